Context: an optimization exercise on an open-source flow, tuned for small area. The choices shown serve that exercise and are no tape-out recipe. The RTL was checked by simulation tests, not by an equivalence proof against the original design. Runs are listed by start time; runs that overlapped did not see each other's results, and the first one shown may already differ from the original design. Some runs may be left out. An edit can pass the tests and still lose a function that they never use. Power figures rest on the tool's default switching activity, not on a simulated workload.

**flow/design.v**
```verilog
module cl_builder
#(
    parameter DATA_WIDTH = 32,
    parameter DATA_PER_CL = 16,
    parameter CL_WIDTH = 512,
    parameter EVICTION_POLICY = "ALL_ZEROS"  
)
(
    input logic clk,
    input logic reset,
    input logic evict,
    input logic data_wr,
    input logic [DATA_WIDTH - 1 : 0 ] data_in,
    output logic out_cl_valid,
    output logic [CL_WIDTH - 1 : 0 ] out_cl
);
    logic                       build_data_valid    [DATA_PER_CL];
    logic [DATA_WIDTH - 1 : 0 ] build_cl            [DATA_PER_CL];
    logic [DATA_PER_CL - 1 : 0][DATA_WIDTH - 1 : 0 ] out_cl_elements;
    logic build_cl_full;
    assign build_cl_full = build_data_valid[DATA_PER_CL-1];
    assign out_cl = out_cl_elements;
    always_ff @(posedge clk) begin
        out_cl_valid <= build_cl_full || evict;
        if (data_wr) begin
            build_cl[0]         <= data_in;
            build_data_valid[0] <= 1;
        end
        else if (build_cl_full || evict || reset) begin
            build_data_valid[0] <= 0;
        end
        for (int i = 1; i < DATA_PER_CL; i++) begin
            if (build_cl_full || evict || reset) begin
                build_data_valid[i] <= 0;
            end
            else if (data_wr) begin
                build_data_valid[i] <= build_data_valid[i-1];
            end
            if (data_wr) begin
                build_cl[i] <= build_cl[i-1];
            end
        end
        for (int i = 0; i < DATA_PER_CL; i++) begin
            if (build_data_valid[i]) begin
                out_cl_elements[i] <= build_cl[i];
            end
            else begin
                if (EVICTION_POLICY == "ALL_ZEROS") begin
                    out_cl_elements[i] <= '0;
                end
                else if (EVICTION_POLICY == "ALL_ONES") begin
                    out_cl_elements[i] <= '1;
                end
            end
        end
    end
endmodule
module cl_fifo
#(
    parameter DATA_WIDTH = 512,
    parameter DEPTH = 8,
    parameter COUNT_WIDTH = 3,
    parameter ALM_FULL_DIFF = 4
)
(
    input  logic                      clock,
    input  logic                      sclr,
    input  logic                      wrreq,
    input  logic                      rdreq,
    input  logic [DATA_WIDTH - 1 : 0] data,
    output logic                      empty,
    output logic                      full,
    output logic                      almost_full,
    output logic [DATA_WIDTH - 1 : 0] q
);
    localparam ALM_FULL_VALUE = DEPTH - ALM_FULL_DIFF;
    logic [DATA_WIDTH - 1 : 0] mem [DEPTH];
    logic [COUNT_WIDTH - 1 : 0] wr_ptr;
    logic [COUNT_WIDTH - 1 : 0] rd_ptr;
    logic [COUNT_WIDTH : 0]     count;
    logic do_wr;
    logic do_rd;
    assign empty       = (count == 0);
    assign full        = (count == DEPTH);
    assign almost_full = (count >= ALM_FULL_VALUE);
    assign q           = mem[rd_ptr];
    assign do_wr = wrreq && !full;
    assign do_rd = rdreq && !empty;
    always_ff @(posedge clock) begin
        if (do_wr) begin
            mem[wr_ptr] <= data;
        end
    end
    always_ff @(posedge clock) begin
        if (sclr) begin
            wr_ptr <= '0;
            rd_ptr <= '0;
            count  <= '0;
        end
        else begin
            if (do_wr) begin
                wr_ptr <= (wr_ptr == DEPTH - 1) ? '0 : wr_ptr + 1'b1;
            end
            if (do_rd) begin
                rd_ptr <= (rd_ptr == DEPTH - 1) ? '0 : rd_ptr + 1'b1;
            end
            count <= count + do_wr - do_rd;
        end
    end
endmodule
module buffered_cl_builder
#(
    parameter DATA_WIDTH = 32,
    parameter DATA_PER_CL = 16,
    parameter CL_WIDTH = 512,
    parameter EVICTION_POLICY = "ALL_ZEROS",  
    parameter BUFFER_DEPTH = 8,  
    parameter ALM_FULL_DIFF = 4  
)
(
    input logic clk,
    input logic reset,
    input logic evict,
    input logic data_wr,
    input logic [DATA_WIDTH - 1 : 0 ] data_in,
    input logic cl_rd,
    output logic alm_full,
    output logic out_cl_valid,
    output logic [CL_WIDTH - 1 : 0 ] out_cl
);
    logic clb_out_cl_valid;
    logic [CL_WIDTH - 1 : 0 ] clb_out_cl;
    logic                      fifo_wr_en;
    logic [CL_WIDTH - 1 : 0 ]  fifo_data_in;
    logic                      fifo_empty;
    logic                      fifo_full;
    logic                      fifo_alm_full;
    logic [CL_WIDTH - 1 : 0 ]  fifo_data_out;
    assign out_cl_valid = ~fifo_empty;
    assign out_cl       = fifo_data_out;
    assign alm_full     = fifo_alm_full;
    always_ff @(posedge clk) begin
        fifo_wr_en   <= clb_out_cl_valid;
        fifo_data_in <= clb_out_cl;
    end
    cl_builder #(
        .DATA_WIDTH(DATA_WIDTH),
        .DATA_PER_CL(DATA_PER_CL),
        .CL_WIDTH(CL_WIDTH),
        .EVICTION_POLICY(EVICTION_POLICY)
    ) cl_builder_internal_mod (
        .clk(clk),
        .reset(reset),
        .evict(evict),
        .data_wr(data_wr),
        .data_in(data_in),
        .out_cl_valid(clb_out_cl_valid),
        .out_cl(clb_out_cl)
    );
    cl_fifo #(
        .DATA_WIDTH(CL_WIDTH),
        .DEPTH(BUFFER_DEPTH),
        .COUNT_WIDTH($clog2(BUFFER_DEPTH)),
        .ALM_FULL_DIFF(ALM_FULL_DIFF)
    ) buffer_fifo_mod (
        .clock(clk),
        .sclr(reset),
        .wrreq(fifo_wr_en),
        .rdreq(cl_rd),
        .data(fifo_data_in),
        .empty(fifo_empty),
        .full(fifo_full),
        .almost_full(fifo_alm_full),
        .q(fifo_data_out)
    );
endmodule
```
**flow/run.sh**
```bash
#!/bin/bash
# synth_recipe.tcl (not shown) runs the flow's synth.tcl, then flattens the netlist and writes it again
# the make line also repeats each setting of config.mk as NAME=value (left out here)
make -C /OpenROAD-flow-scripts/flow DESIGN_CONFIG=/design/flow/config.mk WORK_HOME=/design/flow/orfs CLKGATE_MAP_FILE= SYNTH_SCRIPT=/design/flow/synth_recipe.tcl finish
```
**flow/config.mk**
```make
export PLATFORM = sky130hd
export DESIGN_NAME = buffered_cl_builder
export DESIGN_NICKNAME = buffered_cl_builder
export VERILOG_FILES = /design/flow/design.v
export SDC_FILE = /design/flow/constraint.sdc
export NUM_CORES = 4
export LEC_CHECK = 0
export CAP_MARGIN = 20
export CORE_MARGIN = 2
export CORE_UTILIZATION = 50
export SLEW_MARGIN = 20
export SYNTH_MEMORY_MAX_BITS = 8192
```
**flow/constraint.sdc**
```tcl
create_clock -name core_clock -period 6.0 [get_ports {clk}]
set_input_delay 1.2000 -clock core_clock [delete_from_list [all_inputs] [get_ports {clk}]]
set_output_delay 1.2000 -clock core_clock [all_outputs]
set_load 0.01 [all_outputs]
```
==> impl_metrics.csv, run 1 <==
group,metric,value,unit
status,status,"timing/DRC/antenna clean",
finish,filler_cell_count,27300,
placed_design,hpwl,250,mm
global_routing,grt_max_degree,107,
worst_hold_path,hp-start,"cl_builder_internal_mod.out_cl_elements[222]$_SDFF_PN0_",
placed_design,place.gp.congestion,0.744,
power_and_ir_drop,intPower,71200,µW
finish,area_growth_syn_to_layout,16.6,%
floorplan,num_io_pins,551,
route,viasPerCell,5.58,
floorplan,die_area,393000,µm²
power_and_ir_drop,p_leak,0.0727,µW
route,ant_nets,0,
clock_tree,ctsHoldBuffers,0,
setup_path,critPathSlowestCell,"dfxtp_4",
route,drt-initial-drc-count,6938,
floorplan,row_count,228,
power_and_ir_drop,p_per_area,414,nW/µm²
synthesis,netlist_area,194000,µm²
finish,final_cell_mix,"edfxtp_1, dfxtp_1, mux4_2, clkbuf_16, clkdlybuf4s50_1",
floorplan,coreArea,386000,µm²
sta,drv_slew,0,
setup_path,worstPathCellList,"buf_12, buf_12, mux4_2, mux2_2, clkdlybuf4s50_1",
global_routing,antenna_found_initial,32,
route,avgRoutedWirePerCell,29.3,µm
global_routing,grt_pass1_vias,86000,
finish,fin_util,58.6,%
clock_tree,cts_sinks,5663,
clock_tree,cts_max_path_buffers,4,
power_and_ir_drop,seqPwrFrac,47.6,%
setup_path,reg2reg_to,"buffer_fifo_mod.mem[4][20]$_DFFE_PP_",
worst_hold_path,hold_end,"fifo_data_in[222]$_DFF_P_",
clock_tree,cts_buffers,571,
synthesis,yosysTopAreaCell,"edfxtp_1",
floorplan,start_util,50.2,%
clock_tree,cts_resized,0,
job,maxCapViolCount,0,
synthesis,synth_fp_nets,8201,
setup_path,critPathTopFamily,"buffers and inverters",
sta,hold_violations,0,
power_and_ir_drop,p_sw,22400,µW
global_routing,overflow,0,
setup_path,r2r_start,"buffer_fifo_mod.count[2]$_SDFF_PP0_",
sta,grt_setup_unrepaired,"false",
finish,final_common_cell,"edfxtp_1",
global_routing,track_usage,22.2,%
synthesis,synth_edf_count,4608,
floorplan,die_h,627,µm
clock_tree,ctsHtreeMaxLevel,6,
worst_hold_path,hp-class,"reg2reg",
setup_path,regToRegSetupSlack,2.74,ns
setup_path,cp-start-kind,"flop",
placed_design,portBuffers,550,
sta,setup_viol,0,
power_and_ir_drop,peakVddDrop,0.000279,V
clock_tree,clock_latency,1.03,ns
clock_tree,clk_pin_slew,0.06,ns
synthesis,synth-main-ff-cell,"edfxtp_1",
synthesis,async_flop_share,0,%
synthesis,yosysWarnings,5,
clock_tree,cts_setup_buffers,0,
setup_path,crit_path_end_kind,"output port",
synthesis,yosysTopAreaCellShare,71.4,%
setup_path,ff2ff_path_depth,7,
sta,fin_crit_sh,89.8,%
setup_path,slowest_delay,1.03,ns
sta,slew_headroom,29.4,%
setup_path,arrival,4.19,ns
global_routing,grt_pass1_wl,623,mm
synthesis,ys_ff_latch,5663,
setup_path,path_max_fanout,36,
route,drc,0,
finish,drive_gt1_share,27.0,%
floorplan,die_x,627,µm
route,dr_total_vias,82800,
setup_path,critPathMostFrequentCell,"buf_12",
sta,fin_skew,0.0504,ns
route,firstDrtPassIters,5,
sta,fin_crit,5.39,ns
clock_tree,cts_tree,"yes",
sta,tns,0,ns
worst_hold_path,whs_path_depth,0,
synthesis,synth.avg_cell_area,23.8,µm²
sta,fmax,186,MHz
sta,tightest_slew,1.06,ns
power_and_ir_drop,switching_share,23.9,%
finish,num-nets-final,9196,
synthesis,synth_area_leaders,"edfxtp_1, mux4_2, dfxtp_1, mux2_2, and2_1",
synthesis,syn-instance-count,8153,
power_and_ir_drop,clkPwrFrac,37.5,%
clock_tree,clock-root-buffer,"clkbuf_16",
synthesis,seq_area_frac_synth,82.2,%
setup_path,required,4.80,ns
synthesis,synth_cell_types,30,
route,drt_wl_total,435,mm
setup_path,critical_path_class,"reg2out",
power_and_ir_drop,pwr-share-comb,14.9,%
setup_path,worst-path-buf-inv,3,
## cells in the mapped netlist (10+ instances only)
master	count
mux4_2	1024
clkbuf_1	192
mux2_2	512
buf_6	41
nor2_1	19
ha_1	10
and2_1	513
dfxtp_1	1055
edfxtp_1	4608
buf_2	105
mux2i_1	18
inv_1	10
## registers in the layout, indices dropped and copies added (netlist names), named ones only
| signal | cells |
|---|---|
| buffer_fifo_mod.count | 4 |
| cl_builder_internal_mod.out_cl_valid | 1 |
| cl_builder_internal_mod.build_cl | 512 |
| fifo_data_in | 512 |
| buffer_fifo_mod.mem | 4096 |
| cl_builder_internal_mod.build_data_valid | 16 |
| buffer_fifo_mod.rd_ptr | 3 |
| buffer_fifo_mod.wr_ptr | 3 |
| cl_builder_internal_mod.out_cl_elements | 512 |
| fifo_wr_en | 1 |
## logic make-up after synthesis
| kind of cell | after synthesis | synth area share, % |
|---|---|---|
| AOI/OAI and AO/OA | 12 | 0.0342 |
| xor gates and xnor gates | 1 | 0.00452 |
| adders and majority gates | 11 | 0.0748 |
| buffers and inverters | 349 | 0.902 |
| DFF | 5663 | 82.2 |
| muxes | 1554 | 15.0 |
| and+or+nand+nor | 563 | 1.79 |
## final cells by class
class                           instances  area (µm²)  share of cell area [%]
Clock buffer                          827       16100                    7.12
Inverter                               10        37.5                  0.0166
Multi-Input combinational cell       2141       32800                    14.5
Antenna cell                           17        42.5                  0.0188
Clock inverter                        235        2660                    1.18
Timing Repair Buffer                  761        8540                    3.77
Tap cell                             5175        6470                    2.86
Sequential cell                      5663      160000                    70.5
## worst register-to-register path, delay by kind of cell, from the launching register on
kind,cells,cell delay (ns)
adders and majority gates,1,0.14
buffers and inverters,3,1.55
DFF,1,0.32
and+or+nand+nor,3,0.81
## how the worst max path moves through the flow
stage	endpoint	cells past startpoint	slack, ns
global placement	out_cl[436]	5	1.58
detailed placement	out_cl[434]	5	1.56
finish	out_cl[38]	5	0.61
CTS	out_cl[434]	5	0.45
floorplan	buffer_fifo_mod.mem[0][0]$_DFFE_PP_	5	-11.49
global route	out_cl[434]	5	0.42
## power by group through the flow
| stage | Clock [µW] | Sequential, µW | Combinational, µW |
|---|---|---|---|
| after CTS | 35700 | 44600 | 14300 |
| after detailed placement | 0 | 45400 | 14200 |
| after floorplan | 0 | 45600 | 7440 |
| final | 35100 | 44500 | 13900 |
| after global routing | 37300 | 44700 | 14700 |
| after global placement | 0 | 45300 | 14300 |
## per-stage QoR
stage	cells	hold slack (ns)	area, µm²	power [µW]	worst slack [ns]
floorplan	8153	0.310	194000	53000	-11.49
global placement	13700	0.310	207000	59600	1.58
detailed placement	13800	0.312	207000	59600	1.56
CTS	14800	0.293	226000	94600	0.449
global route	14800	0.310	226000	96600	0.421
finish	14800	0.298	226000	93600	0.612
## metal layers
layer,global-route usage [%],vias to the layer above,routed length [µm]
li1,-,35200,-
met1,30.1,44700,179000
met2,36.5,2257,215000
met3,3.73,632,24600
met4,7.95,2,16300
met5,0,-,10
==> inputs of run 2 (changes only) <==
==> flow/design.v (replaced) <==
module buffered_cl_builder
#(
    parameter DATA_WIDTH = 32,
    parameter DATA_PER_CL = 16,
    parameter CL_WIDTH = 512,
    parameter EVICTION_POLICY = "ALL_ZEROS",
    parameter BUFFER_DEPTH = 8,
    parameter ALM_FULL_DIFF = 4
)
(
    input logic clk,
    input logic reset,
    input logic evict,
    input logic data_wr,
    input logic [DATA_WIDTH - 1 : 0 ] data_in,
    input logic cl_rd,
    output logic alm_full,
    output logic out_cl_valid,
    output logic [CL_WIDTH - 1 : 0 ] out_cl
);
    localparam NBIG = 4;                 
    localparam M    = 4;                 
    localparam SA   = 5;                 
    localparam SB   = 6;
    localparam NONE = 7;                 
    localparam NSLOT = 7;
    localparam QLEN = 6;                 
    logic [4:0] bn;                      
    logic [2:0] bslot;                   
    logic       close;
    assign close = bn[4] | evict;
    logic [2:0] count;                   
    logic       c1, c2;                  
    logic       rd;
    assign rd           = cl_rd & (count != 3'd0);
    assign out_cl_valid = (count != 3'd0);
    assign alm_full     = count[2];
    always_ff @(posedge clk) begin
        c1 <= close & ~reset;
        c2 <= c1 & ~reset;
        if (reset)
            count <= '0;
        else
            count <= count + {2'b0, c2} - {2'b0, rd};
    end
    logic [DATA_WIDTH-1:0] big  [NBIG][DATA_PER_CL];
    logic [3:0]            big_n [NBIG];     
    logic [DATA_WIDTH-1:0] med  [3];
    logic [1:0]            med_n;            
    logic [DATA_WIDTH-1:0] sa, sb;
    logic [NSLOT-1:0] occ;               
    logic [2:0]       q [QLEN];
    logic [2:0]       qlen;
    logic [2:0]       head;
    assign head = q[0];
    logic [NSLOT-1:0] freed, avail, wen;
    logic             grow;              
    logic             need_slot;         
    logic [2:0]       ns;                
    logic [1:0]       need;              
    always_comb begin
        freed = '0;
        if (rd && head != NONE) freed[head] = 1'b1;
        grow = ~close & data_wr &
               ((bslot == NONE) ||
                ((bslot == SA || bslot == SB) && bn == 5'd1) ||
                (bslot == M && bn == 5'd3));
        need_slot = (close & data_wr) | grow;
        avail = ~occ | freed;
        if (grow && bslot != NONE) avail[bslot] = 1'b1;
        if (close || bslot == NONE)
            need = 2'd0;
        else if (bslot == M)
            need = 2'd2;
        else
            need = 2'd1;
        if (need == 2'd0 && avail[SA])
            ns = SA;
        else if (need == 2'd0 && avail[SB])
            ns = SB;
        else if (need != 2'd2 && avail[M])
            ns = M;
        else if (avail[0])
            ns = 3'd0;
        else if (avail[1])
            ns = 3'd1;
        else if (avail[2])
            ns = 3'd2;
        else
            ns = 3'd3;
        wen = '0;
        if (need_slot)
            wen[ns] = 1'b1;
        else if (data_wr && bslot != NONE)
            wen[bslot] = 1'b1;
    end
    logic [DATA_WIDTH-1:0] mv [3];
    always_comb begin
        case (bslot)
            3'd0: for (int i = 0; i < 3; i++) mv[i] = big[0][i];
            3'd1: for (int i = 0; i < 3; i++) mv[i] = big[1][i];
            3'd2: for (int i = 0; i < 3; i++) mv[i] = big[2][i];
            3'd3: for (int i = 0; i < 3; i++) mv[i] = big[3][i];
            3'd4: for (int i = 0; i < 3; i++) mv[i] = med[i];
            3'd5: begin mv[0] = sa; mv[1] = med[0]; mv[2] = med[1]; end
            default: begin mv[0] = sb; mv[1] = med[0]; mv[2] = med[1]; end
        endcase
    end
    always_ff @(posedge clk) begin
        if (reset) begin
            occ   <= '0;
            qlen  <= '0;
            bn    <= '0;
            bslot <= NONE;
        end
        else begin
            qlen <= qlen + {2'b0, close} - {2'b0, rd};
            occ  <= (occ & ~freed & ~((grow && bslot != NONE) ? (7'b1 << bslot) : 7'b0)) | wen;
            if (close) begin
                bn    <= {4'b0, data_wr};
                bslot <= data_wr ? ns : NONE;
            end
            else if (data_wr) begin
                bn <= bn + 5'd1;
                if (grow) bslot <= ns;
            end
        end
        for (int i = 0; i < QLEN; i++) begin
            if (close && (qlen - {2'b0, rd}) == i)
                q[i] <= (bn == 5'd0) ? NONE : bslot;
            else if (rd)
                q[i] <= (i == QLEN - 1) ? q[i] : q[i+1];
        end
        if (close) begin
            for (int s = 0; s < NBIG; s++)
                if (bslot == s) big_n[s] <= bn[3:0] - 4'd1;
            if (bslot == M) med_n <= bn[1:0] - 2'd1;
        end
        for (int s = 0; s < NBIG; s++) begin
            if (wen[s]) begin
                big[s][0] <= data_in;
                for (int i = 1; i < 4; i++) big[s][i] <= mv[i-1];
                for (int i = 4; i < DATA_PER_CL; i++) big[s][i] <= big[s][i-1];
            end
        end
        if (wen[M]) begin
            med[0] <= data_in;
            med[1] <= mv[0];
            med[2] <= mv[1];
        end
        if (wen[SA]) sa <= data_in;
        if (wen[SB]) sb <= data_in;
    end
    logic [3:0] head_n;                  
    logic       head_some;               
    always_comb begin
        head_some = 1'b1;
        case (head)
            3'd0: head_n = big_n[0];
            3'd1: head_n = big_n[1];
            3'd2: head_n = big_n[2];
            3'd3: head_n = big_n[3];
            3'd4: head_n = {2'b0, med_n};
            3'd5, 3'd6: head_n = 4'd0;
            default: begin head_n = 4'd0; head_some = 1'b0; end
        endcase
    end
    always_comb begin
        for (int i = 0; i < DATA_PER_CL; i++) begin
            logic [DATA_WIDTH-1:0] w;
            case (head)
                3'd0: w = big[0][i];
                3'd1: w = big[1][i];
                3'd2: w = big[2][i];
                3'd3: w = big[3][i];
                3'd4: w = (i < 3) ? med[i % 3] : '0;
                3'd5: w = (i == 0) ? sa : '0;
                3'd6: w = (i == 0) ? sb : '0;
                default: w = '0;
            endcase
            out_cl[i*DATA_WIDTH +: DATA_WIDTH] = (head_some && i <= head_n) ? w : '0;
        end
    end
endmodule
==> impl_metrics.csv, run 2 <==
group,metric,value,unit
floorplan,die_area,175000,µm²
route,drt_wl_total,253,mm
sta,drv_slew,0,
clock_tree,cts_sinks,2266,
finish,drive_gt1_share,10.7,%
global_routing,grt_max_degree,187,
power_and_ir_drop,intPower,30500,µW
setup_path,critPathSlowestCell,"clkdlybuf4s50_1",
floorplan,row_count,152,
synthesis,yosysMostFrequentCell,"edfxtp_1",
placed_design,portBuffers,550,
clock_tree,clk_pin_slew,0.06,ns
setup_path,slowest_delay,0.68,ns
route,ant_nets,0,
status,status,"timing/DRC/antenna clean",
setup_path,cp-start-kind,"flop",
global_routing,track_usage,28.5,%
synthesis,synth_cell_types,77,
global_routing,grt_pass1_vias,50300,
setup_path,regToRegSetupSlack,0.99,ns
route,firstDrtPassIters,10,
clock_tree,cts_max_path_buffers,3,
finish,area_growth_syn_to_layout,18.6,%
finish,final_cell_mix,"edfxtp_1, a22oi_1, a21oi_1, clkdlybuf4s50_1, clkbuf_16",
synthesis,ys_ff_latch,2266,
power_and_ir_drop,p_total,45000,µW
worst_hold_path,whs_path_depth,0,
setup_path,worstPathCellList,"inv_1, ha_1, ha_4, buf_4, buf_6, a222oi_1, a21oi_1, clkdlybuf4s50_1",
sta,tns,0,ns
finish,fin_util,59.5,%
power_and_ir_drop,seqPwrFrac,43.2,%
job,maxCapViolCount,0,
clock_tree,clock-root-buffer,"clkbuf_16",
setup_path,crit_path_end_kind,"output port",
synthesis,synth.avg_cell_area,17.0,µm²
power_and_ir_drop,switching_share,32.3,%
sta,tightest_slew,1.33,ns
power_and_ir_drop,p_leak,0.0302,µW
sta,hold_violations,0,
synthesis,syn-instance-count,5055,
finish,top_register,"big",
floorplan,start_util,50.2,%
setup_path,path_max_fanout,58,
placed_design,place.gp.congestion,0.901,
power_and_ir_drop,pwr-share-comb,27.6,%
sta,setup_viol,0,
global_routing,overflow,0,
route,drc,0,
worst_hold_path,hp-start,"big[10][23]$_DFFE_PP_",
synthesis,synth_fp_nets,5121,
power_and_ir_drop,clkPwrFrac,29.1,%
synthesis,yosysTopAreaCell,"edfxtp_1",
clock_tree,clock_latency,0.86,ns
synthesis,async_flop_share,0,%
sta,fin_crit,5.85,ns
setup_path,ff2ff_path_depth,13,
synthesis,synth_edf_count,2244,
synthesis,netlist_area,85800,µm²
placed_design,hpwl,158,mm
global_routing,grt_pass1_wl,366,mm
worst_hold_path,hold_end,"big[11][23]$_DFFE_PP_",
global_routing,met1_usage,41.1,%
finish,final_common_cell,"edfxtp_1",
clock_tree,cts_tree,"yes",
setup_path,critical_path_class,"reg2out",
finish,num-nets-final,5656,
setup_path,required,4.80,ns
sta,fmax,171,MHz
setup_path,r2r_start,"bslot[1]$_SDFFE_PP1P_",
setup_path,reg2reg_to,"big[4][11]$_DFFE_PP_",
sta,fin_crit_sh,97.4,%
worst_hold_path,hp-class,"reg2reg",
floorplan,die_x,418,µm
global_routing,met3_usage,4.46,%
route,drt-initial-drc-count,7293,
synthesis,ys_top_cells_by_count,"edfxtp_1, a22oi_1, a21oi_1",
sta,fin_skew,0.0263,ns
power_and_ir_drop,peakVddDrop,0.000440,V
global_routing,top_usage_layer,"met2",
route,dr_total_vias,51700,
synthesis,yosysWarnings,6,
setup_path,arrival,4.65,ns
power_and_ir_drop,p_per_area,443,nW/µm²
route,viasPerCell,6.46,
synthesis,synth-main-ff-cell,"edfxtp_1",
clock_tree,cts_buffers,224,
floorplan,num_io_pins,551,
finish,largest_register_ffs,2048,
synthesis,seq_area_frac_synth,79.1,%
synthesis,yosysTopAreaCellShare,78.6,%
floorplan,die_h,418,µm
sta,slew_headroom,11.6,%
global_routing,antenna_found_initial,6,
clock_tree,ctsHtreeMaxLevel,4,
route,avgRoutedWirePerCell,31.6,µm
floorplan,coreArea,171000,µm²
power_and_ir_drop,p_sw,14600,µW
sta,grt_setup_unrepaired,"false",
global_routing,grt_use_met2,42.6,%
finish,largestRegisters,"big: 2048 flops, med: 96 flops",
synthesis,synth_area_leaders,"edfxtp_1, a22oi_1, a21oi_1, a222oi_1, clkbuf_1",
[run 2: changes by cell type after synthesis, moves of 507 or more]
cell and change:
edfxtp_1 -2364, and2_1 -507, a22oi_1 +996, dfxtp_1 -1033, a21oi_1 +543, mux4_2 -1024
[run 2: metal layers]
| metal | share of wire, % | vias up | routed length [µm] |
|---|---|---|---|
| met5 | 0.0043 | - | 11 |
| li1 | - | 22200 | - |
| met2 | 45 | 3067 | 115000 |
| met1 | 41 | 26000 | 103000 |
| met3 | 8.6 | 447 | 21700 |
| met4 | 5.4 | 2 | 13600 |
[run 2: logic make-up after synthesis]
group                      share of synthesized area (%)
muxes                                               1.06
adders and majority gates                          0.441
and+or+nand+nor                                     1.63
buffers and inverters                               1.95
AOI/OAI and AO/OA                                   15.7
xor gates and xnor gates                           0.112
DFF                                                 79.1
[run 2: critical path, delay by kind of cell (launching register included)]
kind	cells	cell delay, ns
AOI/OAI and AO/OA	2	0.78
buffers and inverters	4	1.95
DFF	1	0.45
adders and majority gates	2	0.52
[run 2: layout make-up]
type / count / area (µm²)
fill: 12700 / 69300
tap: 2233 / 2790
timing repair buffer: 703 / 7480
clock buffer: 297 / 5970
inverter: 29 / 109
antenna: 2 / 5.00
clock inverter: 109 / 813
sequential: 2266 / 67800
multi-input combinational: 2366 / 16700
[run 2: power by group through the flow]
| stage | Clock [µW] | Sequential [µW] | Combinational, µW |
|---|---|---|---|
| 2_1_floorplan | 0 | 19800 | 6190 |
| 3_3_place_gp | 0 | 19700 | 12300 |
| 3_5_place_dp | 0 | 19800 | 12300 |
| 4_1_cts | 13300 | 19500 | 12400 |
| 5_1_grt | 13900 | 19600 | 13000 |
| 6_report | 13100 | 19500 | 12400 |
[run 2: worst max-delay path by stage]
stage                                  from              endpoint
after floorplan                       cl_rd  big[32][0]$_DFFE_PP_
after global placement    q[0][1]$_DFFE_PP_           out_cl[415]
after detailed placement  q[0][1]$_DFFE_PP_           out_cl[415]
after CTS                 q[0][0]$_DFFE_PP_           out_cl[278]
after global routing      q[0][0]$_DFFE_PP_            out_cl[69]
final                     q[0][0]$_DFFE_PP_            out_cl[89]
[run 2: through the flow]
step / std cells / worst slack (ns) / cell area, µm² / hold slack [ns]
finish: 8005 / 0.154 / 102000 / 0.432
CTS: 7999 / 0.00284 / 102000 / 0.427
floorplan: 5055 / -5.39 / 85800 / 0.414
global route: 8005 / 0.0167 / 102000 / 0.441
global placement: 7593 / 0.643 / 94800 / 0.428
detailed placement: 7593 / 0.558 / 94800 / 0.429
[run 2: timing repair]
action	4_1_cts	5_1_grt
resized for setup	16	2
hold buffers	0	0
setup buffers	0	4
hold endpoints to repair	0	0
pin swaps	0	2
setup endpoints to repair	210	79
==> inputs of run 3 (changes only) <==
--- a/flow/config.mk
+++ b/flow/config.mk
@@ -7,2 +7,3 @@
 export LEC_CHECK = 0
+export ABC_AREA = 1
 export CAP_MARGIN = 20
@@ -10,2 +11,4 @@
 export CORE_UTILIZATION = 50
+export CTS_BUF_LIST = sky130_fd_sc_hd__clkbuf_4
+export CTS_CLUSTER_SIZE = 20
 export SLEW_MARGIN = 20
==> impl_metrics.csv, run 3 <==
group,metric,value,unit
status,status,"timing/DRC/antenna clean",
route,dr_total_vias,59300,
setup_path,arrival,4.73,ns
floorplan,start_util,50.4,%
job,maxCapViolCount,0,
placed_design,placed_cells,9022,
floorplan,coreArea,174000,µm²
sta,tns,0,ns
setup_path,crit_path_end_kind,"output port",
placed_design,portBuffers,550,
sta,grt_setup_unrepaired,"true",
finish,largestRegisters,"big: 2048 flops, med: 96 flops",
global_routing,met3_usage,5.80,%
sta,setup_viol,0,
floorplan,die_h,423,µm
route,drt-initial-drc-count,7216,
floorplan,die_area,179000,µm²
sta,fin_crit,5.93,ns
synthesis,synth_area_leaders,"edfxtp_1, nand2_1, a41oi_1, a221oi_1, clkbuf_1",
sta,fin_skew,0.102,ns
clock_tree,cts_buffers,595,
clock_tree,clock-root-buffer,"clkbuf_4",
clock_tree,cts_tree,"yes",
power_and_ir_drop,peakVddDrop,0.000671,V
floorplan,num_io_pins,551,
setup_path,r2r_start,"q[0][0]$_DFFE_PP_",
clock_tree,cts_max_path_buffers,4,
global_routing,grt_pass1_wl,405,mm
sta,hold_violations,0,
route,viasPerCell,5.93,
finish,final_cell_mix,"edfxtp_1, nand2_1, clkbuf_4, clkdlybuf4s50_1, a41oi_1",
clock_tree,clock_latency,1.40,ns
setup_path,cp-start-kind,"flop",
setup_path,cp-startpoint,"q[0][0]$_DFFE_PP_",
finish,area_growth_syn_to_layout,20.4,%
synthesis,netlist_area,87700,µm²
finish,top_register,"big",
floorplan,row_count,153,
route,drc,0,
global_routing,grt_pass1_vias,58900,
synthesis,yosysMostFrequentCell,"edfxtp_1",
synthesis,synth_cell_types,43,
sta,fin_crit_sh,98.8,%
sta,fmax,169,MHz
finish,num-nets-final,7389,
worst_hold_path,hp-class,"reg2reg",
global_routing,track_usage,31.0,%
global_routing,grt_use_met2,45.6,%
synthesis,yosysTopAreaCellShare,76.9,%
clock_tree,ctsHtreeMaxLevel,6,
finish,final_common_cell,"edfxtp_1",
worst_hold_path,hp-start,"big[36][24]$_DFFE_PP_",
synthesis,syn-instance-count,6307,
placed_design,hpwl,177,mm
power_and_ir_drop,p_leak,0.0335,µW
sta,slew_headroom,20.8,%
finish,drive_gt1_share,16.4,%
finish,stdcell_count,10000,
route,drt_wl_total,280,mm
global_routing,top_usage_layer,"met2",
sta,tightest_slew,1.19,ns
global_routing,antenna_found_initial,7,
global_routing,overflow,0,
placed_design,place.gp.congestion,0.904,
route,ant_nets,0,
global_routing,met1_usage,43.1,%
synthesis,synth.avg_cell_area,13.9,µm²
power_and_ir_drop,p_per_area,423,nW/µm²
route,firstDrtPassIters,7,
synthesis,yosysTopAreaCell,"edfxtp_1",
synthesis,synth_fp_nets,6373,
finish,largest_register_ffs,2048,
synthesis,synth-main-ff-cell,"edfxtp_1",
route,avgRoutedWirePerCell,28.0,µm
setup_path,path_max_fanout,8,
global_routing,grt_max_degree,176,
synthesis,yosysWarnings,6,
clock_tree,clk_pin_slew,0.06,ns
finish,filler_cell_count,13400,
synthesis,async_flop_share,0,%
synthesis,synth_edf_count,2244,
floorplan,die_x,423,µm
setup_path,critical_path_class,"reg2out",
clock_tree,cts_sinks,2266,
setup_path,required,4.80,ns
synthesis,ys_ff_latch,2266,
clock_tree,ctsHoldBuffers,0,
synthesis,seq_area_frac_synth,77.4,%
sta,drv_slew,0,
synthesis,ys_top_cells_by_count,"edfxtp_1, nand2_1, a41oi_1",
run 3: changes by cell type after synthesis, moves of 66 or more:
cell and change:
a21oi_1 -478, a221oi_1 +149, a222oi_1 -181, a22oi_1 -992, a31oi_1 -93, a41oi_1 +397
inv_1 +234, mux2_2 -77, nand2_1 +1911, nand3_1 +66, o22ai_1 +89
run 3: worst paths after layout:
check / endpoint / slack, ns / cells after the start
setup / recovery: out_cl[250] / 0.07 / 13
hold / removal: big[37][24]$_DFFE_PP_ / 0.37 / 0
setup reg to reg: big[18][20]$_DFFE_PP_ / 1.49 / 18
hold reg to reg: big[37][24]$_DFFE_PP_ / 0.37 / 0
run 3: per-layer routing:
| layer | vias to the layer above | wire length (µm) | share of wire (%) |
|---|---|---|---|
| met1 | 29200 | 113000 | 40 |
| met5 | - | 20 | 0.0071 |
| met2 | 3592 | 125000 | 45 |
| met3 | 588 | 24700 | 8.8 |
| met4 | 4 | 17300 | 6.2 |
| li1 | 25900 | - | - |
run 3: power breakdown:
group / switching (µW) / internal (µW) / leakage, µW / total [µW]
Sequential: 382 / 18400 / 0.0204 / 18800
Clock: 6100 / 6680 / 0.00419 / 12800
Combinational: 8780 / 4310 / 0.00891 / 13100
run 3: through the flow:
step	hold slack (ns)	total power [µW]	util, %	worst slack (ns)	area (µm²)
6_report	0.374	44600	60.7	0.0721	106000
5_1_grt	0.388	46400	60.6	-0.0430	106000
4_1_cts	0.388	44700	60.5	0.00441	105000
3_5_place_dp	0.400	31300	55.9	0.464	97300
3_3_place_gp	0.395	31200	55.9	0.556	97300
2_1_floorplan	0.388	25100	-	-8.69	87800
run 3: cell type report:
class	count	area (µm²)	area share, %
repair inverters	3	26.3	0.0249
multi-input cells	3405	18400	17.4
repair buffers	778	8350	7.91
inverters	274	1090	1.04
well taps	2325	2910	2.76
diodes	6	15.0	0.0142
flip-flops and latches	2266	67800	64.3
clock inverters	119	689	0.653
clock buffers	833	6250	5.93
run 3: cell families after synthesis:
logic type / Yosys count / share of synthesized area (%)
flip-flops: 2266 / 77.4
AO/OA/AOI/OAI: 1023 / 9.06
buffers and inverters: 638 / 2.78
XOR/XNOR: 6 / 0.0599
AND/OR/NAND/NOR: 2345 / 10.3
adder cells (fa/ha/maj): 29 / 0.431
run 3: worst max-delay path, cell delays in order, from the launching register on:
cell	delay, ns
edfxtp_1	0.44
inv_2	0.15
ha_2	0.26
ha_4	0.25
clkinvlp_4	0.12
nand4_1	0.13
a21oi_1	0.08
inv_1	0.14
nand2_2	0.12
nor2_4	0.13
buf_4	0.15
a21oi_4	0.10
a41oi_1	0.65
clkdlybuf4s50_1	0.68
run 3: what timing repair did:
item	in CTS	in global routing
pin swaps	9	1
resized for setup	126	24
setup endpoints to repair	480	76
buffers inserted	17	2
cloned	8	1
==> inputs of run 4 (changes only) <==
--- a/flow/config.mk
+++ b/flow/config.mk
@@ -7,3 +7,2 @@
 export LEC_CHECK = 0
-export ABC_AREA = 1
 export CAP_MARGIN = 20
@@ -11,4 +10,5 @@
 export CORE_UTILIZATION = 50
-export CTS_BUF_LIST = sky130_fd_sc_hd__clkbuf_4
-export CTS_CLUSTER_SIZE = 20
+export CTS_BUF_LIST = sky130_fd_sc_hd__clkbuf_16
+export CTS_CLUSTER_DIAMETER = 100
+export CTS_CLUSTER_SIZE = 30
 export SLEW_MARGIN = 20
==> impl_metrics.csv, run 4 <==
group,metric,value,unit
status,status,"timing/DRC/antenna clean",
finish,top_register,"big",
synthesis,synth_edf_count,2244,
global_routing,grt_pass1_vias,48800,
synthesis,synth_fp_nets,5121,
clock_tree,clk_pin_slew,0.11,ns
power_and_ir_drop,intPower,25800,µW
setup_path,path_max_fanout,18,
setup_path,slowest_delay,0.61,ns
synthesis,synth_area_leaders,"edfxtp_1, a22oi_1, a21oi_1, a222oi_1, clkbuf_1",
clock_tree,cts_sinks,2266,
setup_path,critPathSlowestCell,"a21oi_4",
synthesis,ys_ff_latch,2266,
power_and_ir_drop,peakVddDrop,0.000450,V
job,maxCapViolCount,0,
clock_tree,ctsHtreeMaxLevel,3,
synthesis,synth_cell_types,77,
worst_hold_path,hp-class,"reg2reg",
placed_design,place_area,94800,µm²
global_routing,overflow,0,
route,dr_total_vias,50700,
finish,fin_util,56.9,%
clock_tree,cts_tree,"yes",
finish,postLayoutCellArea,97200,µm²
route,drc,0,
sta,slew_headroom,18.7,%
finish,num-nets-final,5517,
synthesis,yosysWarnings,6,
worst_hold_path,hp-start,"big[40][11]$_DFFE_PP_",
placed_design,portBuffers,550,
sta,hold_slack,0.436,ns
setup_path,r2r_start,"bslot[2]$_SDFFE_PP1P_",
finish,drive_gt1_share,7.75,%
setup_path,worstPathCellList,"inv_1, ha_1, ha_4, a222oi_1, o21ai_1, a21boi_4, and2_1, a21oi_4, buf_4, a21oi_1, clkdlybuf4s50_1",
route,drt_wl_total,250,mm
setup_path,cp-startpoint,"q[0][0]$_DFFE_PP_",
setup_path,worst-path-buf-inv,3,
global_routing,antenna_found_initial,5,
sta,fin_crit,5.80,ns
setup_path,required,4.80,ns
global_routing,grt_max_degree,187,
finish,final_cell_mix,"edfxtp_1, a22oi_1, a21oi_1, clkdlybuf4s50_1, a222oi_1",
floorplan,num_io_pins,551,
route,firstDrtPassIters,10,
clock_tree,cts_max_path_buffers,3,
clock_tree,clock_latency,0.76,ns
route,avgRoutedWirePerCell,32.5,µm
synthesis,async_flop_share,0,%
finish,area_growth_syn_to_layout,13.3,%
floorplan,die_h,418,µm
placed_design,place.gp.congestion,0.901,
floorplan,die_x,418,µm
floorplan,row_count,152,
sta,hold_violations,0,
synthesis,yosysMostFrequentCell,"edfxtp_1",
finish,largest_register_ffs,2048,
setup_path,cp-start-kind,"flop",
synthesis,netlist_area,85800,µm²
sta,tightest_slew,1.22,ns
power_and_ir_drop,clkPwrFrac,18.6,%
floorplan,start_util,50.2,%
synthesis,syn-instance-count,5055,
setup_path,critPathTopFamily,"compound AO/OA/AOI/OAI gates",
sta,fin_crit_sh,96.6,%
global_routing,track_usage,28.0,%
sta,grt_setup_unrepaired,"true",
global_routing,grt_pass1_wl,360,mm
finish,final_common_cell,"edfxtp_1",
power_and_ir_drop,p_leak,0.0280,µW
setup_path,arrival,4.60,ns
route,viasPerCell,6.57,
synthesis,yosysTopAreaCell,"edfxtp_1",
synthesis,synth-main-ff-cell,"edfxtp_1",
setup_path,critical_path_class,"reg2out",
sta,fmax,173,MHz
sta,drv_slew,0,
clock_tree,cts_buffers,86,
route,ant_nets,0,
placed_design,hpwl,158,mm
route,drt-initial-drc-count,7454,
power_and_ir_drop,switching_share,34.2,%
synthesis,ys_top_cells_by_count,"edfxtp_1, a22oi_1, a21oi_1",
power_and_ir_drop,pwr-share-comb,31.7,%
clock_tree,clock-root-buffer,"clkbuf_16",
power_and_ir_drop,p_per_area,402,nW/µm²
synthesis,seq_area_frac_synth,79.1,%
sta,setup_viol,0,
floorplan,coreArea,171000,µm²
power_and_ir_drop,seqPwrFrac,49.7,%
synthesis,synth.avg_cell_area,17.0,µm²
setup_path,crit_path_end_kind,"output port",
sta,fin_skew,0.0417,ns
finish,largestRegisters,"big: 2048 flops, med: 96 flops",
power_and_ir_drop,p_sw,13400,µW
synthesis,yosysTopAreaCellShare,78.6,%
floorplan,die_area,175000,µm²
run 4: cell types whose count changed after synthesis, moves of 64 or more:
| cell | previous run | this run |
|---|---|---|
| a222oi_1 | 0 | 181 |
| nand2_1 | 2022 | 111 |
| a21oi_1 | 70 | 548 |
| a211oi_1 | 65 | 1 |
| a31oi_1 | 21 | 114 |
| inv_1 | 263 | 29 |
| a41oi_1 | 400 | 3 |
| nand3_1 | 71 | 5 |
| o22ai_1 | 91 | 2 |
| a22oi_1 | 4 | 996 |
| a221oi_1 | 163 | 14 |
| mux2_2 | 0 | 77 |
run 4: worst reg2reg max path: stages, from the launching register on:
cell and delay, ns:
dfxtp_2 0.74, inv_1 0.22, ha_4 0.34, nor4_1 0.72, a21oi_1 0.12, o21ai_2 0.21
o22ai_1 0.12, nand2_1 0.17, ha_2 0.31, nand3b_1 0.27, or4b_4 0.63, nand2_8 0.25
buf_12 0.44
run 4: kinds of logic after synthesis:
kind of cell,synth area share [%]
AO/OA/AOI/OAI,15.7
XOR/XNOR,0.112
adder cells (fa/ha/maj),0.441
buffers and inverters,1.95
flip-flops,79.1
multiplexers,1.06
AND/OR/NAND/NOR,1.63
run 4: power by group through the flow:
stage | combinational (µW) | sequential (µW) | clock, µW
final | 12400 | 19400 | 7300
after CTS | 12400 | 19400 | 7400
after global routing | 13000 | 19600 | 7890
after detailed placement | 12300 | 19800 | 0
after global placement | 12300 | 19700 | 0
after floorplan | 6190 | 19800 | 0
run 4: cell type report:
type	count	area (µm²)
Antenna cell	3	7.51
Clock buffer	87	2180
Clock inverter	22	186
Fill cell	13000	73800
Inverter	29	109
Multi-Input combinational cell	2366	16700
Sequential cell	2266	67800
Tap cell	2233	2790
Timing Repair Buffer	702	7450
run 4: per-stage QoR:
stage / instances / TNS, ns / total power, µW / worst slack, ns
3_5_place_dp: 7593 / 0 / 32100 / 0.558
6_report: 7708 / 0 / 39100 / 0.204
2_1_floorplan: 5055 / -8008.53 / 26000 / -5.39
4_1_cts: 7702 / 0 / 39200 / 0.00420
3_3_place_gp: 7593 / 0 / 32100 / 0.643
5_1_grt: 7707 / -0.0139 / 40400 / -0.00759
run 4: timing repair:
action	CTS	global route
pin swaps	0	2
setup endpoints to repair	91	114
hold buffers	0	0
setup buffers	0	3
resized for setup	6	3
gates cloned	0	0
run 4: final timing paths:
check / endpoint / depth (start not counted) / slack [ns]
worst max-delay path: out_cl[100] / 11 / 0.20
worst min-delay path: big[41][11]$_DFFE_PP_ / 0 / 0.44
worst max register to register: big[3][14]$_DFFE_PP_ / 12 / 1.00
worst min register to register: big[41][11]$_DFFE_PP_ / 0 / 0.44
run 4: routing by layer:
metal	track usage [%]	vias up	wire (µm)
met5	0	-	0
li1	-	21700	-
met3	3.12	350	19500
met4	12.5	0	12500
met1	41.0	25700	103000
met2	42.5	2865	115000
==> inputs of run 5 (changes only) <==
==> flow/flow/run.sh (new file) <==
#!/bin/bash
# Layout: the standard flow (standard.sh), with two changes:
#  - ports are buffered with sky130_fd_sc_hd__buf_1 (every input and output still gets a buffer)
#  - clock tree synthesis does not insert dummy loads, and clusters up to 30 sinks
# standard.sh's make output goes to make_flow.log here; ORFS writes each step's log under orfs/logs.
set -euo pipefail
export BUFFER_PORTS_ARGS="-buffer_cell sky130_fd_sc_hd__buf_1"
export CTS_ARGS="-sink_clustering_enable -repair_clock_nets -dont_use_dummy_load -buf_list sky130_fd_sc_hd__clkbuf_16 -sink_clustering_size 30 -sink_clustering_max_diameter 80"
bash standard.sh finish > make_flow.log 2>&1
==> flow/standard.sh (new file) <==
#!/bin/bash
# synth_recipe.tcl (not shown) runs the flow's synth.tcl, then flattens the netlist and writes it again
# the make line also repeats each setting of config.mk as NAME=value (left out here)
make -C /OpenROAD-flow-scripts/flow DESIGN_CONFIG=/design/flow/config.mk WORK_HOME=/design/flow/orfs CLKGATE_MAP_FILE= SYNTH_SCRIPT=/design/flow/synth_recipe.tcl "${@:-finish}"
--- a/flow/config.mk
+++ b/flow/config.mk
@@ -9,6 +9,4 @@
 export CORE_MARGIN = 2
-export CORE_UTILIZATION = 50
-export CTS_BUF_LIST = sky130_fd_sc_hd__clkbuf_16
-export CTS_CLUSTER_DIAMETER = 100
-export CTS_CLUSTER_SIZE = 30
+export CORE_UTILIZATION = 58
+export SETUP_SLACK_MARGIN = 0.1
 export SLEW_MARGIN = 20
removed: flow/run.sh
==> impl_metrics.csv, run 5 <==
group,metric,value,unit
status,status,"timing/DRC/antenna clean",
synthesis,synth_cell_types,77,
worst_hold_path,hp-class,"reg2reg",
global_routing,overflow,0,
setup_path,crit_path_end_kind,"output port",
setup_path,cp-start-kind,"flop",
sta,fmax,175,MHz
sta,tns,0,ns
synthesis,syn-instance-count,5055,
power_and_ir_drop,peakVddDrop,0.000386,V
finish,final_cell_mix,"edfxtp_1, a22oi_1, buf_1, a21oi_1, a222oi_1",
finish,area_growth_syn_to_layout,9.37,%
finish,num-nets-final,5558,
finish,postLayoutCellArea,93800,µm²
floorplan,num_io_pins,551,
synthesis,synth.avg_cell_area,17.0,µm²
synthesis,yosysWarnings,6,
clock_tree,clock_latency,0.77,ns
sta,fin_skew,0.0851,ns
route,drt-initial-drc-count,7842,
placed_design,place.gp.congestion,0.891,
floorplan,die_h,389,µm
route,dr_total_vias,51700,
setup_path,critical_path_class,"reg2out",
clock_tree,ctsHtreeMaxLevel,3,
setup_path,slowest_delay,0.83,ns
clock_tree,cts_setup_buffers,0,
sta,grt_setup_unrepaired,"false",
setup_path,critPathMostFrequentCell,"buf_4",
sta,hold_violations,0,
synthesis,ys_ff_latch,2266,
global_routing,grt_pass1_wl,357,mm
synthesis,netlist_area,85800,µm²
finish,largest_register_ffs,2048,
sta,slew_headroom,18.0,%
global_routing,track_usage,32.3,%
sta,setup_viol,0,
route,viasPerCell,6.96,
global_routing,grt_max_degree,194,
clock_tree,cts_buffers,104,
sta,tightest_slew,1.23,ns
synthesis,yosysTopAreaCellShare,78.6,%
synthesis,synth_edf_count,2244,
finish,num_antenna_cells,0,
setup_path,path_max_fanout,64,
placed_design,place_area,91200,µm²
route,drt_wl_total,248,mm
clock_tree,cts_resized,0,
setup_path,required,4.80,ns
clock_tree,cts_sinks,2266,
clock_tree,clock-root-buffer,"clkbuf_16",
floorplan,start_util,58.2,%
setup_path,worst-path-buf-inv,4,
route,drc,0,
setup_path,worstPathCellList,"inv_1, ha_1, ha_4, buf_4, buf_4, a22oi_1, a21oi_1, buf_1",
floorplan,die_x,389,µm
placed_design,hpwl,160,mm
synthesis,synth-main-ff-cell,"edfxtp_1",
route,firstDrtPassIters,9,
sta,fin_crit,5.71,ns
power_and_ir_drop,p_per_area,407,nW/µm²
setup_path,arrival,4.51,ns
synthesis,yosysMostFrequentCell,"edfxtp_1",
power_and_ir_drop,p_leak,0.0269,µW
sta,hold_slack,0.419,ns
clock_tree,cts_max_path_buffers,3,
synthesis,async_flop_share,0,%
sta,drv_slew,0,
setup_path,critPathSlowestCell,"buf_4",
finish,drive_gt1_share,7.83,%
synthesis,ys_top_cells_by_count,"edfxtp_1, a22oi_1, a21oi_1",
global_routing,grt_pass1_vias,48800,
floorplan,die_area,151000,µm²
sta,fin_crit_sh,95.1,%
finish,filler_cell_count,10600,
finish,top_register,"big",
synthesis,synth_area_leaders,"edfxtp_1, a22oi_1, a21oi_1, a222oi_1, clkbuf_1",
floorplan,row_count,141,
setup_path,critPathTopFamily,"buffers and inverters",
finish,largestRegisters,"big: 2048 flops, med: 96 flops",
route,avgRoutedWirePerCell,33.4,µm
clock_tree,ctsHoldBuffers,0,
finish,final_common_cell,"edfxtp_1",
floorplan,coreArea,147000,µm²
synthesis,yosysTopAreaCell,"edfxtp_1",
clock_tree,clk_pin_slew,0.11,ns
synthesis,seq_area_frac_synth,79.1,%
placed_design,portBuffers,550,
route,ant_nets,0,
global_routing,antenna_found_initial,4,
finish,fin_util,63.7,%
clock_tree,cts_tree,"yes",
job,maxCapViolCount,0,
synthesis,synth_fp_nets,5121,
==> run 5: cell types whose count changed in the layout (fill, tap and decap cells not counted), sizes merged <==
cell           delta
diode             -3
clkbuf           +17
clkinvlp          -2
clkinv            -3
buf             +555
inv              -17
clkdlybuf4s50   -532
==> run 5: kinds of logic after synthesis <==
kind of cell,share of synthesized area [%]
multiplexers,1.06
AO/OA/AOI/OAI,15.7
flip-flops,79.1
adder cells (fa/ha/maj),0.441
AND/OR/NAND/NOR,1.63
XOR/XNOR,0.112
buffers and inverters,1.95
==> run 5: through the flow <==
step                worst slack (ns)  cells  power [µW]
CTS                            0.334   7420       38100
global route                   0.155   7420       39500
detailed placement              1.05   7316       30700
finish                         0.295   7420       38200
global placement                1.05   7315       30700
floorplan                      -5.39   5055       26000
==> run 5: routing by layer <==
layer | GRT usage (%) | up-vias | part of all wire [%]
li1 | - | 21800 | -
met1 | 52.1 | 26100 | 42
met2 | 45.0 | 3418 | 43
met3 | 5.77 | 347 | 11
met4 | 9.83 | 4 | 3.5
met5 | 0 | - | 0.011
==> run 5: worst paths after layout <==
path / start / end / slack [ns] / cells past startpoint
min reg2reg: big[13][6]$_DFFE_PP_ / big[14][6]$_DFFE_PP_ / 0.42 / 0
max reg2reg: bslot[0]$_SDFFE_PP1P_ / big[15][31]$_DFFE_PP_ / 1.20 / 14
max: q[0][0]$_DFFE_PP_ / out_cl[150] / 0.29 / 8
min: big[13][6]$_DFFE_PP_ / big[14][6]$_DFFE_PP_ / 0.42 / 0
==> run 5: area by class of cell <==
class / instances / area [µm²] / area share, %
clock buffer: 104 / 2600 / 2.77
sequential: 2266 / 67800 / 72.3
timing repair buffer: 725 / 4220 / 4.50
inverter: 29 / 109 / 0.116
tap: 1930 / 2410 / 2.57
multi-input combinational: 2366 / 16600 / 17.7
==> run 5: power breakdown <==
group / switching (µW) / total [µW] / internal, µW
registers: 584 / 19500 / 18900
logic: 7980 / 11100 / 3090
clock network: 4530 / 7620 / 3090
total: 13100 / 38200 / 25100
==> run 5: worst register-to-register path, stage by stage (launching register included) <==
cell and delay (ns):
dfxtp_1 0.54, inv_1 0.14, ha_1 0.29, ha_4 0.28
nor4bb_2 0.48, o211ai_1 0.15, a22o_2 0.28, nand2_1 0.13
o21a_1 0.18, ha_2 0.29, nand3b_1 0.25, or4b_4 0.62
nand2_8 0.21, buf_12 0.28, buf_4 0.34
==> inputs of run 6 (changes only) <==
--- a/flow/config.mk
+++ b/flow/config.mk
@@ -9,3 +9,3 @@
 export CORE_MARGIN = 2
-export CORE_UTILIZATION = 58
+export CORE_UTILIZATION = 50
 export SETUP_SLACK_MARGIN = 0.1
==> impl_metrics.csv, run 6 <==
group,metric,value,unit
status,status,"timing/DRC/antenna clean",
clock_tree,cts_tree,"yes",
route,ant_nets,0,
global_routing,antenna_found_initial,9,
synthesis,ys_ff_latch,2266,
setup_path,critical_path_class,"reg2out",
power_and_ir_drop,p_total,38400,µW
floorplan,die_x,418,µm
synthesis,synth_cell_types,77,
floorplan,start_util,50.2,%
finish,largest_register_ffs,2048,
finish,final_common_cell,"edfxtp_1",
sta,fin_crit,5.68,ns
clock_tree,ctsHtreeMaxLevel,3,
floorplan,coreArea,171000,µm²
sta,grt_setup_unrepaired,"false",
synthesis,synth_top_family_by_area,"compound AO/OA/AOI/OAI gates",
sta,hold_violations,0,
floorplan,die_area,175000,µm²
placed_design,hpwl,158,mm
placed_design,place.gp.congestion,0.880,
sta,tns,0,ns
synthesis,synth_area_leaders,"edfxtp_1, a22oi_1, a21oi_1, a222oi_1, clkbuf_1",
sta,hold_slack,0.376,ns
clock_tree,cts_buffers,111,
power_and_ir_drop,p_sw,13200,µW
route,drt-initial-drc-count,7089,
route,avgRoutedWirePerCell,32.1,µm
synthesis,synth.avg_cell_area,17.0,µm²
setup_path,cp-start-kind,"flop",
synthesis,synthXorXnorAreaFrac,0.112,%
floorplan,die_h,418,µm
synthesis,synth_fp_nets,5121,
synthesis,syn-instance-count,5055,
synthesis,yosysTopAreaCellShare,78.6,%
power_and_ir_drop,pwr-share-comb,28.9,%
floorplan,row_count,152,
worst_hold_path,hp-class,"reg2reg",
power_and_ir_drop,p_leak,0.0269,µW
power_and_ir_drop,switching_share,34.4,%
synthesis,ys_top_cells_by_count,"edfxtp_1, a22oi_1, a21oi_1",
power_and_ir_drop,peakVddDrop,0.000440,V
power_and_ir_drop,intPower,25200,µW
synthesis,synth_edf_count,2244,
global_routing,grt_pass1_wl,356,mm
clock_tree,clock_latency,0.77,ns
job,maxCapViolCount,0,
placed_design,portBuffers,550,
synthesis,muxShareOfSynthArea,1.06,%
sta,fin_crit_sh,94.7,%
clock_tree,cts_sinks,2266,
setup_path,arrival,4.48,ns
clock_tree,cts_max_path_buffers,3,
setup_path,required,4.80,ns
sta,drv_slew,0,
synthesis,synth-main-ff-cell,"edfxtp_1",
finish,area_growth_syn_to_layout,9.85,%
synthesis,synth_fa_ha_area_share,0.441,%
sta,tightest_slew,1.16,ns
synthesis,yosysMostFrequentCell,"edfxtp_1",
route,firstDrtPassIters,10,
power_and_ir_drop,p_per_area,407,nW/µm²
synthesis,async_flop_share,0,%
global_routing,track_usage,27.7,%
route,drc,0,
setup_path,path_max_fanout,35,
clock_tree,clock-root-buffer,"clkbuf_16",
power_and_ir_drop,seqPwrFrac,50.6,%
finish,drive_gt1_share,7.80,%
setup_path,crit_path_end_kind,"output port",
synthesis,yosysTopAreaCell,"edfxtp_1",
global_routing,grt_max_degree,199,
global_routing,overflow,0,
global_routing,grt_pass1_vias,48500,
sta,setup_viol,0,
placed_design,placed_cells,7598,
finish,largestRegisters,"big: 2048 flops, med: 96 flops",
floorplan,num_io_pins,551,
sta,fin_skew,0.103,ns
finish,num-nets-final,5545,
synthesis,netlist_area,85800,µm²
route,viasPerCell,6.57,
synthesis,yosysWarnings,6,
route,dr_total_vias,50700,
finish,stdcell_count,7714,
power_and_ir_drop,clkPwrFrac,20.5,%
clock_tree,clk_pin_slew,0.11,ns
clock_tree,ctsHoldBuffers,0,
synthesis,synthSimpleGateAreaFrac,1.63,%
sta,slew_headroom,22.8,%
finish,final_cell_mix,"edfxtp_1, a22oi_1, buf_1, a21oi_1, a222oi_1",
synthesis,synth_compound_area_share,15.7,%
route,drt_wl_total,248,mm
sta,fmax,176,MHz
synthesis,seq_area_frac_synth,79.1,%
finish,filler_cell_count,13400,
finish,top_register,"big",
[run 6: cell counts after synthesis]
No cell type changed its count.
[run 6: cell type report]
type	count	area, µm²	share of cell area (%)
Sequential cell	2266	67800	72.0
Antenna cell	4	10.0	0.0106
Tap cell	2233	2790	2.97
Inverter	29	109	0.116
Multi-Input combinational cell	2366	16700	17.7
Timing Repair Buffer	705	4030	4.27
Clock buffer	111	2780	2.95
[run 6: worst paths after layout]
path / start / endpoint / slack (ns) / cells past startpoint
worst min register to register: big[36][7]$_DFFE_PP_ / big[37][7]$_DFFE_PP_ / 0.38 / 0
worst max-delay path: q[0][1]$_DFFE_PP_ / out_cl[160] / 0.32 / 11
worst max register to register: bslot[0]$_SDFFE_PP1P_ / big[3][16]$_DFFE_PP_ / 1.08 / 14
worst min-delay path: big[36][7]$_DFFE_PP_ / big[37][7]$_DFFE_PP_ / 0.38 / 0
[run 6: critical path: stages, from the launching register on]
cell      delay [ns]
edfxtp_1        0.48
inv_1           0.12
ha_2            0.26
buf_4           0.55
a22oi_1         0.19
o21ai_1         0.25
a21boi_2        0.19
buf_4           0.26
a221oi_4        0.20
buf_4           0.34
a21oi_1         0.64
buf_1           0.25
[run 6: cell families (layout without fill, tap and decap cells)]
| group | Yosys count | in the layout |
|---|---|---|
| buffers and inverters | 423 | 845 |
| adder cells (fa/ha/maj) | 29 | 29 |
| AND/OR/NAND/NOR | 315 | 315 |
| AO/OA/AOI/OAI | 1931 | 1931 |
| XOR/XNOR | 11 | 11 |
| multiplexers | 80 | 80 |
| other | 0 | 4 |
| flip-flops | 2266 | 2266 |
[run 6: repair_timing]
item                                    in CTS  in global routing
cloned                                       0                  0
resized for setup                            3                  5
endpoints found under the setup margin      43                 24
setup buffers                                0                  1
[run 6: layer usage]
metal	GRT usage, %	up-vias	share of wire, %
met5	0	-	0.0052
met4	10.8	2	4.5
met3	3.33	362	7.4
met2	42.9	2675	47
met1	40.4	25900	41
li1	-	21700	-
[run 6: through the flow]
step,worst slack [ns],utilization (%),instance area (µm²)
6_report,0.315,55.1,94200
5_1_grt,0.126,55.1,94200
4_1_cts,0.115,55.1,94200
3_5_place_dp,0.672,53.4,91400
3_3_place_gp,0.814,53.4,91400
2_1_floorplan,-5.39,-,85800
[run 6: power by group through the flow]
stage | sequential (µW) | clock, µW | combinational [µW]
final | 19400 | 7860 | 11100
after detailed placement | 19800 | 0 | 11000
after CTS | 19400 | 7980 | 11000
after global placement | 19700 | 0 | 10900
after floorplan | 19800 | 0 | 6190
after global routing | 19600 | 8500 | 11700
==> inputs of run 7 (changes only) <==
--- a/flow/design.v
+++ b/flow/design.v
@@ -167,2 +167,10 @@
     end
+    logic [NSLOT-1:0] hsel;
+    logic [DATA_PER_CL-1:0] hmask;
+    always_comb begin
+        hsel = '0;
+        if (head != NONE) hsel[head] = 1'b1;
+        for (int i = 0; i < DATA_PER_CL; i++)
+            hmask[i] = (i <= head_n);
+    end
     always_comb begin
@@ -170,13 +178,8 @@
             logic [DATA_WIDTH-1:0] w;
-            case (head)
-                3'd0: w = big[0][i];
-                3'd1: w = big[1][i];
-                3'd2: w = big[2][i];
-                3'd3: w = big[3][i];
-                3'd4: w = (i < 3) ? med[i % 3] : '0;
-                3'd5: w = (i == 0) ? sa : '0;
-                3'd6: w = (i == 0) ? sb : '0;
-                default: w = '0;
-            endcase
-            out_cl[i*DATA_WIDTH +: DATA_WIDTH] = (head_some && i <= head_n) ? w : '0;
+            w = '0;
+            for (int s = 0; s < NBIG; s++)
+                w = w | ({DATA_WIDTH{hsel[s] & hmask[i]}} & big[s][i]);
+            if (i < 3) w = w | ({DATA_WIDTH{hsel[M] & hmask[i]}} & med[i % 3]);
+            if (i == 0) w = w | ({DATA_WIDTH{hsel[SA]}} & sa) | ({DATA_WIDTH{hsel[SB]}} & sb);
+            out_cl[i*DATA_WIDTH +: DATA_WIDTH] = w;
         end
==> impl_metrics.csv, run 7 <==
group,metric,value,unit
setup_path,critPathMostFrequentCell,"a222oi_1",
sta,fmax,182,MHz
setup_path,required,4.80,ns
route,viasPerCell,6.39,
clock_tree,cts_tree,"yes",
status,status,"timing/DRC/antenna clean",
clock_tree,clock_latency,0.79,ns
setup_path,slowest_delay,0.48,ns
synthesis,yosysTopAreaCell,"edfxtp_1",
floorplan,die_area,173000,µm²
synthesis,synth_fp_nets,5138,
setup_path,regToRegSetupSlack,1.02,ns
floorplan,die_h,416,µm
setup_path,critical_path_class,"reg2out",
clock_tree,cts_sinks,2266,
clock_tree,clk_pin_slew,0.10,ns
synthesis,netlist_area,84700,µm²
setup_path,cp-startpoint,"q[0][0]$_DFFE_PP_",
global_routing,overflow,0,
synthesis,yosysTopAreaCellShare,79.5,%
setup_path,arrival,4.30,ns
finish,final_common_cell,"edfxtp_1",
setup_path,r2r_start,"q[0][0]$_DFFE_PP_",
placed_design,dp_slack,0.794,ns
sta,fin_skew,0.144,ns
placed_design,portBuffers,550,
global_routing,grt_pass1_vias,47600,
setup_path,cp-start-kind,"flop",
sta,tns,0,ns
power_and_ir_drop,intPower,24400,µW
worst_hold_path,whs_path_depth,0,
power_and_ir_drop,clkPwrFrac,22.2,%
sta,fin_crit,5.50,ns
sta,fin_crit_sh,91.7,%
finish,top_register,"big",
clock_tree,ctsHoldBuffers,0,
route,avgRoutedWirePerCell,31.1,µm
power_and_ir_drop,p_leak,0.0297,µW
route,firstDrtPassIters,10,
sta,setup_viol,0,
setup_path,critPathSlowestCell,"edfxtp_1",
floorplan,start_util,50.2,%
finish,largestRegisters,"big: 2048 flops, med: 96 flops",
finish,regArea,67800,µm²
global_routing,antenna_found_initial,3,
job,maxCapViolCount,0,
sta,grt_setup_unrepaired,"false",
synthesis,yosysMostFrequentCell,"edfxtp_1",
worst_hold_path,hp-class,"reg2reg",
clock_tree,ctsHtreeMaxLevel,3,
clock_tree,cts_setup_buffers,0,
synthesis,synth.avg_cell_area,16.7,µm²
worst_hold_path,hold_end,"big[13][10]$_DFFE_PP_",
finish,drive_gt1_share,7.24,%
worst_hold_path,hp-start,"big[12][10]$_DFFE_PP_",
synthesis,async_flop_share,0,%
placed_design,place.gp.congestion,0.908,
finish,multi_input_area,16000,µm²
power_and_ir_drop,switching_share,30.8,%
sta,slew_headroom,22.5,%
sta,layout_setup_ws,0.496,ns
power_and_ir_drop,p_per_area,378,nW/µm²
synthesis,ys_ff_latch,2266,
global_routing,grt_max_degree,99,
power_and_ir_drop,pwr-share-comb,21.6,%
route,drc,0,
clock_tree,cts_max_path_buffers,3,
finish,final_cell_mix,"edfxtp_1, a22oi_1, nand2_1, buf_1, a222oi_1",
sta,drv_slew,0,
finish,area_growth_syn_to_layout,10.3,%
setup_path,worstPathCellList,"ha_1, a222oi_1, o21ai_1, or2_2, nor3_4, nor2_2, buf_4, a222oi_1, nand2_1, buf_1",
synthesis,yosysWarnings,6,
route,dr_total_vias,49900,
synthesis,syn-instance-count,5072,
floorplan,die_x,416,µm
setup_path,crit_path_end_kind,"output port",
setup_path,ff2ff_path_depth,15,
route,drt_wl_total,243,mm
power_and_ir_drop,p_sw,10900,µW
floorplan,row_count,151,
power_and_ir_drop,seqPwrFrac,56.2,%
finish,largest_register_ffs,2048,
sta,tightest_slew,1.16,ns
power_and_ir_drop,peakVddDrop,0.000323,V
route,ant_nets,0,
synthesis,ys_top_cells_by_count,"edfxtp_1, a22oi_1, nand2_1",
clock_tree,cts_resized,0,
route,drt-initial-drc-count,7062,
synthesis,synth_cell_types,59,
global_routing,grt_pass1_wl,348,mm
finish,fin_util,55.3,%
synthesis,synth_area_leaders,"edfxtp_1, a22oi_1, nand2_1, a222oi_1, clkbuf_1",
synthesis,seq_area_frac_synth,80.1,%
sta,hold_violations,0,
finish,num-nets-final,5659,
global_routing,track_usage,27.5,%
setup_path,path_max_fanout,32,
clock_tree,clock-root-buffer,"clkbuf_16",
synthesis,synth-main-ff-cell,"edfxtp_1",
synthesis,synth_edf_count,2244,
floorplan,coreArea,169000,µm²
floorplan,num_io_pins,551,
clock_tree,cts_buffers,110,
placed_design,hpwl,167,mm
finish,filler_cell_count,13300,
setup_path,reg2reg_to,"big[16][31]$_DFFE_PP_",
[run 7: cell count changes in the layout (fill, tap and decap cells not counted), moves of 15 or more]
cell,before,now
a31oi_1,111,85
a21oi_1,543,89
a22oi_1,996,957
mux2_2,77,17
buf_4,90,119
buf_12,63,48
nor2_1,135,172
nand2_1,107,593
nor2_2,2,53
mux2i_1,2,34
nand3_1,3,71
[run 7: critical path: cells and delay by family, from the launching register on]
| family | cells | cell delay [ns] |
|---|---|---|
| compound gates | 3 | 1.20 |
| simple gates | 4 | 1.11 |
| flops | 1 | 0.48 |
| buf+inv | 2 | 0.47 |
| fa+ha+maj | 1 | 0.35 |
[run 7: worst max-delay path by stage]
stage,slack (ns),end
after CTS,0.46,out_cl[37]
final,0.50,out_cl[37]
after global routing,0.22,out_cl[337]
after floorplan,-8.93,big[32][0]$_DFFE_PP_
after detailed placement,0.79,big[46][24]$_DFFE_PP_
after global placement,0.81,big[46][23]$_DFFE_PP_
[run 7: cells by family after synthesis]
family          synth area share [%]
flops                           80.1
compound gates                  12.7
simple gates                    4.56
buf+inv                         1.54
mux                            0.628
fa+ha+maj                      0.446
xor+xnor                       0.114
[run 7: layer usage]
metal | share of wire (%) | track usage (%)
met3 | 7.0 | 2.70
met4 | 6.1 | 14.7
met5 | 0 | 0
met2 | 47 | 42.7
met1 | 40 | 38.9
[run 7: area by class of cell]
cell class,count,area share [%]
Sequential cell,2266,72.6
Multi-Input combinational cell,2465,17.2
Timing Repair Buffer,717,4.19
Tap cell,2218,2.97
Clock buffer,110,2.95
Inverter,33,0.133
Antenna cell,5,0.0134
[run 7: power groups by stage]
stage,Combinational (µW),Clock (µW),Sequential (µW)
floorplan,4010,0,20500
global placement,7560,0,20200
detailed placement,7610,0,20200
CTS,7630,7930,19900
global route,8030,8430,20000
finish,7630,7830,19900
[run 7: per-stage QoR]
stage          total power, µW  cell area, µm²  hold slack, ns  instances
6_report                 35400           93400           0.334       7814
5_1_grt                  36500           93400           0.330       7809
4_1_cts                  35400           93400           0.336       7809
3_5_place_dp             27800           90700           0.434       7699
3_3_place_gp             27700           90700           0.428       7699
2_1_floorplan            24500           84900           0.414       5072
==> inputs of run 8 (changes only) <==
==> flow/flow/run.sh (replaced) <==
#!/bin/bash
# Layout: the standard flow (standard.sh), with two changes:
#  - ports are buffered with sky130_fd_sc_hd__buf_1 (every input and output still gets a buffer)
#  - clock tree synthesis does not insert dummy loads, and clusters up to 20 sinks under clkbuf_8 leaf buffers
# standard.sh's make output goes to make_flow.log here; ORFS writes each step's log under orfs/logs.
set -euo pipefail
export BUFFER_PORTS_ARGS="-buffer_cell sky130_fd_sc_hd__buf_1"
export CTS_ARGS="-sink_clustering_enable -repair_clock_nets -dont_use_dummy_load -buf_list sky130_fd_sc_hd__clkbuf_8 -root_buf sky130_fd_sc_hd__clkbuf_16 -sink_clustering_size 20 -sink_clustering_max_diameter 60"
bash standard.sh finish > make_flow.log 2>&1
==> impl_metrics.csv, run 8 <==
group,metric,value,unit
status,status,"timing/DRC/antenna clean",
floorplan,die_area,173000,µm²
synthesis,synth_fp_nets,5138,
finish,area_growth_syn_to_layout,9.51,%
synthesis,synth_edf_count,2244,
sta,fin_crit_sh,92.2,%
setup_path,path_max_fanout,32,
global_routing,grt_pass1_vias,48000,
synthesis,netlist_area,84700,µm²
clock_tree,cts_max_path_buffers,3,
worst_hold_path,hp-class,"reg2reg",
route,drc,0,
finish,postLayoutCellArea,92800,µm²
synthesis,ys_ff_latch,2266,
clock_tree,cts_tree,"yes",
finish,num-nets-final,5700,
clock_tree,ctsHtreeMaxLevel,4,
clock_tree,cts_buffers,151,
clock_tree,clock_latency,0.81,ns
finish,drive_gt1_share,7.92,%
power_and_ir_drop,peakVddDrop,0.000307,V
synthesis,synth-main-ff-cell,"edfxtp_1",
placed_design,place.gp.congestion,0.908,
synthesis,async_flop_share,0,%
sta,fin_skew,0.138,ns
placed_design,place_area,90700,µm²
synthesis,yosysMostFrequentCell,"edfxtp_1",
finish,largestRegisters,"big: 2048 flops, med: 96 flops",
finish,fin_util,54.9,%
sta,fin_crit,5.53,ns
floorplan,row_count,151,
setup_path,crit_path_end_kind,"output port",
floorplan,coreArea,169000,µm²
clock_tree,cts_setup_buffers,0,
route,avgRoutedWirePerCell,31.0,µm
placed_design,portBuffers,550,
clock_tree,ctsHoldBuffers,0,
clock_tree,clk_pin_slew,0.11,ns
synthesis,seq_area_frac_synth,80.1,%
synthesis,synth.avg_cell_area,16.7,µm²
synthesis,yosysTopAreaCellShare,79.5,%
synthesis,synth_cell_types,59,
route,viasPerCell,6.38,
route,drt_wl_total,243,mm
finish,largest_register_ffs,2048,
route,drt-initial-drc-count,6873,
sta,tns,0,ns
floorplan,start_util,50.2,%
synthesis,yosysTopAreaCell,"edfxtp_1",
floorplan,num_io_pins,551,
setup_path,critical_path_class,"reg2out",
floorplan,die_x,416,µm
clock_tree,clock-root-buffer,"clkbuf_16",
synthesis,synth_area_leaders,"edfxtp_1, a22oi_1, nand2_1, a222oi_1, clkbuf_1",
floorplan,die_h,416,µm
finish,final_common_cell,"edfxtp_1",
sta,drv_slew,0,
setup_path,arrival,4.33,ns
synthesis,syn-instance-count,5072,
global_routing,grt_pass1_wl,349,mm
global_routing,antenna_found_initial,3,
sta,tightest_slew,1.14,ns
route,ant_nets,0,
global_routing,grt_max_degree,99,
power_and_ir_drop,p_per_area,370,nW/µm²
sta,fmax,181,MHz
finish,top_register,"big",
synthesis,ys_top_cells_by_count,"edfxtp_1, a22oi_1, nand2_1",
synthesis,yosysWarnings,6,
setup_path,required,4.80,ns
global_routing,track_usage,27.7,%
global_routing,overflow,0,
finish,final_cell_mix,"edfxtp_1, a22oi_1, nand2_1, buf_1, a222oi_1",
placed_design,placed_cells,7699,
route,dr_total_vias,50100,
finish,stdcell_count,7851,
clock_tree,cts_sinks,2266,
clock_tree,cts_resized,0,
placed_design,hpwl,167,mm
job,maxCapViolCount,0,
sta,hold_violations,0,
sta,grt_setup_unrepaired,"false",
route,firstDrtPassIters,9,
sta,setup_viol,0,
setup_path,cp-start-kind,"flop",
power_and_ir_drop,p_leak,0.0294,µW
sta,slew_headroom,23.7,%
run 8: cell counts after synthesis:
Identical to the previous run, type by type.
run 8: path summary, 6_finish.rpt:
| path | from | end | slack (ns) | cells after the start |
|---|---|---|---|---|
| setup / recovery | q[0][0]$_DFFE_PP_ | out_cl[37] | 0.47 | 10 |
| hold / removal | big[59][0]$_DFFE_PP_ | big[60][0]$_DFFE_PP_ | 0.41 | 0 |
| setup reg to reg | q[0][0]$_DFFE_PP_ | big[16][31]$_DFFE_PP_ | 1.02 | 15 |
| hold reg to reg | big[59][0]$_DFFE_PP_ | big[60][0]$_DFFE_PP_ | 0.41 | 0 |
run 8: cell type report:
class	instances	area (µm²)
inverter	33	124
timing repair buffer	717	3920
multi-input combinational	2465	16000
antenna	1	2.50
fill	13400	76100
tap	2218	2780
sequential	2266	67800
clock buffer	151	2090
run 8: report_power, final:
| part | internal, µW | total (µW) | switching [µW] |
|---|---|---|---|
| logic | 1990 | 7630 | 5640 |
| clock network | 2280 | 6780 | 4500 |
| registers | 19200 | 19900 | 679 |
run 8: metrics by stage:
| stage | hold WS [ns] | worst slack, ns | total power [µW] |
|---|---|---|---|
| 4_1_cts | 0.395 | 0.422 | 34400 |
| 3_5_place_dp | 0.434 | 0.794 | 27800 |
| 2_1_floorplan | 0.414 | -8.93 | 24500 |
| 5_1_grt | 0.414 | 0.160 | 35400 |
| 6_report | 0.405 | 0.468 | 34300 |
| 3_3_place_gp | 0.428 | 0.810 | 27700 |
run 8: critical path, cell delays in order, from the launching register on:
cell and delay [ns]:
edfxtp_1 0.48, ha_1 0.35, a222oi_1 0.41, o21ai_1 0.32, or2_2 0.43, nor3_4 0.39
nor2_2 0.05, buf_4 0.28, a222oi_1 0.45, nand2_1 0.25, buf_1 0.19
run 8: cell families after synthesis:
family,synth area share [%]
fa+ha+maj,0.446
flops,80.1
xor+xnor,0.114
simple gates,4.56
buf+inv,1.54
compound gates,12.7
mux,0.628
run 8: layer usage:
metal | track usage [%] | wire (µm) | vias up
met4 | 15.6 | 15900 | 0
met5 | 0 | 0 | -
met1 | 38.7 | 97200 | 25300
met2 | 42.6 | 113000 | 2785
li1 | - | - | 21600
met3 | 3.25 | 17600 | 435
==> inputs of run 9 (changes only) <==
--- a/flow/config.mk
+++ b/flow/config.mk
@@ -10,2 +10,3 @@
 export CORE_UTILIZATION = 50
+export GPL_TIMING_DRIVEN = 0
 export SETUP_SLACK_MARGIN = 0.1
==> impl_metrics.csv, run 9 <==
group,metric,value,unit
synthesis,syn-instance-count,5072,
sta,hold_violations,0,
sta,drv_slew,0,
global_routing,track_usage,30.1,%
sta,tightest_slew,1.17,ns
route,firstDrtPassIters,10,
global_routing,grt_max_degree,84,
floorplan,die_x,416,µm
global_routing,antenna_found_initial,1,
setup_path,arrival,4.64,ns
route,drt_wl_total,265,mm
synthesis,yosysWarnings,6,
synthesis,synth-main-ff-cell,"edfxtp_1",
power_and_ir_drop,p_per_area,372,nW/µm²
synthesis,seq_area_frac_synth,80.1,%
synthesis,netlist_area,84700,µm²
worst_hold_path,hp-class,"reg2reg",
clock_tree,clock_latency,0.82,ns
setup_path,worstPathCellList,"ha_1, buf_2, a222oi_1, o21ai_2, or2_2, nor3_4, buf_12, nor2_1, buf_2, a222oi_1, nand2_1, buf_1",
sta,fin_crit_sh,97.3,%
synthesis,synth_fp_nets,5138,
placed_design,portBuffers,548,
route,dr_total_vias,51700,
global_routing,overflow,0,
clock_tree,cts_sinks,2266,
placed_design,hpwl,199,mm
floorplan,row_count,151,
placed_design,dp_slack,-0.537,ns
placed_design,placed_cells,7966,
power_and_ir_drop,p_leak,0.0306,µW
clock_tree,cts_max_path_buffers,3,
job,maxCapViolCount,0,
setup_path,critPathSlowestCell,"edfxtp_1",
finish,final_cell_mix,"edfxtp_1, a22oi_1, nand2_1, buf_1, nor2_1",
clock_tree,cts_buffers,153,
floorplan,num_io_pins,551,
sta,fin_crit,5.84,ns
synthesis,synth_edf_count,2244,
sta,layout_setup_ws,0.163,ns
finish,stdcell_count,8140,
finish,drive_gt1_share,8.94,%
route,ant_nets,0,
sta,fin_skew,0.149,ns
floorplan,coreArea,169000,µm²
clock_tree,ctsHoldBuffers,0,
floorplan,die_h,416,µm
floorplan,die_area,173000,µm²
finish,top_register,"big",
setup_path,critPathTopFamily,"simple AND/OR/NAND/NOR gates",
setup_path,critical_path_class,"reg2out",
clock_tree,clock-root-buffer,"clkbuf_16",
finish,postLayoutCellArea,95100,µm²
synthesis,yosysTopAreaCellShare,79.5,%
sta,setup_viol,0,
route,drc,0,
synthesis,synth_cell_types,59,
clock_tree,cts_tree,"yes",
sta,grt_setup_unrepaired,"true",
global_routing,grt_pass1_wl,371,mm
synthesis,ys_ff_latch,2266,
finish,num-nets-final,5987,
synthesis,ys_top_cells_by_count,"edfxtp_1, a22oi_1, nand2_1",
synthesis,yosysMostFrequentCell,"edfxtp_1",
setup_path,path_max_fanout,10,
finish,final_common_cell,"edfxtp_1",
setup_path,crit_path_end_kind,"output port",
status,status,"timing/DRC/antenna clean",
power_and_ir_drop,p_total,35400,µW
synthesis,synth_area_leaders,"edfxtp_1, a22oi_1, nand2_1, a222oi_1, clkbuf_1",
route,avgRoutedWirePerCell,32.6,µm
route,drt-initial-drc-count,8528,
global_routing,grt_pass1_vias,49600,
setup_path,cp-start-kind,"flop",
finish,area_growth_syn_to_layout,12.3,%
placed_design,place_area,92500,µm²
sta,fmax,171,MHz
sta,slew_headroom,21.7,%
synthesis,yosysTopAreaCell,"edfxtp_1",
finish,largest_register_ffs,2048,
floorplan,start_util,50.2,%
synthesis,synth.avg_cell_area,16.7,µm²
setup_path,regToRegSetupSlack,0.33,ns
synthesis,async_flop_share,0,%
clock_tree,clk_pin_slew,0.11,ns
finish,largestRegisters,"big: 2048 flops, med: 96 flops",
power_and_ir_drop,peakVddDrop,0.000303,V
setup_path,required,4.80,ns
sta,tns,0,ns
setup_path,slowest_delay,0.47,ns
route,viasPerCell,6.35,
placed_design,place.gp.congestion,0.956,
clock_tree,ctsHtreeMaxLevel,4,
setup_path,worst-path-buf-inv,4,
==> run 9: cell counts after synthesis <==
No cell type changed its count.
==> run 9: worst register-to-register path, stage by stage, from the launching register on <==
cell	delay, ns
edfxtp_1	0.47
inv_1	0.15
ha_1	0.20
ha_2	0.35
or4_1	0.61
o22ai_1	0.29
a221o_1	0.30
o21ba_2	0.18
o21a_1	0.22
inv_2	0.10
ha_4	0.21
nor2_1	0.17
nand3_2	0.41
nand2_8	0.27
buf_16	0.33
buf_16	0.42
buf_16	0.48
==> run 9: cells by family (layout without fill, tap and decap cells) <==
kind of cell               Yosys count  in the layout  share of synthesized area, %
and+or+nand+nor                    961            963                          4.56
xor gates and xnor gates            11             11                         0.114
adders and majority gates           29             29                         0.446
muxes                               51             51                         0.628
other                                0              3                             0
buffers and inverters              341           1186                          1.54
AOI/OAI and AO/OA                 1413           1413                          12.7
DFF                               2266           2266                          80.1
==> run 9: path summary, 6_finish.rpt <==
check	from	to	cells past startpoint
worst max-delay path	q[0][0]$_DFFE_PP_	out_cl[33]	12
worst min-delay path	big[28][4]$_DFFE_PP_	big[29][4]$_DFFE_PP_	0
worst max register to register	q[0][0]$_DFFE_PP_	big[7][25]$_DFFE_PP_	16
worst min register to register	big[28][4]$_DFFE_PP_	big[29][4]$_DFFE_PP_	0
==> run 9: layer usage <==
metal	vias to the layer above	wire, µm	global-route usage (%)	share of wire, %
li1	22200	-	-	-
met1	25800	103000	41.0	39
met2	3139	121000	46.0	46
met3	526	22300	4.52	8.4
met4	0	18600	18.8	7.0
met5	-	0	0	0
==> run 9: area by class of cell <==
class	count	area, µm²
well taps	2218	2780
inverters	33	124
clock buffers	153	2120
fillers	13200	73800
multi-input cells	2467	16000
flip-flops and latches	2266	67800
repair buffers	697	4950
plain buffers	303	1310
diodes	3	7.51
==> run 9: timing repair <==
action                                  in CTS  in global routing
cloned                                       0                  2
buffers inserted                            12                  8
pin swaps                                    6                  5
endpoints found under the setup margin     743                231
resized for setup                          135                 47
==> run 9: through the flow <==
| step | hold slack [ns] | utilization (%) |
|---|---|---|
| finish | 0.365 | 56.3 |
| global route | 0.383 | 56.3 |
| CTS | 0.371 | 56.2 |
| detailed placement | 0.432 | 54.8 |
| global placement | 0.428 | 53.1 |
| floorplan | 0.414 | - |
==> run 9: power by group <==
part	internal [µW]	switching, µW	total, µW	leakage [µW]
Combinational	2460	6170	8630	0.00908
Sequential	19200	692	19900	0.0204
Clock	2310	4540	6850	0.00111
==> inputs of run 10 (changes only) <==
==> flow/flow/run.sh (replaced) <==
#!/bin/bash
# Layout: the standard flow (standard.sh), with two changes:
#  - ports are buffered with sky130_fd_sc_hd__buf_1 (every input and output still gets a buffer)
#  - clock tree synthesis does not insert dummy loads, and clusters up to 16 sinks under clkbuf_8 leaf buffers
# standard.sh's make output goes to make_flow.log here; ORFS writes each step's log under orfs/logs.
set -euo pipefail
export BUFFER_PORTS_ARGS="-buffer_cell sky130_fd_sc_hd__buf_1"
export CTS_ARGS="-sink_clustering_enable -repair_clock_nets -dont_use_dummy_load -buf_list sky130_fd_sc_hd__clkbuf_8 -root_buf sky130_fd_sc_hd__clkbuf_16 -sink_clustering_size 16 -sink_clustering_max_diameter 50"
bash standard.sh finish > make_flow.log 2>&1
--- a/flow/config.mk
+++ b/flow/config.mk
@@ -10,4 +10,3 @@
 export CORE_UTILIZATION = 50
-export GPL_TIMING_DRIVEN = 0
-export SETUP_SLACK_MARGIN = 0.1
+export SETUP_SLACK_MARGIN = 0.05
 export SLEW_MARGIN = 20
==> impl_metrics.csv, run 10 <==
group,metric,value,unit
setup_path,arrival,4.35,ns
finish,largest_register_ffs,2048,
finish,top_register,"big",
route,avgRoutedWirePerCell,30.9,µm
synthesis,synth.avg_cell_area,16.7,µm²
global_routing,top_usage_layer,"met2",
sta,fin_skew,0.155,ns
clock_tree,cts_resized,0,
global_routing,grt_use_met2,42.5,%
synthesis,async_flop_share,0,%
route,viasPerCell,6.37,
setup_path,r2r_start,"q[0][0]$_DFFE_PP_",
sta,fmax,180,MHz
clock_tree,cts_sinks,2266,
finish,drive_gt1_share,8.47,%
synthesis,netlist_area,84700,µm²
job,maxCapViolCount,0,
global_routing,track_usage,27.8,%
synthesis,ys_top_cells_by_count,"edfxtp_1, a22oi_1, nand2_1",
route,drc,0,
setup_path,reg2reg_to,"big[16][17]$_DFFE_PP_",
global_routing,overflow,0,
worst_hold_path,hp-start,"big[19][21]$_DFFE_PP_",
global_routing,grt_pass1_wl,350,mm
placed_design,hpwl,167,mm
finish,final_cell_mix,"edfxtp_1, a22oi_1, nand2_1, buf_1",
setup_path,regToRegSetupSlack,1.03,ns
finish,largestRegisters,"big: 2048 flops, med: 96 flops",
finish,filler_cell_count,13300,
floorplan,die_x,416,µm
power_and_ir_drop,p_per_area,375,nW/µm²
sta,grt_setup_unrepaired,"false",
clock_tree,clk_pin_slew,0.10,ns
synthesis,synth_fp_nets,5138,
clock_tree,cts_tree,"yes",
finish,regArea,67800,µm²
worst_hold_path,whs_path_depth,0,
finish,multi_input_area,16000,µm²
floorplan,coreArea,169000,µm²
setup_path,cp-start-kind,"flop",
clock_tree,cts_max_path_buffers,3,
sta,hold_slack,0.379,ns
synthesis,yosysMostFrequentCell,"edfxtp_1",
setup_path,critPathSlowestCell,"a222oi_1",
setup_path,crit_path_end_kind,"output port",
floorplan,start_util,50.2,%
synthesis,synth_edf_count,2244,
global_routing,met1_usage,38.7,%
route,firstDrtPassIters,13,
setup_path,slowest_delay,0.46,ns
sta,setup_viol,0,
global_routing,grt_max_degree,99,
floorplan,row_count,151,
clock_tree,clock_latency,0.85,ns
finish,num-nets-final,5734,
setup_path,ff2ff_path_depth,15,
sta,hold_violations,0,
worst_hold_path,hp-class,"reg2reg",
setup_path,critical_path_class,"reg2out",
setup_path,required,4.80,ns
synthesis,yosysTopAreaCellShare,79.5,%
synthesis,synth_cell_types,59,
clock_tree,ctsHtreeMaxLevel,4,
clock_tree,ctsHoldBuffers,0,
clock_tree,cts_buffers,185,
route,dr_total_vias,50300,
setup_path,path_max_fanout,32,
synthesis,ys_ff_latch,2266,
synthesis,synth_area_leaders,"edfxtp_1, a22oi_1, nand2_1, a222oi_1, clkbuf_1",
sta,fin_crit_sh,92.5,%
worst_hold_path,hold_end,"big[20][21]$_DFFE_PP_",
sta,tns,0,ns
route,drt-initial-drc-count,6821,
synthesis,seq_area_frac_synth,80.1,%
power_and_ir_drop,p_leak,0.0297,µW
floorplan,die_area,173000,µm²
floorplan,num_io_pins,551,
synthesis,syn-instance-count,5072,
power_and_ir_drop,peakVddDrop,0.000307,V
placed_design,place.gp.congestion,0.908,
sta,drv_slew,0,
finish,area_growth_syn_to_layout,10.1,%
synthesis,yosysWarnings,6,
sta,slew_headroom,24.5,%
route,drt_wl_total,244,mm
route,ant_nets,0,
sta,fin_crit,5.55,ns
global_routing,grt_pass1_vias,48300,
synthesis,yosysTopAreaCell,"edfxtp_1",
status,status,"timing/DRC/antenna clean",
floorplan,die_h,416,µm
sta,tightest_slew,1.13,ns
placed_design,portBuffers,550,
synthesis,synth-main-ff-cell,"edfxtp_1",
finish,final_common_cell,"edfxtp_1",
setup_path,worstPathCellList,"inv_1, ha_2, ha_1, a22oi_1, o21ai_1, or2_2, nor3_4, nor2_2, buf_4, a222oi_1, nand2_1, buf_1",
global_routing,met3_usage,3.54,%
global_routing,antenna_found_initial,2,
clock_tree,cts_setup_buffers,0,
clock_tree,clock-root-buffer,"clkbuf_16",
-- run 10: cell type report --
type	instances	area share [%]
tap	2218	2.98
inverter	33	0.133
antenna	2	0.00537
multi-input combinational	2465	17.2
clock buffer	185	2.74
sequential	2266	72.7
timing repair buffer	717	4.20
-- run 10: worst max path at each step --
stage,start,endpoint,slack [ns],cells past startpoint
final,q[0][0]$_DFFE_PP_,out_cl[37],0.45,12
after global routing,q[0][0]$_DFFE_PP_,out_cl[337],0.15,11
after CTS,q[0][0]$_DFFE_PP_,out_cl[37],0.40,10
after detailed placement,data_wr,big[46][24]$_DFFE_PP_,0.79,14
after global placement,data_wr,big[46][23]$_DFFE_PP_,0.81,14
after floorplan,evict,big[32][0]$_DFFE_PP_,-8.93,5
-- run 10: cells by family (layout without fill, tap and decap cells) --
logic type / Yosys count / after routing / share of synthesized area (%)
muxes: 51 / 51 / 0.628
adders and majority gates: 29 / 29 / 0.446
xor gates and xnor gates: 11 / 11 / 0.114
DFF: 2266 / 2266 / 80.1
buffers and inverters: 341 / 935 / 1.54
other: 0 / 2 / 0
AOI/OAI and AO/OA: 1413 / 1413 / 12.7
and+or+nand+nor: 961 / 961 / 4.56
-- run 10: metal layers --
metal	part of all wire, %	vias up
li1	-	21600
met1	40	25400
met2	46	2785
met3	7.3	423
met4	6.5	0
met5	0	-
-- run 10: stage by stage --
| step | worst slack [ns] | area (µm²) | instances | total power [µW] | util (%) |
|---|---|---|---|---|---|
| after floorplan | -8.93 | 84900 | 5072 | 24500 | - |
| after global placement | 0.810 | 90700 | 7699 | 27700 | 53.7 |
| after detailed placement | 0.794 | 90700 | 7699 | 27800 | 53.7 |
| after CTS | 0.403 | 93200 | 7884 | 35000 | 55.2 |
| after global routing | 0.146 | 93200 | 7884 | 36100 | 55.2 |
| final | 0.447 | 93200 | 7886 | 34900 | 55.2 |
-- run 10: power breakdown --
group	leakage [µW]	total [µW]	switching, µW	internal [µW]
combinational	0.00793	7630	5640	1990
clock	0.00134	7410	4650	2760
sequential	0.0204	19900	681	19200
-- run 10: critical path, delay by kind of cell (launching register included) --
family,cells,cell delay [ns]
flip-flops,1,0.45
AND/OR/NAND/NOR,4,1.13
buffers and inverters,3,0.58
adder cells (fa/ha/maj),2,0.47
AO/OA/AOI/OAI,3,0.97
==> inputs of run 11 (changes only) <==
==> flow/flow/run.sh (replaced) <==
#!/bin/bash
# Layout: the standard flow (standard.sh), with two changes:
#  - ports are buffered with sky130_fd_sc_hd__buf_1 (every input and output still gets a buffer)
#  - clock tree synthesis does not insert dummy loads, and clusters up to 20 sinks under clkbuf_8 leaf buffers
# standard.sh's make output goes to make_flow.log here; ORFS writes each step's log under orfs/logs.
set -euo pipefail
export BUFFER_PORTS_ARGS="-buffer_cell sky130_fd_sc_hd__buf_1"
export CTS_ARGS="-sink_clustering_enable -repair_clock_nets -dont_use_dummy_load -buf_list sky130_fd_sc_hd__clkbuf_8 -root_buf sky130_fd_sc_hd__clkbuf_16 -sink_clustering_size 20 -sink_clustering_max_diameter 60"
bash standard.sh finish > make_flow.log 2>&1
--- a/flow/config.mk
+++ b/flow/config.mk
@@ -7,7 +7,7 @@
 export LEC_CHECK = 0
-export CAP_MARGIN = 20
+export CAP_MARGIN = 5
 export CORE_MARGIN = 2
 export CORE_UTILIZATION = 50
-export SETUP_SLACK_MARGIN = 0.05
-export SLEW_MARGIN = 20
+export SETUP_SLACK_MARGIN = 0.1
+export SLEW_MARGIN = 5
 export SYNTH_MEMORY_MAX_BITS = 8192
==> impl_metrics.csv, run 11 <==
group,metric,value,unit
setup_path,path_max_fanout,32,
finish,postLayoutCellArea,92800,µm²
clock_tree,ctsHtreeMaxLevel,4,
route,firstDrtPassIters,8,
floorplan,start_util,50.2,%
finish,final_cell_mix,"edfxtp_1, a22oi_1, nand2_1, buf_1, a222oi_1",
global_routing,track_usage,27.7,%
setup_path,critPathTopFamily,"compound AO/OA/AOI/OAI gates",
sta,hold_slack,0.398,ns
floorplan,num_io_pins,551,
floorplan,die_h,416,µm
job,maxCapViolCount,0,
setup_path,worstPathCellList,"ha_1, a222oi_1, o21ai_1, or2_2, nor3_4, nor2_2, buf_4, a222oi_1, nand2_1, buf_1",
synthesis,seq_area_frac_synth,80.1,%
global_routing,antenna_found_initial,3,
sta,fin_skew,0.123,ns
route,dr_total_vias,50000,
synthesis,async_flop_share,0,%
finish,area_growth_syn_to_layout,9.54,%
clock_tree,clk_pin_slew,0.11,ns
setup_path,critPathMostFrequentCell,"a222oi_1",
finish,top_register,"big",
synthesis,synthXorXnorAreaFrac,0.114,%
finish,drive_gt1_share,7.93,%
sta,drv_slew,0,
synthesis,syn-instance-count,5072,
synthesis,synthSimpleGateAreaFrac,4.56,%
synthesis,yosysWarnings,6,
placed_design,placed_cells,7699,
floorplan,row_count,151,
setup_path,critical_path_class,"reg2out",
sta,tns,0,ns
sta,hold_violations,0,
finish,largest_register_ffs,2048,
power_and_ir_drop,peakVddDrop,0.000304,V
synthesis,synth_compound_area_share,12.7,%
clock_tree,clock-root-buffer,"clkbuf_16",
sta,fin_crit_sh,93.2,%
sta,fmax,179,MHz
global_routing,grt_max_degree,99,
global_routing,grt_pass1_wl,348,mm
finish,stdcell_count,7855,
synthesis,synth-main-ff-cell,"edfxtp_1",
setup_path,arrival,4.39,ns
synthesis,netlist_area,84700,µm²
sta,tightest_slew,1.14,ns
synthesis,synth_fp_nets,5138,
finish,final_common_cell,"edfxtp_1",
status,status,"timing/DRC/antenna clean",
synthesis,synth_cell_types,59,
floorplan,die_x,416,µm
synthesis,ys_ff_latch,2266,
setup_path,cp-start-kind,"flop",
setup_path,slowest_delay,0.49,ns
global_routing,grt_pass1_vias,48300,
synthesis,yosysTopAreaCellShare,79.5,%
route,viasPerCell,6.36,
clock_tree,ctsHoldBuffers,0,
placed_design,place_area,90700,µm²
placed_design,portBuffers,550,
route,drt_wl_total,244,mm
synthesis,yosysTopAreaCell,"edfxtp_1",
synthesis,synth.avg_cell_area,16.7,µm²
clock_tree,cts_max_path_buffers,3,
power_and_ir_drop,p_per_area,370,nW/µm²
synthesis,synth_area_leaders,"edfxtp_1, a22oi_1, nand2_1, a222oi_1, clkbuf_1",
clock_tree,cts_resized,0,
synthesis,yosysMostFrequentCell,"edfxtp_1",
synthesis,synth_top_family_by_area,"compound AO/OA/AOI/OAI gates",
synthesis,synth_edf_count,2244,
clock_tree,cts_buffers,153,
sta,slew_headroom,23.5,%
sta,fin_crit,5.59,ns
clock_tree,clock_latency,0.83,ns
clock_tree,cts_sinks,2266,
setup_path,crit_path_end_kind,"output port",
placed_design,place.gp.congestion,0.908,
setup_path,worst-path-buf-inv,2,
finish,largestRegisters,"big: 2048 flops, med: 96 flops",
placed_design,hpwl,168,mm
synthesis,ys_top_cells_by_count,"edfxtp_1, a22oi_1, nand2_1",
route,ant_nets,0,
floorplan,die_area,173000,µm²
sta,setup_viol,0,
sta,grt_setup_unrepaired,"false",
route,drt-initial-drc-count,6889,
route,avgRoutedWirePerCell,31.0,µm
worst_hold_path,hp-class,"reg2reg",
clock_tree,cts_tree,"yes",
floorplan,coreArea,169000,µm²
power_and_ir_drop,p_leak,0.0294,µW
synthesis,synth_fa_ha_area_share,0.446,%
finish,num-nets-final,5702,
clock_tree,cts_setup_buffers,0,
synthesis,muxShareOfSynthArea,0.628,%
global_routing,overflow,0,
setup_path,required,4.80,ns
route,drc,0,
setup_path,critPathSlowestCell,"edfxtp_1",
-- run 11: cell count changes in the layout (fill, tap and decap cells not counted), sizes merged --
cell,previous run,this run
clkbuf,185,153
diode,2,3
-- run 11: cell type report --
| type | instances | area, µm² |
|---|---|---|
| clock buffers | 153 | 2120 |
| multi-input cells | 2465 | 16000 |
| diodes | 3 | 7.51 |
| flip-flops and latches | 2266 | 67800 |
| fillers | 13400 | 76100 |
| well taps | 2218 | 2780 |
| inverters | 33 | 124 |
| repair buffers | 717 | 3920 |
-- run 11: path summary, 6_finish.rpt --
| kind | startpoint | to | slack, ns | cells past startpoint |
|---|---|---|---|---|
| setup / recovery | q[0][0]$_DFFE_PP_ | out_cl[37] | 0.41 | 10 |
| hold / removal | big[26][5]$_DFFE_PP_ | big[27][5]$_DFFE_PP_ | 0.40 | 0 |
| setup reg to reg | q[0][0]$_DFFE_PP_ | big[59][6]$_DFFE_PP_ | 0.98 | 15 |
| hold reg to reg | big[26][5]$_DFFE_PP_ | big[27][5]$_DFFE_PP_ | 0.40 | 0 |
-- run 11: metrics by stage --
step	setup WS [ns]	power (µW)	util, %
3_3_place_gp	0.810	27700	53.7
6_report	0.411	34400	54.9
5_1_grt	0.132	35500	54.9
4_1_cts	0.417	34500	54.9
2_1_floorplan	-8.93	24500	-
3_5_place_dp	0.785	27800	53.7
-- run 11: metal layers --
metal  GRT usage (%)  wire (µm)  vias to the layer above
li1                -          -                    21600
met1            38.3      97500                    25200
met2            42.7     113000                     2690
met3            3.74      17700                      446
met4            15.5      15300                        0
met5               0          0                        -
-- run 11: kinds of logic after synthesis --
family,Yosys count
mux,51
fa+ha+maj,29
compound gates,1413
xor+xnor,11
simple gates,961
flops,2266
buf+inv,341
-- run 11: where the power goes --
group	total, µW	internal [µW]	switching [µW]
logic	7630	1990	5640
registers	19900	19200	682
clock network	6850	2310	4540
total	34400	23500	10900
==> inputs of run 12 (changes only) <==
--- a/flow/config.mk
+++ b/flow/config.mk
@@ -7,7 +7,6 @@
 export LEC_CHECK = 0
-export CAP_MARGIN = 5
+export CAP_MARGIN = 20
 export CORE_MARGIN = 2
 export CORE_UTILIZATION = 50
-export SETUP_SLACK_MARGIN = 0.1
-export SLEW_MARGIN = 5
+export SLEW_MARGIN = 20
 export SYNTH_MEMORY_MAX_BITS = 8192
==> impl_metrics.csv, run 12 <==
group,metric,value,unit
sta,layout_setup_ws,0.468,ns
global_routing,grt_pass1_vias,48000,
finish,top_register,"big",
sta,slew_headroom,23.7,%
placed_design,place.gp.congestion,0.908,
setup_path,regToRegSetupSlack,1.02,ns
finish,final_common_cell,"edfxtp_1",
sta,grt_setup_unrepaired,"false",
sta,fin_crit,5.53,ns
setup_path,cp-start-kind,"flop",
clock_tree,cts_resized,0,
worst_hold_path,hp-start,"big[59][0]$_DFFE_PP_",
route,viasPerCell,6.38,
setup_path,required,4.80,ns
finish,final_cell_mix,"edfxtp_1, a22oi_1, nand2_1, buf_1, a222oi_1",
sta,drv_slew,0,
floorplan,start_util,50.2,%
setup_path,slowest_delay,0.48,ns
placed_design,portBuffers,550,
sta,tns,0,ns
finish,fin_util,54.9,%
clock_tree,cts_tree,"yes",
clock_tree,clock-root-buffer,"clkbuf_16",
floorplan,die_area,173000,µm²
synthesis,async_flop_share,0,%
clock_tree,clk_pin_slew,0.11,ns
power_and_ir_drop,p_leak,0.0294,µW
synthesis,yosysTopAreaCell,"edfxtp_1",
power_and_ir_drop,switching_share,31.5,%
sta,hold_violations,0,
sta,fin_crit_sh,92.2,%
setup_path,r2r_start,"q[0][0]$_DFFE_PP_",
route,dr_total_vias,50100,
synthesis,synth_cell_types,59,
setup_path,ff2ff_path_depth,15,
power_and_ir_drop,p_total,34300,µW
power_and_ir_drop,seqPwrFrac,58.0,%
power_and_ir_drop,pwr-share-comb,22.3,%
synthesis,synth_edf_count,2244,
clock_tree,cts_setup_buffers,0,
power_and_ir_drop,intPower,23500,µW
floorplan,num_io_pins,551,
sta,fmax,181,MHz
synthesis,synth.avg_cell_area,16.7,µm²
setup_path,reg2reg_to,"big[16][31]$_DFFE_PP_",
placed_design,dp_slack,0.794,ns
floorplan,die_x,416,µm
synthesis,netlist_area,84700,µm²
status,status,"timing/DRC/antenna clean",
sta,setup_viol,0,
route,firstDrtPassIters,9,
route,ant_nets,0,
synthesis,yosysWarnings,6,
setup_path,worst-path-buf-inv,2,
global_routing,track_usage,27.7,%
synthesis,synth_area_leaders,"edfxtp_1, a22oi_1, nand2_1, a222oi_1, clkbuf_1",
power_and_ir_drop,peakVddDrop,0.000307,V
synthesis,seq_area_frac_synth,80.1,%
finish,area_growth_syn_to_layout,9.51,%
setup_path,path_max_fanout,32,
finish,postLayoutCellArea,92800,µm²
synthesis,yosysMostFrequentCell,"edfxtp_1",
floorplan,row_count,151,
clock_tree,ctsHtreeMaxLevel,4,
setup_path,critPathTopFamily,"compound AO/OA/AOI/OAI gates",
setup_path,critical_path_class,"reg2out",
power_and_ir_drop,p_sw,10800,µW
floorplan,coreArea,169000,µm²
clock_tree,ctsHoldBuffers,0,
global_routing,antenna_found_initial,3,
global_routing,overflow,0,
worst_hold_path,hp-class,"reg2reg",
route,avgRoutedWirePerCell,31.0,µm
synthesis,synth_fp_nets,5138,
global_routing,grt_pass1_wl,349,mm
setup_path,worstPathCellList,"ha_1, a222oi_1, o21ai_1, or2_2, nor3_4, nor2_2, buf_4, a222oi_1, nand2_1, buf_1",
synthesis,ys_ff_latch,2266,
floorplan,die_h,416,µm
sta,tightest_slew,1.14,ns
route,drc,0,
job,maxCapViolCount,0,
worst_hold_path,hold_end,"big[60][0]$_DFFE_PP_",
worst_hold_path,whs_path_depth,0,
synthesis,synth-main-ff-cell,"edfxtp_1",
global_routing,grt_max_degree,99,
synthesis,syn-instance-count,5072,
power_and_ir_drop,p_per_area,370,nW/µm²
finish,num-nets-final,5700,
route,drt-initial-drc-count,6873,
route,drt_wl_total,243,mm
setup_path,crit_path_end_kind,"output port",
clock_tree,cts_max_path_buffers,3,
placed_design,place_area,90700,µm²
clock_tree,cts_sinks,2266,
synthesis,ys_top_cells_by_count,"edfxtp_1, a22oi_1, nand2_1",
clock_tree,clock_latency,0.81,ns
finish,largest_register_ffs,2048,
setup_path,arrival,4.33,ns
finish,largestRegisters,"big: 2048 flops, med: 96 flops",
finish,drive_gt1_share,7.92,%
sta,fin_skew,0.138,ns
clock_tree,cts_buffers,151,
setup_path,critPathMostFrequentCell,"a222oi_1",
power_and_ir_drop,clkPwrFrac,19.8,%
placed_design,hpwl,167,mm
synthesis,yosysTopAreaCellShare,79.5,%
setup_path,critPathSlowestCell,"edfxtp_1",
run 12: cell types whose count changed in the layout (fill, tap and decap cells not counted):
cell	before	now
clkbuf_8	152	150
diode_2	3	1
a31oi_2	0	1
a31oi_1	86	85
run 12: kinds of logic (layout without fill, tap and decap cells):
logic type | Yosys count | in the layout | share of synthesized area [%]
XOR/XNOR | 11 | 11 | 0.114
flip-flops | 2266 | 2266 | 80.1
AND/OR/NAND/NOR | 961 | 961 | 4.56
AO/OA/AOI/OAI | 1413 | 1413 | 12.7
multiplexers | 51 | 51 | 0.628
other | 0 | 1 | 0
buffers and inverters | 341 | 901 | 1.54
adder cells (fa/ha/maj) | 29 | 29 | 0.446
run 12: metrics by stage:
step                      cells  hold slack [ns]
final                      7851            0.405
after global routing       7850            0.414
after CTS                  7850            0.395
after detailed placement   7699            0.434
after global placement     7699            0.428
after floorplan            5072            0.414
run 12: how the worst max path moves through the flow:
stage / from / cells after the start / to / slack [ns]
CTS: q[0][0]$_DFFE_PP_ / 10 / out_cl[37] / 0.42
floorplan: evict / 5 / big[32][0]$_DFFE_PP_ / -8.93
global placement: data_wr / 14 / big[46][23]$_DFFE_PP_ / 0.81
global route: q[0][0]$_DFFE_PP_ / 11 / out_cl[337] / 0.16
finish: q[0][0]$_DFFE_PP_ / 10 / out_cl[37] / 0.47
detailed placement: data_wr / 14 / big[46][24]$_DFFE_PP_ / 0.79
run 12: metal layers:
metal | global-route usage, % | up-vias | wire length [µm]
met2 | 42.6 | 2785 | 113000
met1 | 38.7 | 25300 | 97200
met4 | 15.6 | 0 | 15900
li1 | - | 21600 | -
met3 | 3.25 | 435 | 17600
met5 | 0 | - | 0
run 12: layout make-up:
cell class	instances	area [µm²]
diodes	1	2.50
clock buffers	151	2090
fillers	13400	76100
inverters	33	124
multi-input cells	2465	16000
flip-flops and latches	2266	67800
well taps	2218	2780
repair buffers	717	3920
run 12: power by group through the flow:
stage / Clock, µW / Combinational [µW] / Sequential, µW
after detailed placement: 0 / 7610 / 20200
after global routing: 7390 / 8030 / 20000
final: 6780 / 7630 / 19900
after floorplan: 0 / 4010 / 20500
after CTS: 6910 / 7630 / 19900
after global placement: 0 / 7560 / 20200

-- separate check: timing with driven ports --
The flow's constraints put no driver on any port. The routed layouts listed below were extracted and timed again, unchanged, in two steps. Step 1 assumes that a clkbuf_16 drives the clock port and a buf_2 every other input. Step 2 adds t to the input delays and takes it off the output delays; t is the mean of the earliest and latest rising clock arrival at the registers after step 1. Input paths then give back, and output paths get back, about the clock's delay inside the block. Slacks: ideal ports / drivers / drivers and shift; pairs: ideal ports / drivers.
run	shift t [ns]	setup slack, ns	hold slack, ns	worst setup path at the end	cell pins on the clock port's net
run 1	1.114	0.612 / 0.505 / 1.619	0.298 / 0.298 / 0.298	register to output	1
run 2	0.926	0.154 / 0.070 / 0.584	0.432 / 0.432 / 0.432	input to register	1
run 3	1.426	0.072 / -0.004 / 0.379	0.374 / 0.374 / 0.374	input to register	1
run 4	0.828	0.204 / 0.120 / 0.602	0.436 / 0.436 / 0.436	input to register	1
run 5	0.808	0.295 / 0.213 / 0.992	0.419 / 0.419 / 0.419	input to register	1
run 6	0.811	0.315 / 0.234 / 0.663	0.376 / 0.376 / 0.376	input to register	1
run 7	0.800	0.496 / 0.409 / 0.777	0.334 / 0.334 / 0.334	input to register	1
run 8	0.826	0.468 / 0.382 / 0.764	0.405 / 0.405 / 0.405	input to register	1
run 9	0.829	0.163 / 0.079 / 0.211	0.365 / 0.365 / 0.365	input to register	1
run 10	0.854	0.447 / 0.363 / 0.750	0.379 / 0.379 / 0.379	input to register	1
run 11	0.862	0.411 / 0.321 / 0.742	0.398 / 0.398 / 0.398	input to register	1
run 12	0.826	0.468 / 0.382 / 0.764	0.405 / 0.405 / 0.405	input to register	1
After both steps setup and hold are still met in every run listed.
